This design comes from an exercise in tuning for a short achievable clock period and few clock cycles on the open sky130 flow, not from production work. Function was checked by simulation only, so behaviour that the tests miss may differ from the original. Runs are listed by start time; runs that overlapped did not see each other's results, and the first one shown may already differ from the original design. The series may have gaps, and a smaller design here may also do less where the tests do not look. Power and IR drop assume default switching activity.

[design/flow/constraint.sdc]
create_clock -name core_clock -period 9.0 [get_ports {Clock}]
set_input_delay 1.8000 -clock core_clock [delete_from_list [all_inputs] [get_ports {Clock}]]
set_output_delay 1.8000 -clock core_clock [all_outputs]
set_load 0.01 [all_outputs]
[design/flow/config.mk]
export PLATFORM = sky130hd
export DESIGN_NAME = SCCPU
export DESIGN_NICKNAME = SCCPU
export VERILOG_FILES = /design/flow/design.v
export SDC_FILE = /design/flow/constraint.sdc
export NUM_CORES = 4
export LEC_CHECK = 0
export CAP_MARGIN = 30
export CORE_MARGIN = 2
export CORE_UTILIZATION = 40
export SLEW_MARGIN = 20
[design/flow/run.sh]
#!/bin/bash
# synth_recipe.tcl (not shown) runs the flow's synth.tcl, then flattens the netlist and writes it again
# the make line also repeats each setting of config.mk as NAME=value (left out here)
make -C /OpenROAD-flow-scripts/flow DESIGN_CONFIG=/design/flow/config.mk WORK_HOME=/design/flow/orfs CLKGATE_MAP_FILE= SYNTH_SCRIPT=/design/flow/synth_recipe.tcl finish
[design/flow/design.v]
`timescale 1ns / 1ps
module add32(a, b, c
    );
	 input [31:0] a, b;
	 output [31:0] c;
	 assign c=a+b;
endmodule
`timescale 1ns / 1ps
module mux32_2_1(a0,a1,s,y
    );
	 input [31:0] a0,a1;
	 input s;
	 output [31:0] y;
	 reg [31:0] y;
	 always @ (*)
		begin
			case(s)
				1'b0: y=a0;
				1'b1: y=a1;
				default: y=32'h00000000;
			endcase
		end
endmodule
`timescale 1ns / 1ps
module mux32_4_1(a0,a1,a2,a3,s,y
    );
	 input [31:0] a0,a1,a2,a3;
	 input [1:0] s;
	 output [31:0] y;
	 reg [31:0] y;
	 always @ (*)
		begin
			case(s)
				2'b00: y=a0;
				2'b01: y=a1;
				2'b10: y=a2;
				2'b11: y=a3;
				default: y=32'h00000000;
			endcase
		end
endmodule
`timescale 1ns / 1ps
module mux5_2_1(a0,a1,s,y
    );
	 input [4:0] a0,a1;
	 input s;
	 output [4:0] y;
	 reg [4:0] y;
	 always @ (*)
		begin
			case(s)
				1'b0: y=a0;
				1'b1: y=a1;
				default: y=5'b00000;
			endcase
		end
endmodule
`timescale 1ns / 1ps
module dff32(d,clk,clrn,q,stall
    );
	 input [31:0] d;
	 input clk,clrn,stall;
	 output [31:0] q;
    reg [31:0] q;
    always @ (negedge clrn or posedge clk)
	 if(clrn==0)
	     begin
		      q<=0;
		  end
    else
        begin
		      if(stall==0) q<=d;
		  end
endmodule
`timescale 1ns / 1ps
module alu(alua,alub,ealuc,ealu,z
    );
	 input [31:0] alua,alub;
	 input [2:0] ealuc;
	 output [31:0] ealu;
	 output z;
    assign ealu = (ealuc == 3'b000) ? alua + alub :
	               (ealuc == 3'b001) ? alua & alub :
	               (ealuc == 3'b010) ? alua | alub :
	               (ealuc == 3'b011) ? alua ^ alub :
	               (ealuc == 3'b100) ? alub >> alua :
	               (ealuc == 3'b101) ? alub << alua :
	               (ealuc == 3'b110) ? alua - alub :
	    				32'h00000000;
	 assign z = ~|ealu;
endmodule
`timescale 1ns / 1ps
module Regfile(rna,rnb,d,wn,we,clk,clrn,qa,qb
    );
	 input [4:0] rna,rnb,wn;
    input [31:0] d;
	 input we,clk,clrn;
	 output [31:0] qa,qb;
	 reg [31:0] register [1:31];
	 assign qa=(rna==0)?0:((we&&(wn==rna))?d:register[rna]);
	 assign qb=(rnb==0)?0:((we&&(wn==rnb))?d:register[rnb]);
	 integer i;
	 always @(posedge clk or negedge clrn)
	     if(clrn==0)
		  begin 
		  for(i=1;i<32;i=i+1)
		      register[i]<=0;
		  register[5'h01]<=32'h00000001;
		  register[5'h02]<=32'h00000002;
		  register[5'h03]<=32'h00000003;
		  register[5'h04]<=32'h00000004;
		  register[5'h05]<=32'h00000005;
		  register[5'h06]<=32'h00000006;
		  register[5'h07]<=32'h00000007;
		  register[5'h08]<=32'h00000008;
		  end
		  else if((wn!=0)&&we)
		     register[wn]<=d;
endmodule
`timescale 1ns / 1ps
module Control_Unit(rsrtequ,func,
	             op,wreg,m2reg,wmem,aluc,regrt,aluimm,
					 sext,shift
    );
	 input rsrtequ;
	 input [5:0] func,op;
	 output wreg,m2reg,wmem,regrt,aluimm,sext,shift;
	 output [2:0] aluc;
	 reg [2:0] aluc;
	 reg [1:0] pcsource;
	 wire i_add,i_and,i_or,i_xor,i_sll,i_srl;
	 wire i_addi,i_andi,i_ori,i_xori;
	 wire i_lw,i_sw;
	 wire i_beq,i_bne;
	 wire i_j;
	 and(i_add,~op[5],~op[4],~op[3],~op[2],~op[1],~op[0],~func[2],~func[1],func[0]);
	 and(i_and,~op[5],~op[4],~op[3],~op[2],~op[1],op[0],~func[2],~func[1],func[0]);
	 and(i_or,~op[5],~op[4],~op[3],~op[2],~op[1],op[0],~func[2],func[1],~func[0]);
	 and(i_xor,~op[5],~op[4],~op[3],~op[2],~op[1],op[0],func[2],~func[1],~func[0]);
	 and(i_srl,~op[5],~op[4],~op[3],~op[2],op[1],~op[0],~func[2],func[1],~func[0]);
	 and(i_sll,~op[5],~op[4],~op[3],~op[2],op[1],~op[0],~func[2],func[1],func[0]);
	 and(i_addi,~op[5],~op[4],~op[3],op[2],~op[1],op[0]);
	 and(i_andi,~op[5],~op[4],op[3],~op[2],~op[1],op[0]);
	 and(i_ori,~op[5],~op[4],op[3],~op[2],op[1],~op[0]);
	 and(i_xori,~op[5],~op[4],op[3],op[2],~op[1],~op[0]);
	 and(i_lw,~op[5],~op[4],op[3],op[2],~op[1],op[0]);
	 and(i_sw,~op[5],~op[4],op[3],op[2],op[1],~op[0]);
	 and(i_beq,~op[5],~op[4],op[3],op[2],op[1],op[0]);
	 and(i_bne,~op[5],op[4],~op[3],~op[2],~op[1],~op[0]);
	 and(i_j,~op[5],op[4],~op[3],~op[2],op[1],~op[0]);
    assign wreg=i_add|i_and|i_or|i_xor|i_sll|i_srl|i_addi|i_andi|i_ori|i_xori|i_lw;
	 assign regrt=i_addi|i_andi|i_ori|i_xori|i_lw;
	 assign m2reg=i_lw;
	 assign shift=i_sll|i_srl;
	 assign aluimm=i_addi|i_andi|i_ori|i_xori|i_lw|i_sw;
 	 assign sext=i_addi|i_lw|i_sw|i_beq|i_bne;
 	 assign wmem=i_sw;
	always @(rsrtequ or op or func)
		case (op)
			6'b000000: begin aluc<=3'b000; pcsource<=2'b00; end		 
			6'b000001:
				case (func[5:0])
					3'b000001: begin aluc<=3'b001; pcsource<=2'b00; end		 
					3'b000010: begin aluc<=3'b010; pcsource<=2'b00; end		 
					3'b000100: begin aluc<=3'b011; pcsource<=2'b00; end		 
					default: begin aluc<=3'b111; pcsource<=2'b11; end
				endcase
			6'b000010:
				case (func[5:0])
					3'b000010: begin aluc<=3'b100; pcsource<=2'b00; end		 
					3'b000011: begin aluc<=3'b101; pcsource<=2'b00; end		 
					default: begin aluc<=3'b111; pcsource<=2'b11; end
				endcase
			6'b000101: begin aluc<=3'b000; pcsource<=2'b00; end		 
			6'b001001: begin aluc<=3'b001; pcsource<=2'b00; end		 
			6'b001010: begin aluc<=3'b010; pcsource<=2'b00; end		 
			6'b001100: begin aluc<=3'b011; pcsource<=2'b00; end		 
			6'b001101: begin aluc<=3'b000; pcsource<=2'b00; end		 
			6'b001110: begin aluc<=3'b000; pcsource<=2'b00; end		 
			6'b001111: begin aluc<=3'b110; if(rsrtequ) pcsource<=2'b01; else pcsource<=2'b00; end		 
			6'b010000: begin aluc<=3'b110; if(!rsrtequ) pcsource<=2'b01; else pcsource<=2'b00; end		 
			6'b010010: begin aluc<=3'b111; pcsource<=2'b10; end		 
			default: begin aluc<=3'b111; pcsource<=2'b11; end
		endcase
endmodule
`timescale 1ns / 1ps
module IF_STAGE(clk,clrn,pcsource,bpc,jpc,pc4,inst, PC,stall,inst_org
    );
	 input clk, clrn;
	 input [31:0] bpc,jpc;
	 input [1:0] pcsource;
	 input stall;
	 input [31:0] inst_org;    
	 output [31:0] pc4,inst;
	 output [31:0] PC;
	 wire [31:0] pc;
	 wire [31:0] npc;
 	 dff32 program_counter(npc,clk,clrn,pc,stall);    
	 add32 pc_plus4(pc,32'h4,pc4);                    
	 mux32_4_1 next_pc(pc4,bpc,jpc,32'b0,pcsource,npc);  
	 assign PC=pc;
	 assign inst = (pcsource ==2'b01 || pcsource ==2'b10) ? 32'h0 : inst_org;
endmodule
`timescale 1ns / 1ps
module instruction_register(if_pc4,if_inst,clk,clrn,id_pc4,id_inst,stall
    );
	 input [31:0] if_pc4,if_inst;
	 input clk,clrn;
	 input stall;
	 output [31:0] id_pc4,id_inst;
	 reg [31:0] id_pc4,id_inst;
	 always @(posedge clk or negedge clrn)
		 if(clrn == 0)
			 begin
				 id_pc4<=0;
				 id_inst<=0;
			 end
		 else
			 begin
				if(stall==0)
					begin
						id_pc4<=if_pc4;
						id_inst<=if_inst;
					end
			 end
endmodule
`timescale 1ns / 1ps
module ID_STAGE(pc4,inst,
              wdi,clk,clrn,bpc,jpc,pcsource,id_wreg,
				  m2reg,wmem,aluc,aluimm,a,b,imm,
				  shift,id_rn,wb_rn,wb_wreg,
				  exe_result,mem_result,mem_mo,
				  exe_wreg,exe_rn,exe_m2reg,
				  mem_wreg,mem_rn,mem_m2reg,
				  stall,adep,bdep
    );
	 input [31:0] pc4,inst,wdi;
	 input clk,clrn;
	 input [4:0] wb_rn;
	 input  wb_wreg;
	 input [31:0] exe_result,mem_result,mem_mo;
	 input [4:0] exe_rn,mem_rn;
	 input exe_wreg,exe_m2reg,mem_wreg,mem_m2reg;
	 output [31:0] bpc,jpc,a,b,imm;
	 output [2:0] aluc;
	 output [1:0] pcsource;
	 output m2reg,wmem,aluimm,shift,id_wreg;
	 output [4:0] id_rn;
	 output stall;
	 output [1:0] adep,bdep;
	 wire wreg;
	 wire rsrtequ;
	 wire [5:0] op,func;
	 wire [4:0] rs,rt,rd,rn;
	 wire [31:0] qa,qb,br_offset;
	 wire [15:0] ext16;
	 wire regrt,sext,e,wmem_org;
	 assign func=inst[25:20];
	 assign op=inst[31:26];
	 assign rs=inst[9:5];
	 assign rt=inst[4:0];
	 assign rd=inst[14:10];
    assign adep = ((exe_rn != 5'b0) & exe_wreg & (exe_rn == rs) &  ~exe_m2reg) ? 2'b01 :
               ((mem_rn != 5'b0) & mem_wreg & (mem_rn == rs) & ~mem_m2reg) ? 2'b10 :
               ((mem_rn != 5'b0) & mem_wreg & (mem_rn == rs) &  mem_m2reg) ? 2'b11 : 2'b00;
	 assign bdep = ((exe_rn != 5'b0) & exe_wreg & (exe_rn == rt) &  ~exe_m2reg) ? 2'b01 :
               ((mem_rn != 5'b0) & mem_wreg & (mem_rn == rt) & ~mem_m2reg) ? 2'b10 :
               ((mem_rn != 5'b0) & mem_wreg & (mem_rn == rt) &  mem_m2reg) ? 2'b11 : 2'b00;
	 assign stall = (exe_rn !=0)&((rs == exe_rn) | (rt == exe_rn)& ~regrt) & (exe_wreg&exe_m2reg);
	 mux32_4_1 fwa_mux(qa,exe_result,mem_result,mem_mo,adep,a);
	 mux32_4_1 fwb_mux(qb,exe_result,mem_result,mem_mo,bdep,b);
	 Control_Unit cu(rsrtequ,func,
	             op,wreg,m2reg,wmem_org,aluc,regrt,aluimm,
					 sext,shift);
	 assign id_wreg = ~stall & wreg;
	 assign wmem = ~stall & wmem_org;
    Regfile rf (rs,rt,wdi,wb_rn,wb_wreg,clk,clrn,qa,qb);
	 assign rsrtequ = ( ~|( a ^ b ) )&&( (inst[31:26] == 6'b001111) || (inst[31:26] == 6'b010000));
	 assign pcsource = (inst[31:26] == 6'b001111 && rsrtequ) || (inst[31:26] == 6'b010000 && ~rsrtequ) ? 2'b01:
							 (inst[31:26] == 6'b010010) ? 2'b10 : 2'b00;
	 mux5_2_1 des_reg_num (rd,rt,regrt,rn);
	 assign e=sext&inst[25];
	 assign ext16={16{e}};
	 assign imm={ext16,inst[25:10]};
	 assign br_offset={imm[29:0],2'b00};
	 add32 br_addr (pc4,br_offset,bpc);
	 assign jpc={pc4[31:28],inst[25:0],2'b00};
	 assign id_rn = rn;
endmodule
`timescale 1ns / 1ps
module id_exe_register(id_m2reg,id_wmem,id_aluc,id_aluimm,id_ra,id_rb,
id_imm,id_shift,id_wreg,id_rn,clk,clrn,exe_m2reg,exe_wmem,exe_aluc,
exe_aluimm,exe_ra,exe_rb,exe_imm,exe_shift,exe_wreg,exe_rn
    );
input [2:0] id_aluc;
input [4:0] id_rn;
input id_m2reg,id_wmem,id_aluimm,id_shift,id_wreg;
input [31:0] id_ra,id_rb,id_imm;
input clk,clrn;
output [2:0] exe_aluc;
output exe_m2reg,exe_wmem,exe_aluimm,exe_shift,exe_wreg;
output [4:0] exe_rn;
output [31:0] exe_ra,exe_rb,exe_imm;
reg [2:0]exe_aluc;
reg [4:0] exe_rn;
reg exe_m2reg,exe_wmem,exe_aluimm,exe_shift,exe_wreg;
reg [31:0] exe_ra,exe_rb,exe_imm;
always @(posedge clk or negedge clrn)
		 if(clrn == 0)
			 begin
				 exe_aluc<=0;
				 exe_rn<=0;
				 exe_m2reg<=0;
				 exe_wmem<=0;
				 exe_aluimm<=0;
				 exe_shift<=0;
				 exe_wreg<=0;
				 exe_ra<=0;
				 exe_rb<=0;
				 exe_imm<=0;
			 end
		 else
			begin
			    exe_aluc<=id_aluc;
				 exe_rn<=id_rn;
				 exe_m2reg<=id_m2reg;
				 exe_wmem<=id_wmem;
				 exe_aluimm<=id_aluimm;
				 exe_shift<=id_shift;
				 exe_wreg<=id_wreg;
				 exe_ra<=id_ra;
				 exe_rb<=id_rb;
				 exe_imm<=id_imm;
			end
endmodule
`timescale 1ns / 1ps
module EXE_STAGE(ealuc,ealuimm,ea,eb,eimm,eshift,ealu,z
    );
	 input [31:0] ea,eb,eimm;
	 input [2:0] ealuc;
	 input ealuimm,eshift;
	 output [31:0] ealu;
	 output z;
	 wire [31:0] alua,alub,sa;
	 assign sa={27'b0,eimm[9:5]};
	 mux32_2_1 alu_ina (ea,sa,eshift,alua);
	 mux32_2_1 alu_inb (eb,eimm,ealuimm,alub);
 	 alu al_unit (alua,alub,ealuc,ealu,z); 
endmodule
`timescale 1ns / 1ps
module exe_mem_register(exe_Alu_Result,exe_rb,exe_wmem,exe_m2reg,exe_wreg
,exe_rn,clk,clrn,mem_Alu_Result,mem_rb,mem_wmem,mem_m2reg,mem_wreg,mem_rn
    );
input [31:0] exe_Alu_Result,exe_rb;
input [4:0] exe_rn;
input exe_wmem,exe_m2reg,exe_wreg;
input clrn,clk;
output [31:0] mem_Alu_Result,mem_rb;
output [4:0] mem_rn;
output mem_wmem,mem_m2reg,mem_wreg;
reg [31:0] mem_Alu_Result,mem_rb;
reg [4:0]mem_rn;
reg mem_wmem,mem_m2reg,mem_wreg;
always @(posedge clk or negedge clrn)
		 if(clrn == 0)
			 begin
				 mem_Alu_Result<=0;
				 mem_rb<=0;
				 mem_rn<=0;
				 mem_wmem<=0;
				 mem_m2reg<=0;
				 mem_wreg<=0;
			 end
		 else
			begin
			    mem_Alu_Result<=exe_Alu_Result;
				 mem_rb<=exe_rb;
				 mem_rn<=exe_rn;
				 mem_wmem<=exe_wmem;
				 mem_m2reg<=exe_m2reg;
				 mem_wreg<=exe_wreg;
			end
endmodule
`timescale 1ns / 1ps
module MEM_STAGE(we,addr,datain,clk,clrn,dataout
    );
	 input [31:0] datain;
	 input [4:0] addr;
	 input clk,clrn,we;
	 output [31:0] dataout;
	 reg [31:0] ram [0:31];
	 assign dataout=ram[addr];
	 integer i;
	 always @(posedge clk or negedge clrn)
	 if(clrn==0)
	 begin
	 for(i=0;i<32;i=i+1)
	    ram[i]<=0;
	 ram[5'h01]<=32'h00000001;
	 ram[5'h02]<=32'h00000002;
	 ram[5'h03]<=32'h00000003;
	 ram[5'h04]<=32'h00000004;
	 ram[5'h05]<=32'h00000005;
	 ram[5'h06]<=32'h00000006;
	 ram[5'h07]<=32'h00000007;
	 ram[5'h08]<=32'h00000008;
	 end
	 else if(we)
	    ram[addr]<=datain;
endmodule
`timescale 1ns / 1ps
module mem_wb_register(mem_Alu_Result,mem_m2reg,mem_wreg,mem_rn,mem_mo
    ,clk,clrn,wb_Alu_Result,wb_m2reg,wb_wreg,wb_rn,wb_mo);
input [31:0] mem_Alu_Result,mem_mo;
input mem_m2reg,mem_wreg;
input [4:0] mem_rn;
input clrn,clk;
output [31:0] wb_Alu_Result,wb_mo;
output [4:0]wb_rn;
output wb_m2reg,wb_wreg;
reg [31:0] wb_Alu_Result,wb_mo;
reg [4:0]wb_rn;
reg wb_m2reg,wb_wreg;
always @(posedge clk or negedge clrn)
		 if(clrn == 0)
			 begin
				 wb_Alu_Result<=0;
				 wb_mo<=0;
				 wb_rn<=0;
				 wb_m2reg<=0;
				 wb_wreg<=0;
			 end
		 else
			begin
			    wb_Alu_Result<=mem_Alu_Result;
				 wb_mo<=mem_mo;
				 wb_rn<=mem_rn;
				 wb_m2reg<=mem_m2reg;
				 wb_wreg<=mem_wreg;
			end
endmodule
`timescale 1ns / 1ps
module WB_STAGE(r_alu,m_o,m2reg,wdi
    );
	 input [31:0] r_alu;
	 input [31:0] m_o;
	 input m2reg;
	 output [31:0] wdi;
	 mux32_2_1 wb_stage (r_alu, m_o, m2reg, wdi);
endmodule
`timescale 1ns / 1ps
module SCCPU(Clock, Resetn, if_PC, imem_data,
             wb_we, wb_rn, wb_data, dm_we, dm_addr, dm_wdata
    );
	 input Clock, Resetn;
	 input [31:0] imem_data;      
	 output [31:0] if_PC;         
	 output wb_we;                
	 output [4:0] wb_rn;
	 output [31:0] wb_data;
	 output dm_we;                
	 output [4:0] dm_addr;
	 output [31:0] dm_wdata;
	 wire [1:0] pcsource;
	 wire [31:0] bpc, jpc, pc4;
	 wire [31:0] wdi;
	 wire stall;
	 wire [1:0] adep,bdep;
	 wire [31:0] if_pc4, if_Inst, exe_Alu_Result;
	 wire [31:0] id_pc4,id_Inst;
	 wire[4:0] id_rn;
	 wire[2:0] id_aluc;
	 wire[31:0] id_ra,id_rb,id_imm;
	 wire id_m2reg,id_wmem,id_aluimm,id_shift,id_wreg;
	 wire[4:0] exe_rn;
	 wire[2:0] exe_aluc;
	 wire[31:0] exe_ra,exe_rb,exe_imm;
	 wire exe_m2reg,exe_wmem,exe_aluimm,exe_shift,exe_wreg,z;
	 wire [31:0] mem_Alu_Result,mem_rb;
	 wire mem_wmem,mem_m2reg,mem_wreg;
	 wire [4:0] mem_rn;
	 wire [31:0] mem_mo;
	 wire [31:0] wb_Alu_Result,wb_mo;
	 wire wb_m2reg,wb_wreg;
	 IF_STAGE stage1 (Clock, Resetn, pcsource, bpc, jpc, if_pc4, if_Inst, if_PC, stall, imem_data);
	 instruction_register IF_ID_register(if_pc4,if_Inst,Clock, Resetn,id_pc4,id_Inst,stall);
	 ID_STAGE stage2 (id_pc4,id_Inst, wdi, Clock, Resetn, bpc, jpc, pcsource,
				   id_wreg,id_m2reg, id_wmem, id_aluc, id_aluimm, id_ra, id_rb, id_imm, id_shift,
					id_rn,wb_rn,wb_wreg,exe_Alu_Result,mem_Alu_Result,mem_mo,exe_wreg,exe_rn,exe_m2reg,
					 mem_wreg,mem_rn,mem_m2reg,stall,adep,bdep );
	 id_exe_register  ID_EXE_register(id_m2reg,id_wmem,id_aluc,id_aluimm,id_ra,id_rb,
    id_imm,id_shift,id_wreg,id_rn,Clock, Resetn,exe_m2reg,exe_wmem,exe_aluc,
    exe_aluimm,exe_ra,exe_rb,exe_imm,exe_shift,exe_wreg,exe_rn);
	 EXE_STAGE stage3 (exe_aluc, exe_aluimm, exe_ra, exe_rb, exe_imm, exe_shift, exe_Alu_Result, z);
	 exe_mem_register 	EXE_MEM_register(exe_Alu_Result,exe_rb,exe_wmem,exe_m2reg,exe_wreg
      ,exe_rn,Clock, Resetn,mem_Alu_Result,mem_rb,mem_wmem,mem_m2reg,mem_wreg,mem_rn);
	 MEM_STAGE stage4 (mem_wmem, mem_Alu_Result[4:0], mem_rb, Clock, Resetn, mem_mo);
	 mem_wb_register MEM_WB_register(mem_Alu_Result,mem_m2reg,mem_wreg,mem_rn,mem_mo
    ,Clock, Resetn,wb_Alu_Result,wb_m2reg,wb_wreg,wb_rn,wb_mo);
	 WB_STAGE stage5 (wb_Alu_Result, wb_mo, wb_m2reg, wdi);
	 assign wb_we    = wb_wreg & (wb_rn != 5'b0);
	 assign wb_data  = wdi;
	 assign dm_we    = mem_wmem;
	 assign dm_addr  = mem_Alu_Result[4:0];
	 assign dm_wdata = mem_rb;
endmodule
==> results of run 1 <==
==> final timing paths <==
kind	startpoint	endpoint	slack, ns	cells after the start
max in group asynchronous	Resetn	stage2.rf.register[3][21]	5.68	3
min reg2reg	EXE_MEM_register.mem_Alu_Result[9]	MEM_WB_register.wb_Alu_Result[9]	0.37	0
min in group asynchronous	Resetn	stage4.ram[30][24]	0.84	1
max	ID_EXE_register.exe_shift	stage1.program_counter.q[19]	0.45	22
min	EXE_MEM_register.mem_Alu_Result[9]	MEM_WB_register.wb_Alu_Result[9]	0.37	0
max reg2reg	ID_EXE_register.exe_shift	stage1.program_counter.q[19]	0.45	22
==> logic make-up (layout without fill, tap and decap cells) <==
| kind of cell | after synthesis | count (layout) |
|---|---|---|
| simple gates | 3370 | 3370 |
| other cells | 0 | 48 |
| mux | 1283 | 1283 |
| buf+inv | 1253 | 1338 |
| compound gates | 3383 | 3383 |
| fa+ha+maj | 129 | 129 |
| xor+xnor | 137 | 137 |
| flops | 2349 | 2349 |
==> report_power, final <==
| part | switching, mW | internal, mW | total (mW) |
|---|---|---|---|
| registers | 1.10 | 11.4 | 12.5 |
| logic | 4.32 | 1.90 | 6.22 |
| clock network | 4.67 | 6.64 | 11.3 |
| total | 10.1 | 19.9 | 30.0 |
==> metrics by stage <==
stage / setup slack (ns) / instances / instance area [µm²] / hold slack [ns] / total power [mW]
after detailed placement: 0.731 / 15400 / 127000 / 0.356 / 18.5
after floorplan: 2.53 / 11900 / 119000 / 0.331 / 15.3
final: 0.452 / 16000 / 137000 / 0.368 / 30.0
after CTS: 0.656 / 15900 / 136000 / 0.369 / 29.7
after global placement: 0.744 / 15400 / 127000 / 0.358 / 18.4
after global routing: 0.157 / 15900 / 137000 / 0.374 / 30.8
==> routing by layer <==
layer	share of wire (%)	vias to the layer above	GRT usage (%)
met2	41	9347	56.9
met4	9.2	32	29.3
met1	36	55600	49.5
li1	-	43600	-
met5	0.085	-	0.918
met3	13	3025	14.5
==> placed cells by master, fill, tap and decap left out, drive strengths merged, types with 28 or more instances in the layout <==
cell type / netlist / layout
a2111oi: 74 / 74
a211oi: 46 / 46
a21o: 47 / 47
a21oi: 888 / 888
a221oi: 95 / 95
a222oi: 41 / 41
a22o: 91 / 91
a22oi: 902 / 902
a31oi: 42 / 42
and3: 233 / 233
buf: 278 / 548
clkbuf: 799 / 403
clkdlybuf4s50: 0 / 140
clkinv: 4 / 47
dfrtp: 2323 / 2323
diode: 0 / 48
ha: 126 / 126
inv: 172 / 182
mux2: 1065 / 1065
mux2i: 216 / 216
nand2: 918 / 918
nand2b: 48 / 48
nand3: 367 / 367
nand3b: 34 / 34
nand4: 233 / 233
nor2: 1067 / 1067
nor2b: 45 / 45
nor3: 126 / 126
nor4: 79 / 79
o211ai: 68 / 68
o21ai: 644 / 644
o221ai: 40 / 40
o22ai: 85 / 85
o31ai: 28 / 28
or3: 41 / 41
or4: 31 / 31
xnor2: 79 / 79
xor2: 58 / 58
==> flip-flops by register name, summed over array words and instances, names as in the netlist, 3 cells and up <==
register,flops
EXE_MEM_register.mem_rb,32
ID_EXE_register.exe_imm,17
MEM_WB_register.wb_rn,5
IF_ID_register.id_pc4,32
MEM_WB_register.wb_Alu_Result,32
ID_EXE_register.exe_aluc,3
MEM_WB_register.wb_mo,32
EXE_MEM_register.mem_rn,5
stage2.rf.register,992
EXE_MEM_register.mem_Alu_Result,32
ID_EXE_register.exe_rn,5
stage4.ram,1024
ID_EXE_register.exe_ra,32
ID_EXE_register.exe_rb,32
IF_ID_register.id_inst,32
stage1.program_counter.q,32
==> area by class of cell <==
class	instances	area, µm²	area share (%)
Antenna cell	48	120	0.0878
Clock buffer	399	8050	5.88
Clock inverter	71	840	0.613
Inverter	176	661	0.483
Multi-Input combinational cell	8302	56900	41.6
Sequential cell	2349	58800	43.0
Tap cell	3939	4930	3.60
Timing Repair Buffer	692	6530	4.77
==> results.toml, run 1 <==
[routing]
drtPass1Iterations = 13
drt_iter0_markers = 19300
wl_per_cell_um = 38.8
remaining_drc_errors = 0
vias_per_cell = 6.98
vias = 112000
wl_mm = 620
antenna_left = 0

[floorplan]
fp.dieH_um = 550
num_rows = 200
die_w_um = 550
dieArea_mm2 = 0.302
core_mm2 = 0.297
ios = 142
initial_core_util_pct = 40.2

[finish]
drive_above_1_share_pct = 20.0
fin_nets = 12000
final_core_util_pct = 46.2
nFillCells = 27500
areaGrowthSynthToFinish_pct = 14.9

[yosys]
synthesis.area_mm2 = 0.119
synth_top_cell_area_share_pct = 48.8
yosysMostFrequentCell = "dfrtp_1"
synth-edff-count = 0
synth.area.top_cells = "dfrtp_1, mux2_2, a22oi_1"
synthSimpleGateAreaFrac_pct = 13.3
synth_top_family_by_area = "compound AO/OA/AOI/OAI gates"
ys_seq_elements = 2349
synth_area_leader_cell = "dfrtp_1"
synthAdderAreaFrac_pct = 1.37
synth_mux_area_share_pct = 12.0
yosys-top-cells-count = "dfrtp_1, nor2_1, mux2_2, nand2_1, a22oi_1"
seq_area_frac_synth_pct = 49.4
synthCells = 11900
async_reset_ff_share_pct = 100
avgSynthCellArea_um2 = 10.0
ys_types = 100
yosys_warnings = 13
synthXorXnorAreaFrac_pct = 1.01
synth-main-ff-cell = "dfrtp_1"
synth_compound_area_share_pct = 18.8

[timing]
fin_skew_ns = 0.0735
hold_viol_final = 0
tightest_slew_ns = 1.23
tns_ns = 0
rsz0062_at_grt = "false"
fin_crit_ns = 8.55
clock.fmax_mhz = 117
period_share_pct = 95.0
drv_slew = 0
relSlewSlack_pct = 17.8
final-setup-viol-count = 0

[cts]
htreeDepth = 5
post_cts_resized = 0
cts_tree = "built"
clock_sinks = 2349
clkSlewWorstSetupHoldPaths_ns = 0.06
holdBufCountCts = 0
insertion_delay_ns = 0.91
root_buffer = "clkbuf_16"
cts_setup_buffers = 0
clk_path_buf_depth = 4
cts_made_buffers = 269

[pwr]
power.density_mw_per_mm2 = 219
peakVddDrop_v = 0.000173
power.leakage_nw = 62.6

[setup_path]
crit_family = "compound AO/OA/AOI/OAI gates"
max_stage_delay_ns = 0.92
cp-end-kind = "register"
path_class = "reg -> reg"
cp.arrival_ns = 9.33
crit_fanout = 48
crit_buf_inv = 3
crit_required_ns = 9.78
start_kind = "register"
crit_chain = "mux2i_4 -> buf_4 -> fa_1 -> o21bai_1 -> a2111oi_2 -> nor4b_1 -> nor3_1 -> nor3_1 -> a221oi_1 -> o21a_1 -> nor2_1 -> o311a_1 -> o211ai_1 -> o21ai_0 -> a221oi_1 -> xnor2_1 -> o31ai_1 -> buf_4 -> nand2_2 -> buf_4 -> o221a_2 -> a21oi_1"
timing.critical_path.mode_cell = "buf_4"
crit_path_top_delay_cell = "a221oi_1"

[placed_design]
port_buffers = 141
dp_hpwl_mm = 409
gp_congestion = 1.05

[run_status]
status = "timing/DRC/antenna clean"

[global_route]
grt_first_pass_wirelength_mm = 854
grt_overflow = 0
grt_max_degree = 175
grt_pass1_vias = 106000
antenna_found_initial = 69
grt_usage_pct = 40.0

[worst_hold_path]
hold_class = "reg -> reg"

[run]
cap_violations = 0
Testbench counts, summed over its fixed seeds: cycles 35,570.
==> run 2: changes to the inputs <==
==> design/flow/design.v (replaced) <==
`timescale 1ns / 1ps
module SCCPU(Clock, Resetn, if_PC, imem_data,
             wb_we, wb_rn, wb_data, dm_we, dm_addr, dm_wdata
    );
	input Clock, Resetn;
	input [31:0] imem_data;      
	output [31:0] if_PC;         
	output wb_we;                
	output [4:0] wb_rn;
	output [31:0] wb_data;
	output dm_we;                
	output [4:0] dm_addr;
	output [31:0] dm_wdata;
	reg [31:0] pc;
	reg [31:0] rf [1:31];
	reg [31:0] dmem [0:31];
	reg        e_valid;
	reg        e_wreg, e_load, e_store, e_br, e_bne, e_pred;
	reg        e_add, e_and, e_or, e_xor, e_srl, e_sll;
	reg        e_useimm;
	reg        e_fma, e_fmb, e_fwa, e_fwb, e_nfa, e_nfb;
	reg [4:0]  e_rd, e_sa;
	reg [31:0] e_a, e_b, e_imm, e_alt;
	reg        m_wr, m_load, m_st;
	reg [4:0]  m_rd;
	reg [31:0] m_res;            
	reg [31:0] m_sel;            
	reg [4:0]  m_addr;
	reg [31:0] m_data;
	reg [31:0] w_res;
	reg        o_we;
	reg [4:0]  o_rd;
	reg [31:0] o_data;
	wire [31:0] inst = imem_data;
	wire [5:0] op = inst[31:26];
	wire [5:0] fn = inst[25:20];
	wire [4:0] rs = inst[9:5];
	wire [4:0] rt = inst[4:0];
	wire [4:0] rdf = inst[14:10];
	wire d_rtype0 = (op == 6'b000000);
	wire d_rtype1 = (op == 6'b000001);
	wire d_rtype2 = (op == 6'b000010);
	wire d_add  = d_rtype0 & (fn == 6'b000001);
	wire d_and  = d_rtype1 & (fn == 6'b000001);
	wire d_or   = d_rtype1 & (fn == 6'b000010);
	wire d_xor  = d_rtype1 & (fn == 6'b000100);
	wire d_srl  = d_rtype2 & (fn == 6'b000010);
	wire d_sll  = d_rtype2 & (fn == 6'b000011);
	wire d_addi = (op == 6'b000101);
	wire d_andi = (op == 6'b001001);
	wire d_ori  = (op == 6'b001010);
	wire d_xori = (op == 6'b001100);
	wire d_lw   = (op == 6'b001101);
	wire d_sw   = (op == 6'b001110);
	wire d_beq  = (op == 6'b001111);
	wire d_bne  = (op == 6'b010000);
	wire d_j    = (op == 6'b010010);
	wire d_br   = d_beq | d_bne;
	wire d_iform = d_addi | d_andi | d_ori | d_xori | d_lw;
	wire d_wreg  = d_add | d_and | d_or | d_xor | d_srl | d_sll | d_iform;
	wire [4:0] d_rd = d_iform ? rt : rdf;
	wire d_sext  = d_addi | d_lw | d_sw | d_br;
	wire [31:0] d_imm = {{16{d_sext & inst[25]}}, inst[25:10]};
	wire d_usea  = d_add | d_and | d_or | d_xor | d_iform | d_sw | d_br;
	wire d_useb  = d_add | d_and | d_or | d_xor | d_srl | d_sll | d_sw | d_br;
	wire [31:0] rf_a = (rs == 5'd0) ? 32'd0 : rf[rs];
	wire [31:0] rf_b = (rt == 5'd0) ? 32'd0 : rf[rt];
	wire e_wr  = e_valid & e_wreg & (e_rd != 5'd0);
	wire d_fma = e_wr & (e_rd == rs);
	wire d_fmb = e_wr & (e_rd == rt);
	wire d_fwa = ~d_fma & m_wr & (m_rd == rs);
	wire d_fwb = ~d_fmb & m_wr & (m_rd == rt);
	wire stall = e_load & ((d_fma & d_usea) | (d_fmb & d_useb));
	wire [31:0] pc4 = pc + 32'd4;
	wire [31:0] btarget = pc4 + {{14{inst[25]}}, inst[25:10], 2'b00};
	wire [31:0] jtarget = {pc4[31:28], inst[25:0], 2'b00};
	wire d_pred = d_br & inst[25];    
	wire [31:0] a = ({32{e_fma}} & m_res) | ({32{e_fwa}} & w_res) | ({32{e_nfa}} & e_a);
	wire [31:0] b = ({32{e_fmb}} & m_res) | ({32{e_fwb}} & w_res) | ({32{e_nfb}} & e_b);
	wire [31:0] src2 = e_useimm ? e_imm : b;
	wire [31:0] sum = a + src2;
	wire [31:0] res = ({32{e_add}} & sum)
	                | ({32{e_and}} & (a & src2))
	                | ({32{e_or}}  & (a | src2))
	                | ({32{e_xor}} & (a ^ src2))
	                | ({32{e_srl}} & (b >> e_sa))
	                | ({32{e_sll}} & (b << e_sa));
	wire [4:0] maddr = a[4:0] + e_imm[4:0];
	wire eq = (a == b);
	wire taken = e_bne ? ~eq : eq;
	wire mispredict = e_valid & e_br & (taken != e_pred);
	reg [31:0] mrd;
	integer k;
	always @(*) begin
		mrd = 32'd0;
		for (k = 0; k < 32; k = k + 1)
			mrd = mrd | ({32{m_sel[k]}} & dmem[k]);
	end
	wire [31:0] mres = m_load ? mrd : m_res;
	always @(posedge Clock or negedge Resetn)
		if (!Resetn) pc <= 32'd0;
		else if (mispredict) pc <= e_alt;
		else if (stall) pc <= pc;
		else if (d_j) pc <= jtarget;
		else if (d_pred) pc <= btarget;
		else pc <= pc4;
	always @(posedge Clock or negedge Resetn)
		if (!Resetn) begin
			e_valid <= 1'b0;
			e_wreg <= 1'b0; e_store <= 1'b0; e_br <= 1'b0; e_load <= 1'b0;
		end else begin
			e_valid <= ~mispredict & ~stall;
			e_wreg <= d_wreg; e_store <= d_sw; e_br <= d_br; e_load <= d_lw & ~mispredict & ~stall;
		end
	always @(posedge Clock) begin
		e_bne <= d_bne; e_pred <= d_pred;
		e_add <= d_add | d_addi; e_and <= d_and | d_andi; e_or <= d_or | d_ori;
		e_xor <= d_xor | d_xori; e_srl <= d_srl; e_sll <= d_sll;
		e_useimm <= d_iform | d_sw;
		e_fma <= d_fma; e_fmb <= d_fmb; e_fwa <= d_fwa; e_fwb <= d_fwb;
		e_nfa <= ~d_fma & ~d_fwa; e_nfb <= ~d_fmb & ~d_fwb;
		e_rd <= d_rd; e_sa <= inst[19:15];
		e_a <= rf_a; e_b <= rf_b; e_imm <= d_imm;
		e_alt <= d_pred ? pc4 : btarget;
	end
	always @(posedge Clock or negedge Resetn)
		if (!Resetn) begin
			m_wr <= 1'b0; m_st <= 1'b0; o_we <= 1'b0;
		end else begin
			m_wr <= e_wr; m_st <= e_valid & e_store; o_we <= m_wr;
		end
	always @(posedge Clock) begin
		m_load <= e_load;
		m_rd <= e_rd;
		m_res <= res;
		m_sel <= 32'd1 << maddr;
		m_addr <= maddr;
		m_data <= b;
		w_res <= mres;
	end
	always @(posedge Clock)
		if (m_wr) begin
			o_rd <= m_rd;
			o_data <= mres;
		end
	integer i;
	always @(posedge Clock or negedge Resetn)
		if (!Resetn) begin
			for (i = 1; i < 32; i = i + 1)
				rf[i] <= (i <= 8) ? i : 32'd0;
		end else if (m_wr)
			rf[m_rd] <= mres;
	always @(posedge Clock or negedge Resetn)
		if (!Resetn) begin
			for (i = 0; i < 32; i = i + 1)
				dmem[i] <= (i >= 1 && i <= 8) ? i : 32'd0;
		end else begin
			for (i = 0; i < 32; i = i + 1)
				if (m_st & m_sel[i]) dmem[i] <= m_data;
		end
	assign if_PC    = pc;
	assign wb_we    = o_we;
	assign wb_rn    = o_rd;
	assign wb_data  = o_data;
	assign dm_we    = m_st;
	assign dm_addr  = m_addr;
	assign dm_wdata = m_data;
endmodule
--- a/design/flow/config.mk
+++ b/design/flow/config.mk
@@ -7,2 +7,3 @@
 export LEC_CHECK = 0
+export ABC_CLOCK_PERIOD_IN_PS = 3000
 export CAP_MARGIN = 30
@@ -10,2 +11,3 @@
 export CORE_UTILIZATION = 40
+export SETUP_SLACK_MARGIN = 5
 export SLEW_MARGIN = 20
==> run 2 against run 1 <==
Net effect:
- routed wire length fell by 21%
- clock power decreased by 5%
- combinational power is 55% lower
- hold slack gained 0.046 ns
- sequential share of layout area rose by 2.2 points
- synthesized area shrank 6.9%
- first-iteration DRC count decreased by 21%
- non-clock buffer count fell by 72
- via count down 19%
- synthesized cell count shrank 23%
- utilization is 0.41 points higher
- largest cell class unchanged
==> results.toml, run 2 <==
[run_status]
status = "timing/DRC/antenna clean"

[finish]
layout_common_cells = "mux2_2, dfrtp_1, a22oi_1"
largest_reg_flops = 1024
largest_registers = "dmem x1024, rf x992"
fin_area_mm2 = 0.129
final_common_cell = "mux2_2"
largest-register = "dmem"
drive_above_1_share_pct = 35.3
final_cells = 13100
fin_nets = 9345
areaGrowthSynthToFinish_pct = 15.9

[global_route]
grt_pass1_vias = 88000
grt_usage_pct = 33.7
antenna_found_initial = 17
grt_max_degree = 182
grt_overflow = 0
grt_first_pass_wirelength_mm = 679

[yosys]
yosys-top-cells-count = "mux2_2, dfrtp_1, clkbuf_1, a22oi_1, a221oi_1"
synth.area.top_cells = "dfrtp_1, mux2_2, dfxtp_1"
synth_top_cell_area_share_pct = 45.8
synth-main-ff-cell = "dfrtp_1"
synthesis.area_mm2 = 0.111
seq_area_frac_synth_pct = 52.4
synthCells = 9176
avgSynthCellArea_um2 = 12.1
yosysMostFrequentCell = "mux2_2"
yosys_warnings = 3
ys_seq_elements = 2365
synth-edff-count = 37
ys_types = 88
async_reset_ff_share_pct = 86.9
synth_area_leader_cell = "dfrtp_1"

[timing]
relSlewSlack_pct = 20.1
tns_ns = 0
setup_ws_ns = 4.88
clock.fmax_mhz = 243
rsz0062_at_grt = "true"
drv_slew = 0
period_share_pct = 45.8
fin_crit_ns = 4.12
tightest_slew_ns = 1.20
final-setup-viol-count = 0
hold_viol_final = 0
fin_skew_ns = 0.0785

[setup_path]
crit_family = "simple AND/OR/NAND/NOR gates"
crit_buf_inv = 2
reg2reg_depth = 19
startpoint = "imem_data[7]"
path_class = "in -> reg"
start_kind = "input pin"
reg2reg_to = "pc[27]"
rrSetupSlack_ns = 4.90
crit_chain = "dlygate4sd2_1 -> nand3b_1 -> nor2_4 -> buf_4 -> a22o_1 -> a221oi_1 -> nand4_1 -> nor3_1 -> a21oi_1"
crit_required_ns = 9.81
cp-end-kind = "register"
reg2reg_from = "pc[4]"
cp-endpoint = "e_a[16]"
cp_num_cells = 9
max_stage_delay_ns = 0.59
cp.arrival_ns = 4.93
crit_path_top_delay_cell = "dlygate4sd2_1"
crit_fanout = 23

[floorplan]
initial_core_util_pct = 40.2
ios = 142
fp.dieH_um = 530
core_mm2 = 0.276
dieArea_mm2 = 0.281
die_w_um = 530
num_rows = 193

[cts]
cts_tree = "built"
root_buffer = "clkbuf_16"
insertion_delay_ns = 0.99
clkSlewWorstSetupHoldPaths_ns = 0.06
cts_made_buffers = 243
clk_path_buf_depth = 4
htreeDepth = 4
clock_sinks = 2365

[routing]
drt_iter0_markers = 15300
wl_mm = 487
antenna_left = 0
vias = 90300
wl_per_cell_um = 37.1
vias_per_cell = 6.88
remaining_drc_errors = 0
drtPass1Iterations = 14

[placed_design]
port_buffers = 141
place_ws_ns = 3.24
placedCellCount = 12500
place_area_mm2 = 0.118
dp_hpwl_mm = 275
gp_congestion = 0.976

[pwr]
peakVddDrop_v = 0.000181
power.density_mw_per_mm2 = 192
power.leakage_nw = 59.2

[worst_hold_path]
hold_class = "reg -> reg"

[run]
cap_violations = 0
[run 2: cell types whose count changed after synthesis, sizes merged, moves of 337 or more]
| cell | previous run | this run |
|---|---|---|
| o21ai | 644 | 128 |
| a21oi | 888 | 323 |
| nand2 | 918 | 347 |
| mux2 | 1065 | 2052 |
| a22oi | 902 | 565 |
| nor2 | 1067 | 308 |
[run 2: cells by family (layout without fill, tap and decap cells)]
logic type / Yosys count / count (layout) / share of synthesized area (%)
flip-flops: 2365 / 2365 / 52.4
AO/OA/AOI/OAI: 2161 / 2161 / 14.9
multiplexers: 2125 / 2125 / 21.6
AND/OR/NAND/NOR: 1302 / 1302 / 5.55
buffers and inverters: 985 / 1221 / 3.37
XOR/XNOR: 136 / 136 / 1.07
adder cells (fa/ha/maj): 102 / 102 / 1.17
other: 0 / 8 / 0
[run 2: through the flow]
step                      total power, mW  hold slack (ns)  util, %
after CTS                            24.5            0.411     46.1
after global placement               13.8            0.383     42.5
after floorplan                      12.7            0.361        -
after global routing                 25.4            0.417     46.6
after detailed placement             13.8            0.393     42.6
final                                24.7            0.413     46.6
[run 2: worst min path at each step]
| stage | cells past startpoint | start | to |
|---|---|---|---|
| 2_1_floorplan | 0 | e_load | m_load |
| 3_3_place_gp | 0 | pc[0] | e_alt[0] |
| 3_5_place_dp | 0 | pc[1] | e_alt[1] |
| 4_1_cts | 0 | pc[1] | e_alt[1] |
| 5_1_grt | 0 | pc[1] | e_alt[1] |
| 6_report | 0 | pc[1] | e_alt[1] |
[run 2: final cells by class]
type                       instances  area (µm²)
fill                           24600      148000
sequential                      2365       58100
multi-input combinational       5826       50900
clock buffer                     341        6990
timing repair buffer             620        5900
tap                             3705        4640
clock inverter                   106        1320
inverter                         154         587
antenna                            8        20.0
[run 2: routing by layer]
metal | up-vias | wire length, µm | share of wire (%) | GRT usage [%]
met3 | 2391 | 56600 | 12 | 10.6
met4 | 20 | 40600 | 8.3 | 22.1
met2 | 6803 | 213000 | 44 | 51.0
met5 | - | 319 | 0.065 | 0.462
met1 | 46100 | 177000 | 36 | 41.2
li1 | 35000 | - | - | -
[run 2: timing repair]
item | in CTS | in global routing
setup buffers | 89 | 62
setup endpoints to repair | 157 | 102
gates cloned | 0 | 1
pin swaps | 52 | 63
resized for setup | 147 | 131
hold buffers | 0 | 0
[run 2: power breakdown]
part,total [mW],switching [mW],internal (mW)
clock,10.7,4.50,6.20
combinational,2.82,1.76,1.07
sequential,11.1,0.258,10.9
Testbench counts for the RTL of run 2, summed over its fixed seeds: cycles 34,270.
==> run 3: changes to the inputs <==
--- a/design/flow/design.v
+++ b/design/flow/design.v
@@ -1 +1,29 @@
+`timescale 1ns / 1ps
+module add32(a, b, ci, c);
+	parameter N = 32;
+	input [N-1:0] a, b;
+	input ci;
+	output [N-1:0] c;
+	wire [N-1:0] p0 = a ^ b;
+	wire [N-1:0] g0 = {a[N-1:1] & b[N-1:1], (a[0] & b[0]) | (p0[0] & ci)};
+	wire [N-1:0] g [0:5];
+	wire [N-1:0] p [0:5];
+	assign g[0] = g0;
+	assign p[0] = p0;
+	genvar l, i;
+	generate
+		for (l = 0; l < 5; l = l + 1) begin : lvl
+			for (i = 0; i < N; i = i + 1) begin : bit_
+				if (i >= (1 << l)) begin : comb
+					assign g[l+1][i] = g[l][i] | (p[l][i] & g[l][i - (1 << l)]);
+					assign p[l+1][i] = p[l][i] & p[l][i - (1 << l)];
+				end else begin : pass
+					assign g[l+1][i] = g[l][i];
+					assign p[l+1][i] = p[l][i];
+				end
+			end
+		end
+	endgenerate
+	assign c = p0 ^ {g[5][N-2:0], ci};
+endmodule
 `timescale 1ns / 1ps
@@ -13,3 +41,3 @@
 	output [31:0] dm_wdata;
-	reg [31:0] pc;
+	reg [31:2] pc;               
 	reg [31:0] rf [1:31];
@@ -22,3 +50,4 @@
 	reg [4:0]  e_rd, e_sa;
-	reg [31:0] e_a, e_b, e_imm, e_alt;
+	reg [31:0] e_a, e_b, e_imm;
+	reg [31:2] e_alt;
 	reg        m_wr, m_load, m_st;
@@ -73,6 +102,12 @@
 	wire stall = e_load & ((d_fma & d_usea) | (d_fmb & d_useb));
-	wire [31:0] pc4 = pc + 32'd4;
-	wire [31:0] btarget = pc4 + {{14{inst[25]}}, inst[25:10], 2'b00};
-	wire [31:0] jtarget = {pc4[31:28], inst[25:0], 2'b00};
-	wire d_pred = d_br & inst[25];    
+	wire [31:2] pc4 = pc + 30'd1;
+	wire [31:2] btarget;             
+	add32 #(.N(30)) btadd (.a(pc), .b({{14{inst[25]}}, inst[25:10]}), .ci(1'b1), .c(btarget));
+	wire [31:2] jtarget = {pc4[31:28], inst[25:0]};
+	wire e_addw = e_wr & e_add;
+	wire d_zres = d_br & e_addw & (((e_rd == rs) & (rt == 5'd0)) | ((e_rd == rt) & (rs == 5'd0)));
+	wire d_same = d_br & (rs == rt);
+	wire d_fres = d_zres | d_same;
+	wire d_ftaken = d_same ? d_beq : (d_bne ^ sum_zero);
+	wire d_pred = d_br & ~d_fres & inst[25];    
 	wire [31:0] a = ({32{e_fma}} & m_res) | ({32{e_fwa}} & w_res) | ({32{e_nfa}} & e_a);
@@ -80,3 +115,4 @@
 	wire [31:0] src2 = e_useimm ? e_imm : b;
-	wire [31:0] sum = a + src2;
+	wire [31:0] sum;
+	add32 alu_add (.a(a), .b(src2), .ci(1'b0), .c(sum));
 	wire [31:0] res = ({32{e_add}} & sum)
@@ -88,2 +124,5 @@
 	wire [4:0] maddr = a[4:0] + e_imm[4:0];
+	wire [31:0] zx = a ^ src2;
+	wire [31:0] zc = {a[30:0] | src2[30:0], 1'b0};
+	wire sum_zero = &(~(zx ^ zc));
 	wire eq = (a == b);
@@ -100,3 +139,3 @@
 	always @(posedge Clock or negedge Resetn)
-		if (!Resetn) pc <= 32'd0;
+		if (!Resetn) pc <= 30'd0;
 		else if (mispredict) pc <= e_alt;
@@ -104,3 +143,3 @@
 		else if (d_j) pc <= jtarget;
-		else if (d_pred) pc <= btarget;
+		else if (d_pred | (d_fres & d_ftaken)) pc <= btarget;
 		else pc <= pc4;
@@ -112,3 +151,3 @@
 			e_valid <= ~mispredict & ~stall;
-			e_wreg <= d_wreg; e_store <= d_sw; e_br <= d_br; e_load <= d_lw & ~mispredict & ~stall;
+			e_wreg <= d_wreg; e_store <= d_sw; e_br <= d_br & ~d_fres; e_load <= d_lw & ~mispredict & ~stall;
 		end
@@ -160,3 +199,3 @@
 		end
-	assign if_PC    = pc;
+	assign if_PC    = {pc, 2'b00};
 	assign wb_we    = o_we;
==> design/flow/flow/run.sh (new file) <==
#!/bin/bash
set -euo pipefail
export SETUP_SLACK_MARGIN=5.6
bash standard.sh > standard_flow.log 2>&1
==> design/flow/standard.sh (new file) <==
#!/bin/bash
# synth_recipe.tcl (not shown) runs the flow's synth.tcl, then flattens the netlist and writes it again
# the make line also repeats each setting of config.mk as NAME=value (left out here)
make -C /OpenROAD-flow-scripts/flow DESIGN_CONFIG=/design/flow/config.mk WORK_HOME=/design/flow/orfs CLKGATE_MAP_FILE= SYNTH_SCRIPT=/design/flow/synth_recipe.tcl "${@:-finish}"
--- a/design/flow/config.mk
+++ b/design/flow/config.mk
@@ -11,3 +11,2 @@
 export CORE_UTILIZATION = 40
-export SETUP_SLACK_MARGIN = 5
 export SLEW_MARGIN = 20
removed: design/flow/run.sh
==> run 3 against run 2 <==
Net effect:
- non-clock buffer count rose by 323
- power rose by 0.22%
- clock power barely moved
- fmax rose by 2.3%
==> results.toml, run 3 <==
[yosys]
synth-edff-count = 37
synth-main-ff-cell = "dfrtp_1"
synthCells = 9309
avgSynthCellArea_um2 = 12.0
synthesis.area_mm2 = 0.112
seq_area_frac_synth_pct = 51.9
yosysMostFrequentCell = "mux2_2"
yosys-top-cells-count = "mux2_2, dfrtp_1, clkbuf_1, a22oi_1, a221oi_1"
yosys_warnings = 5
ys_seq_elements = 2361
synth_area_leader_cell = "dfrtp_1"
synth.area.top_cells = "dfrtp_1, mux2_2, dfxtp_1"
async_reset_ff_share_pct = 87.0
ys_types = 80
synth_top_cell_area_share_pct = 45.5

[routing]
vias_per_cell = 6.91
wl_mm = 521
drtPass1Iterations = 17
remaining_drc_errors = 0
wl_per_cell_um = 38.4
drt_iter0_markers = 16600
vias = 93600
antenna_left = 0

[finish]
drive_above_1_share_pct = 40.7
layout_common_cells = "mux2_2, dfrtp_1, a22oi_1"
largest_registers = "dmem x1024, rf x992"
largest-register = "dmem"
fin_nets = 9773
final_common_cell = "mux2_2"
fin_area_mm2 = 0.135
largest_reg_flops = 1024
areaGrowthSynthToFinish_pct = 20.7

[placed_design]
place_area_mm2 = 0.119
gp_congestion = 0.998
dp_hpwl_mm = 291
port_buffers = 139

[timing]
fin_crit_ns = 4.03
tns_ns = 0
hold_viol_final = 0
drv_slew = 0
period_share_pct = 44.8
tightest_slew_ns = 1.21
relSlewSlack_pct = 19.0
rsz0062_at_grt = "true"
clock.fmax_mhz = 248
final-setup-viol-count = 0
fin_skew_ns = 0.0836

[setup_path]
path_class = "reg -> reg"
max_stage_delay_ns = 0.40
reg2reg_depth = 17
crit_fanout = 8
crit_chain = "buf_6 -> a222oi_1 -> buf_4 -> clkinvlp_4 -> mux2i_4 -> ha_4 -> xnor2_2 -> nor4_4 -> nand4_1 -> nor2_4 -> xnor2_4 -> o211a_4 -> buf_6 -> mux2_4 -> a211oi_2 -> a21oi_1 -> o21ai_1"
timing.critical_path.mode_cell = "buf_6"
reg2reg_from = "e_fwb"
cp-end-kind = "register"
reg2reg_to = "pc[13]"
cp.arrival_ns = 4.91
crit_path_top_delay_cell = "dfxtp_4"
crit_required_ns = 9.88
crit_family = "compound AO/OA/AOI/OAI gates"
rrSetupSlack_ns = 4.97
start_kind = "register"
crit_buf_inv = 4

[floorplan]
ios = 142
core_mm2 = 0.277
fp.dieH_um = 532
die_w_um = 532
num_rows = 193
dieArea_mm2 = 0.283
initial_core_util_pct = 40.3

[run]
cap_violations = 0

[global_route]
antenna_found_initial = 29
grt_max_degree = 185
grt_first_pass_wirelength_mm = 722
grt_overflow = 0
grt_pass1_vias = 91600
grt_usage_pct = 35.5

[cts]
clkSlewWorstSetupHoldPaths_ns = 0.07
htreeDepth = 4
holdBufCountCts = 0
clk_path_buf_depth = 4
cts_tree = "built"
clock_sinks = 2361
root_buffer = "clkbuf_16"
insertion_delay_ns = 0.99
cts_made_buffers = 244

[worst_hold_path]
whs_path_depth = 2
min_to = "pc[8]"
hold_class = "reg -> reg"
hold_start = "e_alt[8]"

[pwr]
p_int_mw = 18.1
peakVddDrop_v = 0.000188
p_clk_share_pct = 42.9
power.density_mw_per_mm2 = 183
power.leakage_nw = 61.9
comb_power_share_pct = 12.4
power_switching_share_pct = 26.6
pwr-share-seq_pct = 44.7
p_switching_mw = 6.58
power_mw = 24.7

[run_status]
status = "timing/DRC/antenna clean"
==> run 3: cell count changes in the layout (fill, tap and decap cells not counted), moves of 35 or more <==
| cell | before | now |
|---|---|---|
| nor3_1 | 114 | 64 |
| dfxtp_1 | 232 | 195 |
| a22oi_1 | 563 | 617 |
| ha_1 | 76 | 39 |
| bufbuf_16 | 0 | 35 |
| buf_2 | 8 | 71 |
| buf_12 | 35 | 85 |
| clkdlybuf4s50_1 | 98 | 5 |
| buf_4 | 381 | 614 |
| a221oi_1 | 400 | 361 |
==> run 3: cell families (layout without fill, tap and decap cells) <==
family / count (synthesis) / after routing / share of synthesized area (%)
buf+inv: 1002 / 1523 / 3.39
xor+xnor: 163 / 163 / 1.29
compound gates: 2196 / 2200 / 14.9
other cells: 1 / 18 / 0.00336
flops: 2361 / 2361 / 51.9
simple gates: 1337 / 1339 / 5.75
mux: 2147 / 2147 / 21.6
fa+ha+maj: 102 / 102 / 1.16
==> run 3: repair_timing <==
item                                    4_1_cts  5_1_grt
gates cloned                                 41        3
buffers inserted                            327       91
endpoints found under the setup margin      646      272
endpoints found under the hold margin         0        0
gates resized for setup                    1021      279
pin swaps                                   135      119
==> run 3: worst max path at each step <==
stage / cells after the start / from / slack (ns) / endpoint
after floorplan: 14 / imem_data[10] / 4.79 / pc[20]
after global placement: 15 / e_fwb / 2.76 / pc[20]
after detailed placement: 11 / imem_data[7] / 2.86 / pc[20]
after CTS: 17 / e_fmb / 5.08 / m_res[28]
after global routing: 18 / e_fmb / 4.91 / pc[13]
final: 17 / e_fwb / 4.97 / pc[13]
==> run 3: per-layer routing <==
metal | wire, µm | vias up | global-route usage, %
li1 | - | 36000 | -
met1 | 187000 | 47600 | 43.5
met2 | 224000 | 7449 | 53.2
met3 | 64300 | 2586 | 11.9
met4 | 44900 | 24 | 23.3
met5 | 303 | - | 0.742
==> run 3: area by class of cell <==
type / instances / area [µm²]
inverters: 135 / 567
repair buffers: 943 / 9600
fillers: 24300 / 142000
clock buffers: 354 / 7050
diodes: 16 / 40.0
well taps: 3705 / 4640
clock inverters: 91 / 1170
multi-input cells: 5953 / 53500
flip-flops and latches: 2361 / 58200
==> run 3: worst reg2reg max path: stages (launching register included) <==
cell        delay, ns
dfxtp_4          0.40
buf_6            0.16
a222oi_1         0.28
buf_4            0.21
clkinvlp_4       0.14
mux2i_4          0.24
ha_4             0.26
xnor2_2          0.15
nor4_4           0.35
nand4_1          0.19
nor2_4           0.29
xnor2_4          0.11
o211a_4          0.34
buf_6            0.14
mux2_4           0.29
a211oi_2         0.17
a21oi_1          0.06
o21ai_1          0.20
==> run 3: per-stage QoR <==
| stage | cells | util, % | hold WS (ns) | setup WS [ns] |
|---|---|---|---|---|
| finish | 13600 | 48.6 | 0.416 | 4.97 |
| global route | 13500 | 48.6 | 0.441 | 4.91 |
| CTS | 13400 | 47.9 | 0.419 | 5.08 |
| detailed placement | 12600 | 42.8 | 0.420 | 2.86 |
| global placement | 12600 | 42.7 | 0.415 | 2.76 |
| floorplan | 9310 | - | 0.381 | 4.79 |
==> run 3: power groups by stage <==
| stage | logic (mW) | registers [mW] | clock network, mW |
|---|---|---|---|
| global placement | 2.28 | 11.3 | 0 |
| floorplan | 1.32 | 11.2 | 0 |
| detailed placement | 2.31 | 11.3 | 0 |
| finish | 3.07 | 11.0 | 10.6 |
| global route | 3.23 | 11.0 | 11.1 |
| CTS | 2.78 | 11.0 | 10.6 |
Testbench counts for the RTL of run 3, summed over its fixed seeds: cycles 32,988.
==> run 4: changes to the inputs <==
--- a/design/flow/design.v
+++ b/design/flow/design.v
@@ -47,6 +47,6 @@
 	reg        e_add, e_and, e_or, e_xor, e_srl, e_sll;
-	reg        e_useimm;
 	reg        e_fma, e_fmb, e_fwa, e_fwb, e_nfa, e_nfb;
+	reg        e_f2m, e_f2w, e_f2n;    
 	reg [4:0]  e_rd, e_sa;
-	reg [31:0] e_a, e_b, e_imm;
+	reg [31:0] e_a, e_b, e_imm, e_b2;
 	reg [31:2] e_alt;
@@ -92,2 +92,3 @@
 	wire [31:0] d_imm = {{16{d_sext & inst[25]}}, inst[25:10]};
+	wire d_useimm = d_iform | d_sw;
 	wire d_usea  = d_add | d_and | d_or | d_xor | d_iform | d_sw | d_br;
@@ -106,3 +107,3 @@
 	wire [31:2] jtarget = {pc4[31:28], inst[25:0]};
-	wire e_addw = e_wr & e_add;
+	wire e_addw = e_wr & e_add & ~e_fma & e_f2n;
 	wire d_zres = d_br & e_addw & (((e_rd == rs) & (rt == 5'd0)) | ((e_rd == rt) & (rs == 5'd0)));
@@ -114,7 +115,7 @@
 	wire [31:0] b = ({32{e_fmb}} & m_res) | ({32{e_fwb}} & w_res) | ({32{e_nfb}} & e_b);
-	wire [31:0] src2 = e_useimm ? e_imm : b;
+	wire [31:0] src2 = ({32{e_f2m}} & m_res) | ({32{e_f2w}} & w_res) | ({32{e_f2n}} & e_b2);
 	wire [31:0] sum;
 	add32 alu_add (.a(a), .b(src2), .ci(1'b0), .c(sum));
-	wire [31:0] res = ({32{e_add}} & sum)
-	                | ({32{e_and}} & (a & src2))
+	wire [31:0] res = ({32{e_add}} & sum) | res_other;
+	wire [31:0] res_other = ({32{e_and}} & (a & src2))
 	                | ({32{e_or}}  & (a | src2))
@@ -124,4 +125,5 @@
 	wire [4:0] maddr = a[4:0] + e_imm[4:0];
-	wire [31:0] zx = a ^ src2;
-	wire [31:0] zc = {a[30:0] | src2[30:0], 1'b0};
+	wire [31:0] a_nm = e_fwa ? w_res : e_a;
+	wire [31:0] zx = a_nm ^ e_b2;
+	wire [31:0] zc = {a_nm[30:0] | e_b2[30:0], 1'b0};
 	wire sum_zero = &(~(zx ^ zc));
@@ -138,9 +140,14 @@
 	wire [31:0] mres = m_load ? mrd : m_res;
+	reg [31:2] npc_n;
+	always @(*)
+		if (mispredict) npc_n = e_alt;
+		else if (stall) npc_n = pc;
+		else if (d_j) npc_n = jtarget;
+		else if (d_pred) npc_n = btarget;
+		else npc_n = pc4;
+	wire [31:2] npc_t = (mispredict | stall) ? npc_n : btarget;
+	wire take_f = d_fres & d_ftaken;
 	always @(posedge Clock or negedge Resetn)
 		if (!Resetn) pc <= 30'd0;
-		else if (mispredict) pc <= e_alt;
-		else if (stall) pc <= pc;
-		else if (d_j) pc <= jtarget;
-		else if (d_pred | (d_fres & d_ftaken)) pc <= btarget;
-		else pc <= pc4;
+		else pc <= take_f ? npc_t : npc_n;
 	always @(posedge Clock or negedge Resetn)
@@ -157,5 +164,6 @@
 		e_xor <= d_xor | d_xori; e_srl <= d_srl; e_sll <= d_sll;
-		e_useimm <= d_iform | d_sw;
 		e_fma <= d_fma; e_fmb <= d_fmb; e_fwa <= d_fwa; e_fwb <= d_fwb;
 		e_nfa <= ~d_fma & ~d_fwa; e_nfb <= ~d_fmb & ~d_fwb;
+		e_f2m <= d_fmb & ~d_useimm; e_f2w <= d_fwb & ~d_useimm; e_f2n <= d_useimm | (~d_fmb & ~d_fwb);
+		e_b2 <= d_useimm ? d_imm : rf_b;
 		e_rd <= d_rd; e_sa <= inst[19:15];
==> design/flow/flow/run.sh (replaced) <==
#!/bin/bash
set -euo pipefail
export SETUP_SLACK_MARGIN=5.6
export BUFFER_PORTS_ARGS="-buffer_cell sky130_fd_sc_hd__buf_4"
bash standard.sh MATCH_CELL_FOOTPRINT=0 finish > standard_flow.log 2>&1
==> run 4 against run 3 <==
Net effect:
- the layout now fails its checks (max-slew violations)
- largest power group unchanged
- largest cell class unchanged
- flip-flop and latch count is 27 higher
- critical endpoint is now m_res[31]
- synthesized area is 2.0% higher
- synthesized cell count is 2.3% higher
- utilization is 0.079 points higher
- die area is 2.0% higher
- via count is 3.9% higher
==> results.toml, run 4 <==
[placed_design]
port_buffers = 139
dp_hpwl_mm = 302
place_ws_ns = 3.85
gp_congestion = 1.01

[floorplan]
fp.dieH_um = 538
die_w_um = 538
num_rows = 195
core_mm2 = 0.283
initial_core_util_pct = 40.3
dieArea_mm2 = 0.289
ios = 142

[global_route]
grt_overflow = 0
grt_max_degree = 183
grt_usage_pct = 36.2
grt_first_pass_wirelength_mm = 744
antenna_found_initial = 27
grt_pass1_vias = 94400

[yosys]
ys_seq_elements = 2388
yosys_warnings = 5
synthCells = 9519
yosys-top-cells-count = "mux2_2, dfrtp_1, clkbuf_1, a22oi_1, a221oi_1"
synthesis.area_mm2 = 0.114
synth_top_cell_area_share_pct = 44.6
async_reset_ff_share_pct = 86.0
seq_area_frac_synth_pct = 51.3
avgSynthCellArea_um2 = 12.0
ys_types = 89
synth-edff-count = 37
synth.area.top_cells = "dfrtp_1, mux2_2, dfxtp_1"
synth_area_leader_cell = "dfrtp_1"
yosysMostFrequentCell = "mux2_2"
synth-main-ff-cell = "dfrtp_1"

[routing]
antenna_left = 0
wl_per_cell_um = 39.1
drtPass1Iterations = 17
vias_per_cell = 7.04
vias = 97300
drt_iter0_markers = 18300
remaining_drc_errors = 0
wl_mm = 540

[run_status]
status = "finished with violations"
so_faults = "max-slew violations"

[timing]
setup_ws_ns = 5.11
final-setup-viol-count = 0
fin_skew_ns = 0.0689
clock.fmax_mhz = 257
relSlewSlack_pct = -3.40
tns_ns = 0
tightest_slew_ns = 1.55
rsz0062_at_grt = "true"
hold_viol_final = 0
period_share_pct = 43.2
fin_crit_ns = 3.89
drv_slew = 2

[finish]
fin_nets = 10000
nFillCells = 24700
multi_input_area_mm2 = 0.0550
largest-register = "dmem"
layout_common_cells = "mux2_2, dfrtp_1, buf_4"
seq_area_mm2 = 0.0587
areaGrowthSynthToFinish_pct = 21.0
final_core_util_pct = 48.7
drive_above_1_share_pct = 40.2
largest_registers = "dmem x1024, rf x992"
largest_reg_flops = 1024
final_common_cell = "mux2_2"

[cts]
cts_made_buffers = 267
clock_sinks = 2388
root_buffer = "clkbuf_16"
clk_path_buf_depth = 4
holdBufCountCts = 0
clkSlewWorstSetupHoldPaths_ns = 0.06
insertion_delay_ns = 0.89
cts_tree = "built"
htreeDepth = 5

[setup_path]
start_kind = "register"
reg2reg_to = "m_res[31]"
reg2reg_from = "e_fwa"
reg2reg_depth = 15
rrSetupSlack_ns = 5.11
crit_fanout = 6
path_class = "reg -> reg"
cp-end-kind = "register"
cp.arrival_ns = 4.64
startpoint = "e_fwa"
crit_required_ns = 9.76

[pwr]
power.leakage_nw = 63.4
power_mw = 25.4
peakVddDrop_v = 0.000167
power.density_mw_per_mm2 = 184

[worst_hold_path]
min_to = "m_rd[1]"
hold_class = "reg -> reg"
hold_start = "e_rd[1]"
whs_path_depth = 0

[run]
cap_violations = 0
==> run 4: through the flow <==
step | cell area, µm² | cells | hold WS [ns]
2_1_floorplan | 115000 | 9520 | 0.374
4_1_cts | 135000 | 13700 | 0.417
5_1_grt | 138000 | 13800 | 0.425
3_3_place_gp | 121000 | 12900 | 0.400
6_report | 138000 | 13800 | 0.413
3_5_place_dp | 121000 | 12900 | 0.408
==> run 4: worst max-delay path, cell delays in order (launching register included) <==
cell      delay [ns]
dfxtp_4         0.39
buf_8           0.15
buf_16          0.13
a222oi_1        0.44
buf_4           0.21
inv_2           0.04
ha_4            0.27
nand2_1         0.08
a211oi_2        0.29
o41ai_4         0.16
a2111o_1        0.44
a211o_4         0.40
a21oi_4         0.17
a41oi_2         0.16
mux2i_1         0.15
a211o_1         0.28
==> run 4: worst max-delay path by stage <==
stage | endpoint | depth (start not counted)
finish | m_res[31] | 15
global route | m_res[31] | 17
CTS | pc[30] | 16
detailed placement | e_b2[26] | 10
global placement | e_b2[16] | 10
floorplan | pc[30] | 13
==> run 4: logic make-up after synthesis <==
kind of cell | synth area share [%]
AO/OA/AOI/OAI | 15.1
XOR/XNOR | 1.30
adder cells (fa/ha/maj) | 1.47
buffers and inverters | 3.52
flip-flops | 51.3
multiplexers | 21.4
other | 0.00329
AND/OR/NAND/NOR | 5.83
==> run 4: final cells by class <==
cell class	count	area share, %
clock buffers	398	5.77
flip-flops and latches	2388	42.6
diodes	16	0.0291
repair inverters	1	0.00817
multi-input cells	6101	39.9
inverters	172	0.510
repair buffers	927	7.13
clock inverters	72	0.645
well taps	3743	3.40
==> run 4: repair_timing <==
item / CTS / global route
buffers inserted: 290 / 87
pin swaps: 166 / 169
cloned: 43 / 11
resized for setup: 482 / 317
endpoints found under the setup margin: 544 / 513
==> run 4: report_power, final <==
group / switching [mW] / internal [mW] / leakage, nW
combinational: 1.78 / 1.10 / 27.8
sequential: 0.310 / 11.0 / 31.3
clock: 4.65 / 6.61 / 4.36
total: 6.73 / 18.7 / 63.4
==> run 4: routing by layer <==
metal	part of all wire [%]	wire length (µm)	track usage [%]
met1	37	199000	46.0
met4	8.0	43500	22.2
met5	0.082	443	0.724
met3	13	72500	13.0
met2	42	225000	52.3
Testbench counts for the RTL of run 4, summed over its fixed seeds: cycles 32,988.
==> run 5: changes to the inputs <==
--- a/design/flow/design.v
+++ b/design/flow/design.v
@@ -6,8 +6,9 @@
 	output [N-1:0] c;
-	wire [N-1:0] p0 = a ^ b;
-	wire [N-1:0] g0 = {a[N-1:1] & b[N-1:1], (a[0] & b[0]) | (p0[0] & ci)};
-	wire [N-1:0] g [0:5];
-	wire [N-1:0] p [0:5];
-	assign g[0] = g0;
-	assign p[0] = p0;
+	wire [N-1:0] p = a ^ b;
+	wire [N-1:0] g = a & b;
+	wire [N-1:0] t = a | b;
+	wire [N-1:0] hh [0:5];
+	wire [N-1:0] tt [0:5];
+	assign hh[0] = {g[N-1:1], g[0] | ci};
+	assign tt[0] = {t[N-2:0], 1'b0};
 	genvar l, i;
@@ -17,7 +18,7 @@
 				if (i >= (1 << l)) begin : comb
-					assign g[l+1][i] = g[l][i] | (p[l][i] & g[l][i - (1 << l)]);
-					assign p[l+1][i] = p[l][i] & p[l][i - (1 << l)];
+					assign hh[l+1][i] = hh[l][i] | (tt[l][i] & hh[l][i - (1 << l)]);
+					assign tt[l+1][i] = tt[l][i] & tt[l][i - (1 << l)];
 				end else begin : pass
-					assign g[l+1][i] = g[l][i];
-					assign p[l+1][i] = p[l][i];
+					assign hh[l+1][i] = hh[l][i];
+					assign tt[l+1][i] = tt[l][i];
 				end
@@ -26,3 +27,4 @@
 	endgenerate
-	assign c = p0 ^ {g[5][N-2:0], ci};
+	wire [N-1:0] h = hh[5];
+	assign c = p ^ {t[N-2:0] & h[N-2:0], ci};
 endmodule
@@ -47,4 +49,4 @@
 	reg        e_add, e_and, e_or, e_xor, e_srl, e_sll;
-	reg        e_fma, e_fmb, e_fwa, e_fwb, e_nfa, e_nfb;
-	reg        e_f2m, e_f2w, e_f2n;    
+	reg        e_fsa, e_foa, e_fsb, e_fob, e_fwa, e_fwb, e_nfa, e_nfb;
+	reg        e_f2s, e_f2o, e_f2w, e_f2n;    
 	reg [4:0]  e_rd, e_sa;
@@ -54,3 +56,5 @@
 	reg [4:0]  m_rd;
-	reg [31:0] m_res;            
+	reg [31:0] m_sum;            
+	reg [31:0] m_oth;            
+	reg        m_isadd;
 	reg [31:0] m_sel;            
@@ -107,3 +111,3 @@
 	wire [31:2] jtarget = {pc4[31:28], inst[25:0]};
-	wire e_addw = e_wr & e_add & ~e_fma & e_f2n;
+	wire e_addw = e_wr & e_add & ~e_fsa & ~e_foa & e_f2n;
 	wire d_zres = d_br & e_addw & (((e_rd == rs) & (rt == 5'd0)) | ((e_rd == rt) & (rs == 5'd0)));
@@ -113,8 +117,7 @@
 	wire d_pred = d_br & ~d_fres & inst[25];    
-	wire [31:0] a = ({32{e_fma}} & m_res) | ({32{e_fwa}} & w_res) | ({32{e_nfa}} & e_a);
-	wire [31:0] b = ({32{e_fmb}} & m_res) | ({32{e_fwb}} & w_res) | ({32{e_nfb}} & e_b);
-	wire [31:0] src2 = ({32{e_f2m}} & m_res) | ({32{e_f2w}} & w_res) | ({32{e_f2n}} & e_b2);
+	wire [31:0] a = ({32{e_fsa}} & m_sum) | ({32{e_foa}} & m_oth) | ({32{e_fwa}} & w_res) | ({32{e_nfa}} & e_a);
+	wire [31:0] b = ({32{e_fsb}} & m_sum) | ({32{e_fob}} & m_oth) | ({32{e_fwb}} & w_res) | ({32{e_nfb}} & e_b);
+	wire [31:0] src2 = ({32{e_f2s}} & m_sum) | ({32{e_f2o}} & m_oth) | ({32{e_f2w}} & w_res) | ({32{e_f2n}} & e_b2);
 	wire [31:0] sum;
 	add32 alu_add (.a(a), .b(src2), .ci(1'b0), .c(sum));
-	wire [31:0] res = ({32{e_add}} & sum) | res_other;
 	wire [31:0] res_other = ({32{e_and}} & (a & src2))
@@ -139,2 +142,3 @@
 	end
+	wire [31:0] m_res = m_isadd ? m_sum : m_oth;
 	wire [31:0] mres = m_load ? mrd : m_res;
@@ -164,5 +168,6 @@
 		e_xor <= d_xor | d_xori; e_srl <= d_srl; e_sll <= d_sll;
-		e_fma <= d_fma; e_fmb <= d_fmb; e_fwa <= d_fwa; e_fwb <= d_fwb;
+		e_fsa <= d_fma & e_add; e_foa <= d_fma & ~e_add; e_fsb <= d_fmb & e_add; e_fob <= d_fmb & ~e_add;
+		e_fwa <= d_fwa; e_fwb <= d_fwb;
 		e_nfa <= ~d_fma & ~d_fwa; e_nfb <= ~d_fmb & ~d_fwb;
-		e_f2m <= d_fmb & ~d_useimm; e_f2w <= d_fwb & ~d_useimm; e_f2n <= d_useimm | (~d_fmb & ~d_fwb);
+		e_f2s <= d_fmb & e_add & ~d_useimm; e_f2o <= d_fmb & ~e_add & ~d_useimm; e_f2w <= d_fwb & ~d_useimm; e_f2n <= d_useimm | (~d_fmb & ~d_fwb);
 		e_b2 <= d_useimm ? d_imm : rf_b;
@@ -181,3 +186,5 @@
 		m_rd <= e_rd;
-		m_res <= res;
+		m_sum <= sum;
+		m_oth <= res_other;
+		m_isadd <= e_add;
 		m_sel <= 32'd1 << maddr;
--- a/design/flow/config.mk
+++ b/design/flow/config.mk
@@ -7,6 +7,5 @@
 export LEC_CHECK = 0
-export ABC_CLOCK_PERIOD_IN_PS = 3000
 export CAP_MARGIN = 30
 export CORE_MARGIN = 2
-export CORE_UTILIZATION = 40
+export CORE_UTILIZATION = 50
 export SLEW_MARGIN = 20
==> run 5 against run 4 <==
Net effect:
- now clean on timing, DRC and antenna
- first-iteration DRC count decreased by 2.2%
- sequential power hardly changed
- design area increased by 1.0%
- count of clock-buffer cells in the layout rose by 7
- register-to-register slack better by 0.22 ns
- via count rose by 1.7%
- largest cell class unchanged
- largest power group is now clock
==> results.toml, run 5 <==
[timing]
fin_skew_ns = 0.0756
period_share_pct = 40.7
rsz0062_at_grt = "true"
clock.fmax_mhz = 273
relSlewSlack_pct = 18.1
drv_slew = 0
final-setup-viol-count = 0
fin_crit_ns = 3.67
tightest_slew_ns = 1.23
hold_viol_final = 0
tns_ns = 0

[worst_hold_path]
hold_class = "reg -> reg"

[routing]
wl_per_cell_um = 41.1
wl_mm = 548
antenna_left = 0
drtPass1Iterations = 14
remaining_drc_errors = 0
drt_iter0_markers = 17900
vias_per_cell = 7.42
vias = 98900

[yosys]
synth-edff-count = 37
synth_top_cell_area_share_pct = 43.4
avgSynthCellArea_um2 = 11.9
yosys_warnings = 5
yosys-top-cells-count = "mux2_2, dfrtp_1, a22oi_1, clkbuf_1, a221oi_1"
yosysMostFrequentCell = "mux2_2"
synth_area_leader_cell = "dfrtp_1"
synthCells = 9810
synth.area.top_cells = "dfrtp_1, mux2_2, dfxtp_1"
seq_area_frac_synth_pct = 50.6
synthesis.area_mm2 = 0.117
ys_types = 97
async_reset_ff_share_pct = 84.7
synth-main-ff-cell = "dfrtp_1"
ys_seq_elements = 2424

[cts]
cts_tree = "built"
clock_sinks = 2424
holdBufCountCts = 0
root_buffer = "clkbuf_16"
clk_path_buf_depth = 4
clkSlewWorstSetupHoldPaths_ns = 0.06
insertion_delay_ns = 0.96
cts_made_buffers = 283
htreeDepth = 5

[run_status]
status = "timing/DRC/antenna clean"

[setup_path]
cp-end-kind = "register"
crit_fanout = 9
start_kind = "register"
crit_required_ns = 9.83
cp.arrival_ns = 4.50
path_class = "reg -> reg"
rrSetupSlack_ns = 5.33

[pwr]
peakVddDrop_v = 0.000168
power.leakage_nw = 64.3
power.density_mw_per_mm2 = 191
power_mw = 26.5

[global_route]
grt_pass1_vias = 95600
grt_max_degree = 174
grt_usage_pct = 45.0
grt_first_pass_wirelength_mm = 755
antenna_found_initial = 34
grt_overflow = 0

[floorplan]
ios = 142
initial_core_util_pct = 50.3
die_w_um = 488
fp.dieH_um = 488
dieArea_mm2 = 0.238
core_mm2 = 0.233
num_rows = 177

[finish]
fin_nets = 10300
fin_area_mm2 = 0.139
final_core_util_pct = 59.9
final_cells = 13300
largest-register = "dmem"
nFillCells = 18600
largest_reg_flops = 1024
areaGrowthSynthToFinish_pct = 19.1
layout_common_cells = "mux2_2, dfrtp_1, a22oi_1"
final_common_cell = "mux2_2"
drive_above_1_share_pct = 38.9
largest_registers = "dmem x1024, rf x992"

[placed_design]
dp_hpwl_mm = 313
gp_congestion = 1.02
place_area_mm2 = 0.123
placedCellCount = 12500
port_buffers = 139

[run]
cap_violations = 0
[run 5: per-layer routing]
layer | up-vias | global-route usage [%] | wire length, µm
met5 | - | 0.184 | 194
met4 | 20 | 30.4 | 48400
met3 | 2774 | 15.6 | 72100
met2 | 8155 | 65.5 | 230000
met1 | 50200 | 56.3 | 197000
li1 | 37800 | - | -
[run 5: area by class of cell]
cell class / instances / area (µm²) / area share [%]
sequential: 2424 / 59500 / 42.7
multi-input combinational: 6342 / 56600 / 40.7
timing repair buffer: 836 / 8940 / 6.42
clock buffer: 405 / 8340 / 5.99
tap: 3043 / 3810 / 2.73
clock inverter: 91 / 1340 / 0.963
inverter: 179 / 701 / 0.503
antenna: 12 / 30.0 / 0.0216
timing repair inverter: 1 / 5.00 / 0.00359
[run 5: worst max-delay path, stage by stage (launching register included)]
cell       delay [ns]
dfxtp_4          0.44
clkbuf_16        0.20
buf_4            0.14
mux2i_1          0.20
ha_1             0.29
xnor2_1          0.17
nor4_1           0.32
nand4_1          0.14
or3_4            0.40
mux2_4           0.33
o21ai_4          0.24
nand4_4          0.27
buf_6            0.22
o221a_4          0.21
[run 5: timing repair]
| item | in CTS | in global routing |
|---|---|---|
| gates resized for setup | 543 | 207 |
| endpoints found under the setup margin | 521 | 228 |
| endpoints found under the hold margin | 0 | 0 |
| pin swaps | 80 | 94 |
| setup buffers | 179 | 97 |
| gates cloned | 48 | 6 |
[run 5: kinds of logic after synthesis]
group,count (synthesis),share of synthesized area (%)
xor gates and xnor gates,174,1.30
AOI/OAI and AO/OA,2338,15.4
buffers and inverters,1048,3.52
and+or+nand+nor,1435,5.92
other,1,0.00321
DFF,2424,50.6
adders and majority gates,214,2.31
muxes,2176,20.9
[run 5: metrics by stage]
step / worst slack (ns) / hold slack [ns]
3_3_place_gp: 2.94 / 0.409
4_1_cts: 5.45 / 0.396
6_report: 5.33 / 0.422
3_5_place_dp: 3.37 / 0.408
5_1_grt: 5.34 / 0.406
2_1_floorplan: 4.89 / 0.381
[run 5: final timing paths]
kind                            depth (start not counted)     endpoint  startpoint
worst max-delay path                                   13       pc[29]       e_fwa
worst min-delay path                                    0      m_rd[4]     e_rd[4]
worst max register to register                         13       pc[29]       e_fwa
worst min register to register                          0      m_rd[4]     e_rd[4]
max in group asynchronous                               3   rf[10][25]      Resetn
min in group asynchronous                               1  dmem[2][24]      Resetn
[run 5: where the power goes]
part | internal (mW) | switching, mW
logic | 1.11 | 1.92
clock network | 7.36 | 4.76
registers | 11.1 | 0.245
total | 19.6 | 6.92
Testbench counts for the RTL of run 5, summed over its fixed seeds: cycles 32,988.
==> run 6: changes to the inputs <==
==> design/flow/flow/run.sh (replaced) <==
#!/bin/bash
# The standard layout (standard.sh: ORFS from synthesis to the final DEF) with
# changes to how ORFS optimises, none to the constraints:
#  - the port buffers are buf_4 cells (ORFS otherwise picks clkdlybuf4s50_1,
#    which the footprint-matched resizer cannot swap for a faster buffer),
#  - the resizer may change a cell's footprint when sizing,
#  - setup repair does not clone gates (a clone adds load to its driver after
#    the max-slew/max-cap repair has run).
# Synthesis, floorplan, power grid, CTS, routing and the final DEF are ORFS's.
set -euo pipefail
export SETUP_SLACK_MARGIN=5.6
export SKIP_GATE_CLONING=1
export BUFFER_PORTS_ARGS="-buffer_cell sky130_fd_sc_hd__buf_4"
bash standard.sh MATCH_CELL_FOOTPRINT=0 finish > standard_flow.log 2>&1
--- a/design/flow/config.mk
+++ b/design/flow/config.mk
@@ -7,5 +7,5 @@
 export LEC_CHECK = 0
-export CAP_MARGIN = 30
+export CAP_MARGIN = 35
 export CORE_MARGIN = 2
-export CORE_UTILIZATION = 50
-export SLEW_MARGIN = 20
+export CORE_UTILIZATION = 40
+export SLEW_MARGIN = 30
==> run 6 against run 5 <==
Net effect:
- critical path depth is 3 higher
- clock power fell by 3%
- largest cell class unchanged
- largest power group unchanged
- register-to-register slack worse by 0.08 ns
- routed wire length up 4.0%
==> results.toml, run 6 <==
[finish]
layout_common_cells = "mux2_2, dfrtp_1, a22oi_1"
areaGrowthSynthToFinish_pct = 19.2
drive_above_1_share_pct = 38.2
largest_reg_flops = 1024
fin_area_mm2 = 0.139
largest_registers = "dmem x1024, rf x992"
fin_nets = 10200
final_common_cell = "mux2_2"
largest-register = "dmem"

[routing]
vias = 99600
vias_per_cell = 7.06
drtPass1Iterations = 14
remaining_drc_errors = 0
wl_per_cell_um = 40.4
drt_iter0_markers = 18400
wl_mm = 570
antenna_left = 0

[pwr]
peakVddDrop_v = 0.000162
comb_power_share_pct = 11.1
power.density_mw_per_mm2 = 188
p_int_mw = 19.2
p_switching_mw = 7.00
power.leakage_nw = 63.8
power_switching_share_pct = 26.8
p_clk_share_pct = 44.9
pwr-share-seq_pct = 43.9

[floorplan]
dieArea_mm2 = 0.297
core_mm2 = 0.291
die_w_um = 545
fp.dieH_um = 545
num_rows = 198
ios = 142
initial_core_util_pct = 40.2

[yosys]
synthSimpleGateAreaFrac_pct = 5.92
synth_area_leader_cell = "dfrtp_1"
synth-edff-count = 37
synth-main-ff-cell = "dfrtp_1"
yosys-top-cells-count = "mux2_2, dfrtp_1, a22oi_1, clkbuf_1, a221oi_1"
ys_types = 97
synthesis.area_mm2 = 0.117
synth_top_family_by_area = "multiplexers"
async_reset_ff_share_pct = 84.7
ys_seq_elements = 2424
synthAdderAreaFrac_pct = 2.31
synth_mux_area_share_pct = 20.9
synth.area.top_cells = "dfrtp_1, mux2_2, dfxtp_1"
seq_area_frac_synth_pct = 50.6
synthCells = 9810
yosysMostFrequentCell = "mux2_2"
avgSynthCellArea_um2 = 11.9
synth_compound_area_share_pct = 15.4
yosys_warnings = 5
synthXorXnorAreaFrac_pct = 1.30
synth_top_cell_area_share_pct = 43.4

[run]
cap_violations = 0

[setup_path]
crit_path_top_delay_cell = "or3_4"
crit_chain = "buf_16 -> buf_12 -> buf_16 -> buf_16 -> buf_6 -> buf_4 -> mux2i_1 -> xnor2_2 -> nand3_1 -> or3_4 -> mux2_2 -> o21ai_4 -> nand4_4 -> buf_4 -> buf_16 -> mux2i_2"
rrSetupSlack_ns = 5.26
cp-end-kind = "register"
max_stage_delay_ns = 0.43
reg2reg_to = "pc[7]"
crit_fanout = 14
path_class = "reg -> reg"
crit_required_ns = 9.75
crit_family = "buffers and inverters"
reg2reg_depth = 16
timing.critical_path.mode_cell = "buf_16"
cp.arrival_ns = 4.49
crit_buf_inv = 8
start_kind = "register"
reg2reg_from = "e_fwa"

[cts]
clkSlewWorstSetupHoldPaths_ns = 0.06
htreeDepth = 5
clock_sinks = 2424
root_buffer = "clkbuf_16"
clk_path_buf_depth = 4
cts_made_buffers = 273
insertion_delay_ns = 0.89
cts_tree = "built"

[global_route]
grt_overflow = 0
grt_usage_pct = 37.3
grt_first_pass_wirelength_mm = 779
antenna_found_initial = 32
grt_pass1_vias = 96400
grt_max_degree = 196

[timing]
clock.fmax_mhz = 267
drv_slew = 0
final-setup-viol-count = 0
fin_skew_ns = 0.0542
fin_crit_ns = 3.74
tightest_slew_ns = 1.10
period_share_pct = 41.6
relSlewSlack_pct = 26.6
hold_viol_final = 0
tns_ns = 0
rsz0062_at_grt = "true"

[worst_hold_path]
whs_path_depth = 0
min_to = "m_rd[3]"
hold_class = "reg -> reg"
hold_start = "e_rd[3]"

[run_status]
status = "timing/DRC/antenna clean"

[placed_design]
gp_congestion = 1.02
place_area_mm2 = 0.125
port_buffers = 139
dp_hpwl_mm = 334
run 6: through the flow:
stage                     setup slack, ns  util, %  hold WS (ns)  power [mW]  cells
after CTS                            5.44     47.4         0.426        25.9  14000
after detailed placement             3.29     42.8         0.414        14.1  13300
after floorplan                      4.89        -         0.381        12.9   9811
after global placement               3.17     42.5         0.414        14.1  13300
after global routing                 5.26     47.9         0.439        26.8  14100
final                                5.26     47.9         0.431        26.2  14100
run 6: power groups by stage:
stage | Clock [mW] | Sequential, mW | Combinational (mW)
floorplan | 0 | 11.5 | 1.36
global route | 12.2 | 11.5 | 3.05
finish | 11.7 | 11.5 | 2.91
global placement | 0 | 11.7 | 2.38
detailed placement | 0 | 11.7 | 2.43
CTS | 11.8 | 11.5 | 2.71
run 6: worst max-delay path by stage:
stage	from	endpoint	slack, ns	cells after the start
after global placement	imem_data[0]	pc[27]	3.17	11
final	e_fwa	pc[7]	5.26	16
after CTS	m_st	dm_we	5.44	2
after floorplan	imem_data[25]	pc[24]	4.89	10
after detailed placement	imem_data[0]	pc[27]	3.29	11
after global routing	e_fwa	pc[7]	5.26	15
run 6: cells by family after synthesis:
kind of cell	after synthesis
adders and majority gates	214
muxes	2176
xor gates and xnor gates	174
buffers and inverters	1048
AOI/OAI and AO/OA	2338
DFF	2424
other	1
and+or+nand+nor	1435
run 6: metal layers:
metal | vias to the layer above | share of wire, % | GRT usage [%] | routed length, µm
met4 | 20 | 8.7 | 25.0 | 49700
met2 | 8488 | 41 | 53.2 | 234000
li1 | 37500 | - | - | -
met5 | - | 0.082 | 0.568 | 470
met3 | 2983 | 14 | 14.6 | 78200
met1 | 50600 | 36 | 46.5 | 208000
run 6: area by class of cell:
type                            count  area, µm²
Inverter                          179        689
Timing Repair Buffer              766       8470
Tap cell                         3900       4880
Antenna cell                       26       65.1
Clock buffer                      407       8190
Sequential cell                  2424      59300
Fill cell                       25800     152000
Multi-Input combinational cell   6339      56600
Clock inverter                     78       1060
run 6: repair_timing:
action,in CTS,in global routing
resized for setup,463,164
buffers inserted,193,66
endpoints found under the setup margin,359,415
hold buffers,0,0
pin swaps,66,52
cloned,0,0

-- port drivers added, routing unchanged --
In the flow no input, the clock included, has a driving cell. The finished layouts below were timed again as built, in two steps. Step 1: set_driving_cell puts a clkbuf_16 on Clock and a buf_2 on each other input, an assumption about the parent block. Step 2 adds t to the input delays and takes it off the output delays; t is the mean of the earliest and latest rising clock arrival at the registers after step 1. Input paths then give back, and output paths get back, about the clock's delay inside the block. Slacks: ideal ports / drivers / drivers and shift; pairs: ideal ports / drivers.
| run | t (ns) | setup slack, ns | latest minus earliest clock arrival (ns) | worst register clock-pin slew, ns |
|---|---|---|---|---|
| run 1 | 0.988 | 0.452 / 0.452 / 0.452 | 0.076 / 0.076 | 0.07 / 0.07 |
| run 2 | 1.038 | 4.877 / 4.900 / 3.899 | 0.079 / 0.079 | 0.07 / 0.07 |
| run 3 | 1.050 | 4.971 / 4.971 / 4.130 | 0.084 / 0.084 | 0.07 / 0.07 |
| run 4 | 0.965 | 5.112 / 5.112 / 4.321 | 0.075 / 0.075 | 0.07 / 0.07 |
| run 5 | 1.031 | 5.335 / 5.335 / 4.357 | 0.078 / 0.078 | 0.07 / 0.07 |
| run 6 | 0.960 | 5.259 / 5.259 / 4.464 | 0.060 / 0.060 | 0.08 / 0.08 |
